From an optimization exercise on the open Yosys and OpenROAD flow, aimed at small area, a short achievable clock period and few clock cycles; shortcuts taken in it are not production practice.
Only simulation tests tie the RTL to the original design; equivalence was not proved.
The runs stand in the order in which they began. Some may have run side by side, so a run need not build on the results above it, and the first need not be the original design.
Some runs may be left out. An edit can pass the tests and still lose a function that they never use.
No activity file was given, so power comes from the tool's default toggle rates.

**flow/run.sh**
```bash
#!/bin/bash
# synth_recipe.tcl (not shown) runs the flow's synth.tcl, then flattens the netlist and writes it again
# the make line also repeats each setting of config.mk as NAME=value (left out here)
make -C /OpenROAD-flow-scripts/flow DESIGN_CONFIG=/design/flow/config.mk WORK_HOME=/design/flow/orfs CLKGATE_MAP_FILE= SYNTH_SCRIPT=/design/flow/synth_recipe.tcl finish
```
**flow/config.mk**
```make
export PLATFORM = sky130hd
export DESIGN_NAME = alu_top
export DESIGN_NICKNAME = alu_top
export VERILOG_FILES = /design/flow/design.v
export SDC_FILE = /design/flow/constraint.sdc
export NUM_CORES = 4
export LEC_CHECK = 0
export CAP_MARGIN = 20
export CORE_MARGIN = 2
export CORE_UTILIZATION = 40
export PLACE_DENSITY = 0.6
export SLEW_MARGIN = 20
```
**flow/constraint.sdc**
```tcl
create_clock -name core_clock -period 100.0 [get_ports {clk}]
set_input_delay 20.0000 -clock core_clock [delete_from_list [all_inputs] [get_ports {clk}]]
set_output_delay 20.0000 -clock core_clock [all_outputs]
set_load 0.01 [all_outputs]
```
**flow/design.v**
```verilog
module alu (
    input  wire [31:0] A,
    input  wire [31:0] B,
    input  wire [4:0]  OP,
    input  wire        SIGNED_OP,
    output reg  [31:0] Y,
    output reg         Carry,
    output reg         Overflow
);
    wire [32:0] A_ext = {SIGNED_OP & A[31], A};
    wire [32:0] B_ext = {SIGNED_OP & B[31], B};
    wire        sub   = OP[0];
    wire [32:0] T     = A_ext + (sub ? ~B_ext : B_ext) + {32'd0, sub};
    wire [31:0] mul   = A * B;
    always @(*) begin
        Y        = 32'd0;
        Carry    = 1'b0;
        Overflow = 1'b0;
        case (OP)
            5'd0, 5'd1: begin
                Y        = T[31:0];
                Carry    = T[32];
                Overflow = T[32] ^ T[31];
            end
            5'd2:  Y = A & B;
            5'd3:  Y = A | B;
            5'd4:  Y = A ^ B;
            5'd5:  Y = ~A;
            5'd6:  Y = {A[30:0], 1'b0};
            5'd7:  Y = {1'b0, A[31:1]};
            5'd8:  Y = {A[30:0], A[31]};
            5'd9:  Y = {A[0], A[31:1]};
            5'd10: Y = B;
            5'd11: Y = mul;
            default: Y = 32'd0;
        endcase
    end
endmodule
module alu_top (
    input  wire        clk,
    input  wire        rst,
    input  wire        in_valid,
    output wire        in_ready,
    input  wire [31:0] a,
    input  wire [31:0] b,
    input  wire [4:0]  op,
    input  wire        signed_op,
    output reg         out_valid,
    output reg  [31:0] y,
    output reg         zero,
    output reg         carry,
    output reg         overflow,
    output reg         negative,
    output reg         parity
);
    localparam [4:0] OP_DIV = 5'd12;
    reg  [31:0] a_r, b_r;
    reg  [4:0]  op_r;
    reg         s_r;
    reg         v_r;       
    reg         first;     
    reg  [2:0]  cnt;       
    reg         rdy;
    assign in_ready = rdy;
    wire [31:0] alu_y;
    wire        alu_c, alu_v;
    alu u_alu (.A(a_r), .B(b_r), .OP(op_r), .SIGNED_OP(s_r),
               .Y(alu_y), .Carry(alu_c), .Overflow(alu_v));
    reg  [4:0] clz;
    integer i;
    always @(*) begin
        clz = 5'd0;
        for (i = 0; i < 32; i = i + 1)
            if (b_r[i]) clz = 5'd31 - i[4:0];
    end
    wire        bz    = (b_r == 32'd0);
    wire [31:0] d     = first ? (b_r << clz) : b_r;
    wire [2:0]  kin   = first ? {1'b0, ~clz[1:0]} + 3'd1 : 3'd0;
    wire [32:0] w0    = {a_r, 1'b0} >> kin;
    wire [3:0]  dbits = {a_r, 1'b0} << (3'd4 - kin);  
    reg  [32:0] w;
    reg  [33:0] t;
    reg  [31:0] q;
    always @(*) begin
        w = w0;
        q = first ? 32'd0 : y;
        for (i = 0; i < 4; i = i + 1) begin
            t = {1'b0, w} - {2'b00, d};
            q = {q[30:0], ~t[33]};
            w = {(t[33] ? w[31:0] : t[31:0]), (i < 3) ? dbits[3 - i] : 1'b0};
        end
    end
    wire [2:0] cnt_now = first ? clz[4:2] : cnt;
    wire       div_done = (first & bz) | (cnt_now == 3'd0);
    wire is_div = (op_r == OP_DIV);
    wire done   = ~is_div | div_done;
    wire cont   = v_r & ~done;
    wire [31:0] res   = is_div ? (bz & first ? 32'd0 : q) : alu_y;
    wire        res_c = is_div ? 1'b0 : alu_c;
    wire        res_v = is_div ? 1'b0 : alu_v;
    wire take = in_valid & rdy;
    always @(posedge clk) begin
        if (cont) begin
            a_r <= w[32:1];
            b_r <= d;
        end else begin
            a_r      <= a;
            b_r      <= b;
            op_r     <= op;
            s_r      <= signed_op;
        end
        if (cont) begin
            cnt   <= cnt_now - 3'd1;
            first <= 1'b0;
        end else begin
            first <= 1'b1;
        end
        if (v_r) begin
            y        <= res;
            zero     <= (res == 32'd0);
            carry    <= res_c;
            overflow <= res_v;
            negative <= res[31];
            parity   <= ^res;
        end
        if (rst) begin
            v_r       <= 1'b0;
            out_valid <= 1'b0;
            rdy       <= 1'b1;
        end else begin
            out_valid <= v_r & done;
            if (cont) begin
                v_r <= 1'b1;
                rdy <= (cnt_now == 3'd1);
            end else begin
                v_r <= take;
                rdy <= ~(take & (op == OP_DIV) & (b[31:28] == 4'd0));
            end
        end
    end
endmodule
```
==> flow_summary.ini, run 1 <==
[floorplanning]
core-area_um2 = 88100
dieArea_um2 = 90910
core.rowCount = 109
die_w_um = 301.5
die_h_um = 301.5
initial_core_util_pct = 40.19
pin_count = 112

[worst_setup_path]
worst_r2r_startpoint = b_r[4]$_DFF_P_
worstRegToRegCells = 63
start_kind = flop
critPathTopFamily = buffers and inverters
crit_chain = clkdlybuf4s50_1
worstPathArrival_ps = 1550
r2r_end = parity$_DFFE_PP_
cp-startpoint = y[25]$_DFFE_PP_
cp_data_required_time_ps = 80000
slowest_stage = clkdlybuf4s50_1
cp-endpoint = y[25]
critPathBufInv = 1
cp-end-kind = output pin
worstSetupPathType = flop to output pin
slowest_delay_ps = 580
crit_path_max_fanout = 2
r2r_slack_ps = 80040
cp.depth = 1

[sta]
worstMarginPinSlew_ps = 1259
final.setup.worst_slack_ps = 78450
rsz0062_at_grt = no
hold_violations = 0
post-route-period-util_pct = 21.55
tns_ps = 0
setup_viol = 0
slew_violations = 0
slew_headroom_pct = 13.93
fin_crit_ps = 21550
skew_ps = 18.28
fmax_mhz = 46.41

[worst_hold_path]
hold_class = flop to flop

[route]
wl_per_cell_um = 25.82
drt-total-wl_mm = 145.1
ant_nets = 0
drt_pre_antenna_iters = 8
drt_iter0_markers = 3705
vias = 33530
post_drt_via_cell_ratio = 5.969
drcViolationCount = 0

[run_status]
outcome = finished clean

[yosys]
synth_edf_count = 45
avgSynthCellArea_um2 = 7.989
synth_seq_cells = 113
syn_nets = 5285
synth_cell_types = 91
syn-instance-count = 4432
yosys_warnings = 2
synth_area_um2 = 35410
synth_ff_type = dfxtp_1
synth-seq-area-share_pct = 7.662
async_flop_share_pct = 0

[finish]
nets = 5288
layout_common_cells = 651 x inv_1, 618 x nand2_1, 413 x fa_1
fill_cells = 9122
final_common_cell = inv_1
synthToLayoutAreaGrowth_pct = 8.708
final_util_pct = 43.69
drive_above_1_share_pct = 6.677

[placed_design]
gp_congestion = 0.9898
dp_slack_ps = 77950
port-buffer-count = 111
dp_hpwl_mm = 109.2

[clock_tree]
cts_hold_buf = 0
cts_setup_buffers = 0
clock_latency_ps = 520
cts_resized = 0
numCtsBuffers = 17
root_buffer = clkbuf_16
clock_sinks = 113
clkTransAtPathRegs_ps = 70
cts_max_level = 4
cts_tree = done
clockBufferDepth = 2

[global_routing]
antenna_found_initial = 6
overflow = 0
grt_max_degree = 113
grt_usage_pct = 31.98
grt_pass1_vias = 32850
grt_pass1_wl_mm = 212.7

[job]
drv_cap = 0
[layout make-up]
class,count,area (µm²),share of cell area (%)
antenna,5,12.51,0.03251
clock buffer,17,425.4,1.105
clock inverter,15,157.7,0.4096
inverter,665,2496,6.485
multi-input combinational,3420,29300,76.12
sequential,113,2716,7.058
tap,1165,1458,3.787
timing repair buffer,218,1927,5.006
[flip-flops by register name, indices dropped and copies added (netlist names)]
signal,cells
parity,1
carry,1
y,32
zero,1
s_r,1
v_r,1
rdy,1
cnt,3
out_valid,1
first,1
op_r,5
b_r,32
overflow,1
a_r,32
[metrics by stage]
step / std cells / hold WS (ps) / instance area (µm²)
finish: 5618 / 499.3 / 38490
CTS: 5613 / 492.1 / 38480
floorplan: 4432 / 496.9 / 35410
detailed placement: 5581 / 483.2 / 37890
global route: 5613 / 538.4 / 38480
global placement: 5581 / 490.9 / 37890
[Yosys cell counts (35+ instances only)]
library cell | n | area share (%)
o21ai_0 | 160 | 2.3
buf_1 | 62 | 0.66
nor2_1 | 340 | 3.6
fa_1 | 413 | 23
a211oi_1 | 35 | 0.74
xor2_1 | 101 | 2.5
ha_1 | 367 | 13
a21o_1 | 79 | 1.7
nand2_1 | 620 | 6.6
xnor2_1 | 166 | 4.1
nor3_1 | 42 | 0.59
mux2i_1 | 167 | 4.7
nand3_1 | 58 | 0.82
inv_1 | 651 | 6.9
edfxtp_1 | 45 | 3.8
mux2_2 | 100 | 3.2
clkbuf_1 | 139 | 1.5
a21oi_1 | 226 | 3.2
dfxtp_1 | 68 | 3.8
[layer usage]
| layer | up-vias | GRT usage [%] | part of all wire, % |
|---|---|---|---|
| li1 | 14760 | - | - |
| met1 | 16350 | 41.66 | 39 |
| met2 | 1922 | 48.90 | 43 |
| met3 | 501 | 7.233 | 11 |
| met4 | 6 | 17.94 | 6.6 |
| met5 | - | 0 | 0.025 |
[logic make-up (layout without fill, tap and decap cells)]
kind of cell / count (synthesis) / count (layout) / share of synthesized area [%]
other: 0 / 5 / 0
AND/OR/NAND/NOR: 1226 / 1226 / 14.72
AO/OA/AOI/OAI: 862 / 862 / 16.09
adder cells (fa/ha/maj): 780 / 780 / 36.32
buffers and inverters: 899 / 915 / 9.771
XOR/XNOR: 268 / 268 / 6.669
multiplexers: 284 / 284 / 8.761
flip-flops: 113 / 113 / 7.662
[how the worst min path moves through the flow]
stage	startpoint	end	slack [ps]	cells after the start
6_report	rdy$_SDFF_PP1_	v_r$_SDFF_PP0_	500	2
5_1_grt	rdy$_SDFF_PP1_	v_r$_SDFF_PP0_	540	2
4_1_cts	rdy$_SDFF_PP1_	v_r$_SDFF_PP0_	490	2
3_5_place_dp	rdy$_SDFF_PP1_	v_r$_SDFF_PP0_	480	2
3_3_place_gp	rdy$_SDFF_PP1_	v_r$_SDFF_PP0_	490	2
2_1_floorplan	rdy$_SDFF_PP1_	v_r$_SDFF_PP0_	500	2
Testbench counts, summed over its fixed seeds: cycles 17,325.
Power of run 1 is not shown: default switching activity piles up to over one toggle a cycle in this logic, so the estimate is an artifact.
==> run 2: changes to the inputs <==
==> flow/design.v (replaced) <==
module alu #(
    parameter DIV = 1               
) (
    input  wire [33:0] S,
    input  wire [33:0] C,
    input  wire [31:0] Y,
    input  wire        div,
    input  wire        idle,
    input  wire        sin,
    input  wire        mbit,
    output wire [33:0] SO,
    output wire [33:0] CO,
    output wire        qp,
    output wire        qn
);
    wire [3:0] p  = S[33:30] ^ C[33:30];
    wire [3:0] g  = S[33:30] & C[33:30];
    wire       c3 = g[2] | (p[2] & g[1]) | (p[2] & p[1] & g[0]);
    wire       f3 = p[3] ^ c3;
    wire       en = (DIV != 0) & div & ~idle;
    assign qp = en & ~f3;
    assign qn = en & f3 & ~(&p[2:0]);
    wire        add = qn | (~div & mbit);
    wire [33:0] X   = {qp, qp, ({32{qp}} & ~Y) | ({32{add}} & Y)};
    wire [33:0] S2  = {S[32:0], sin};
    wire [33:0] C2  = {C[32:0], 1'b0};
    assign SO = S2 ^ C2 ^ X;
    assign CO = {(S2[32:0] & C2[32:0]) | (X[32:0] & (S2[32:0] | C2[32:0])), qp};
endmodule
module alu_top (
    input  wire        clk,
    input  wire        rst,
    input  wire        in_valid,
    output wire        in_ready,
    input  wire [31:0] a,
    input  wire [31:0] b,
    input  wire [4:0]  op,
    input  wire        signed_op,
    output reg         out_valid,
    output reg  [31:0] y,
    output reg         zero,
    output reg         carry,
    output reg         overflow,
    output reg         negative,
    output reg         parity
);
    localparam [4:0] OP_MUL = 5'd11;
    localparam [4:0] OP_DIV = 5'd12;
    localparam K   = 8;             
    localparam KD  = 4;             
    localparam LKD = 2;             
    localparam [3:0] M_ADD = 4'd0, M_AND = 4'd1, M_OR  = 4'd2, M_XOR = 4'd3,
                     M_NOT = 4'd4, M_SHL = 4'd5, M_SHR = 4'd6, M_ROL = 4'd7,
                     M_ROR = 4'd8, M_PSB = 4'd9, M_ZRO = 4'd10;
    reg  [31:0] a_r, b_r, qn_r;
    reg  [4:0]  op_r;
    reg         s_r;
    reg         va, first, rdy;
    reg  [2:0]  cnt;                
    reg  [33:0] S, C;
    reg         cb, mb, vb;
    reg  [3:0]  md;
    assign in_ready = rdy;
    wire is_mul = (op_r == OP_MUL);
    wire is_div = (op_r == OP_DIV);
    wire dfirst = first & is_div;
    reg  [4:0] lz;
    integer i;
    always @(*) begin
        lz = 5'd0;
        for (i = 0; i < 32; i = i + 1)
            if (b_r[i]) lz = 5'd31 - i[4:0];
    end
    wire        bz = (b_r == 32'd0);
    wire [31:0] Y  = dfirst ? (b_r << lz) : b_r;   
    wire [LKD-1:0] kidle = dfirst ? ~lz[LKD-1:0] : {LKD{1'b0}};
    reg  [KD-1:0]  din;                             
    always @(*) begin
        for (i = 0; i < KD; i = i + 1)
            din[i] = dfirst & (i <= kidle) & a_r[(kidle - i) & (KD - 1)];
    end
    wire [31:0] a_sh = (a_r >> kidle) >> 1;
    wire [33:0] s0 = first ? (is_div ? {2'b00, a_sh} : 34'd0) : S;
    wire [33:0] c0 = first ? 34'd0 : C;
    wire [33:0] sv [0:K];
    wire [33:0] cv [0:K];
    wire [K-1:0] qpv, qnv;
    assign sv[0] = s0;
    assign cv[0] = c0;
    genvar g;
    generate
        for (g = 0; g < K; g = g + 1) begin : step
            alu #(.DIV(g < KD)) u_step (
                .S(sv[g]), .C(cv[g]), .Y(Y), .div(is_div),
                .idle(g < kidle), .sin(g < KD ? din[g % KD] : 1'b0), .mbit(a_r[31 - g]),
                .SO(sv[g + 1]), .CO(cv[g + 1]), .qp(qpv[K - 1 - g]), .qn(qnv[K - 1 - g])
            );
        end
    endgenerate
    wire [31:0] qp_cat = {(dfirst ? {(32-KD){1'b0}} : a_r[31-KD:0]), qpv[K-1:K-KD]};
    wire [31:0] qn_cat = {(first ? {(32-KD){1'b0}} : qn_r[31-KD:0]), qnv[K-1:K-KD]};
    wire [33:0] wsum   = sv[KD] + cv[KD];
    wire        wneg   = wsum[33];
    wire [2:0]  cnt_now = first ? (is_mul ? 3'd3 : lz[4:LKD]) : cnt;
    wire last = (cnt_now == 0);
    wire done = ~(is_mul | is_div) | last | (dfirst & bz);
    wire cont = va & ~done;
    wire       sub   = (op_r == 5'd1);
    wire [32:0] a_ext = {s_r & a_r[31], a_r};
    wire [32:0] b_ext = {s_r & b_r[31], b_r} ^ {33{sub}};
    reg [3:0] md_d;
    always @(*) begin
        case (op_r)
            5'd0, 5'd1, OP_MUL, OP_DIV: md_d = M_ADD;
            5'd2:  md_d = M_AND;
            5'd3:  md_d = M_OR;
            5'd4:  md_d = M_XOR;
            5'd5:  md_d = M_NOT;
            5'd6:  md_d = M_SHL;
            5'd7:  md_d = M_SHR;
            5'd8:  md_d = M_ROL;
            5'd9:  md_d = M_ROR;
            5'd10: md_d = M_PSB;
            default: md_d = M_ZRO;
        endcase
    end
    reg  [33:0] s_d, c_d;
    reg         cb_d;
    always @(*) begin
        if (dfirst & bz) begin
            s_d  = 34'd0;
            c_d  = 34'd0;
            cb_d = 1'b0;
        end else if (is_div & last) begin
            s_d  = {2'b00, qp_cat};
            c_d  = {2'b11, ~qn_cat};
            cb_d = ~wneg;
        end else if (is_div) begin
            s_d  = sv[KD];
            c_d  = cv[KD];
            cb_d = 1'b0;
        end else if (is_mul) begin
            s_d  = sv[K];
            c_d  = cv[K];
            cb_d = 1'b0;
        end else begin
            s_d  = {1'b0, a_ext};
            c_d  = {sub, b_ext};
            cb_d = sub;
        end
    end
    reg  [32:0] t;
    reg         cy;
    always @(*) begin
        cy = cb;
        for (i = 0; i < 33; i = i + 1) begin
            t[i] = S[i] ^ C[i] ^ cy;
            cy   = (S[i] & C[i]) | (S[i] & cy) | (C[i] & cy);
        end
    end
    reg [31:0] r;
    always @(*) begin
        case (md)
            M_ADD:   r = t[31:0];
            M_AND:   r = S[31:0] & C[31:0];
            M_OR:    r = S[31:0] | C[31:0];
            M_XOR:   r = S[31:0] ^ C[31:0];
            M_NOT:   r = ~S[31:0];
            M_SHL:   r = {S[30:0], 1'b0};
            M_SHR:   r = {1'b0, S[31:1]};
            M_ROL:   r = {S[30:0], S[31]};
            M_ROR:   r = {S[0], S[31:1]};
            M_PSB:   r = C[31:0];
            default: r = 32'd0;
        endcase
    end
    wire take = in_valid & rdy;
    always @(posedge clk) begin
        if (cont) begin
            a_r <= is_mul ? {a_r[31-K:0], {K{1'b0}}} : qp_cat;
            b_r <= Y;
        end else begin
            a_r  <= a;
            b_r  <= b;
            op_r <= op;
        end
        s_r   <= signed_op;
        qn_r  <= qn_cat;
        cnt   <= cnt_now - 1'b1;
        first <= ~cont;
        S  <= s_d;
        C  <= c_d;
        cb <= cb_d;
        md <= md_d;
        mb <= (op_r[4:1] == 4'd0);
        y        <= r;
        zero     <= (r == 32'd0);
        carry    <= mb & t[32];
        overflow <= mb & (t[32] ^ t[31]);
        negative <= r[31];
        parity   <= ^r;
        if (rst) begin
            va        <= 1'b0;
            vb        <= 1'b0;
            out_valid <= 1'b0;
            rdy       <= 1'b1;
        end else begin
            vb        <= va & done;
            out_valid <= vb;
            if (cont) begin
                va  <= 1'b1;
                rdy <= (cnt_now == 1);
            end else begin
                va  <= take;
                rdy <= ~(take & ((op == OP_MUL) |
                                 ((op == OP_DIV) & (b[31:32-KD] == 0))));
            end
        end
    end
endmodule
==> flow_summary.ini, run 2 <==
[run_status]
outcome = finished clean

[worst_setup_path]
crit_path_max_fanout = 2
worstPathArrival_ps = 1490
critPathBufInv = 1
r2r_slack_ps = 81020
slowest_delay_ps = 540
slowest_stage = clkdlybuf4s50_1
critPathTopFamily = buffers and inverters
cp_data_required_time_ps = 80000
worstSetupPathType = flop to output pin
cp-end-kind = output pin
crit_chain = clkdlybuf4s50_1
start_kind = flop

[global_routing]
grt_usage_pct = 32.00
grt_pass1_vias = 23260
busiest_layer = met2
grtUsageMet2_pct = 49.46
antenna_found_initial = 2
overflow = 0
grt_use_met3_pct = 7.160
grt_pass1_wl_mm = 153.5
grt_max_degree = 79
grt_use_met1_pct = 43.71

[clock_tree]
clock_latency_ps = 620
cts_resized = 0
cts_setup_buffers = 0
clkTransAtPathRegs_ps = 60
root_buffer = clkbuf_16
cts_max_level = 1
numCtsBuffers = 30
cts_tree = done
cts_hold_buf = 0
clock_sinks = 216
clockBufferDepth = 3

[floorplanning]
die_h_um = 253.9
die_w_um = 253.9
core.rowCount = 91
pin_count = 112
core-area_um2 = 61710
initial_core_util_pct = 40.46
dieArea_um2 = 64440

[route]
ant_nets = 0
post_drt_via_cell_ratio = 6.116
wl_per_cell_um = 26.93
drt-total-wl_mm = 103.3
vias = 23460
drcViolationCount = 0
drt_iter0_markers = 2775
drt_pre_antenna_iters = 6

[sta]
hold_violations = 0
rsz0062_at_grt = no
fin_crit_ps = 21490
worstMarginPinSlew_ps = 1123
slew_violations = 0
fmax_mhz = 46.54
post-route-period-util_pct = 21.49
setup_viol = 0
skew_ps = 21.11
slew_headroom_pct = 24.83
tns_ps = 0

[finish]
final_util_pct = 45.16
layout_common_cells = 330 x nor2_1, 309 x nand2_1, 282 x inv_1
fill_cells = 6157
nets = 3476
synthToLayoutAreaGrowth_pct = 11.59
reg_top3 = C: 34 flops, S: 34 flops
final_common_cell = nor2_1
drive_above_1_share_pct = 6.940

[power]
vdd_drop_max_v = 0.00001161
power_leakage_nw = 12.47
powerDensity_nw_per_um2 = 15.92

[yosys]
synth_area_leaders = fa_1 22%, dfxtp_1 17%, ha_1 7.7%, mux2i_1 6.1%, nor2_1 5.0%
synth-xor-area-share_pct = 2.490
synth_top_family_by_area = adder cells
synth_simple_gate_area_share_pct = 15.65
async_flop_share_pct = 0
yosys_warnings = 1
synth_mux_area_share_pct = 7.446
synth_edf_count = 5
synth_seq_cells = 216
avgSynthCellArea_um2 = 8.329
post-synth-top-count-cell = nor2_1
synthAdderAreaFrac_pct = 29.71
synth-seq-area-share_pct = 17.52
synth_ff_type = dfxtp_1
synth_top_area_share_pct = 22.05
yosys.area.top_type = fa_1
yosys-top-cells-count = 333 x nor2_1, 311 x nand2_1, 284 x inv_1, 275 x fa_1, 211 x dfxtp_1
syn_nets = 3499
syn-instance-count = 2998
synth_cell_types = 91
synth_area_um2 = 24970
synth_compound_area_share_pct = 19.07

[placed_design]
dp_hpwl_mm = 78.04
gp_congestion = 0.9810
port-buffer-count = 111

[job]
drv_cap = 0

[worst_hold_path]
hold_class = flop to flop
run 2: layer usage:
metal / vias up / wire [µm]
met2: 1390 / 45530
met1: 11620 / 42460
li1: 10240 / -
met3: 204 / 10880
met5: - / 10
met4: 2 / 4436
run 2: path summary, 6_finish.rpt:
kind                      from          endpoint  depth (start not counted)
min reg2reg         mb$_DFF_P_     carry$_DFF_P_                          1
max             rdy$_SDFF_PP1_          in_ready                          1
max reg2reg  op_r[1]$_DFFE_PN_  C[28]$_SDFF_PP0_                         60
min                 mb$_DFF_P_     carry$_DFF_P_                          1
run 2: metrics by stage:
stage	total power [mW]	setup slack, ps	cells	hold slack, ps	instance area [µm²]
after floorplan	0.2456	79100	2998	413.8	24970
after global placement	0.3224	78120	3780	420.9	26820
after detailed placement	0.3260	78160	3780	436.1	26830
after CTS	0.4412	78480	3834	450.4	27860
after global routing	0.4683	78470	3834	471.2	27860
final	0.4436	78510	3836	446.9	27870
run 2: cell families (layout without fill, tap and decap cells):
kind of cell / Yosys count / after routing
simple gates: 886 / 886
compound gates: 692 / 692
buf+inv: 527 / 526
fa+ha+maj: 428 / 428
flops: 216 / 216
mux: 178 / 178
xor+xnor: 71 / 71
other cells: 0 / 2
run 2: layout make-up:
cell class	instances	area [µm²]	share of cell area [%]
Sequential cell	216	4375	15.70
Timing Repair Buffer	186	1674	6.008
Multi-Input combinational cell	2255	18650	66.94
Clock buffer	38	852.1	3.058
Clock inverter	16	182.7	0.6555
Inverter	286	1076	3.861
Tap cell	837	1047	3.758
Antenna cell	2	5.005	0.01796
run 2: where the power goes:
part	switching, mW	leakage (nW)	internal, mW	total [mW]
Sequential	0.0104	1.81	0.0943	0.105
Combinational	0.129	10.2	0.0971	0.226
Clock	0.0476	0.493	0.0657	0.113
Total	0.187	12.5	0.257	0.444
Testbench counts for the RTL of run 2, summed over its fixed seeds: cycles 20,987.
==> run 3: changes to the inputs <==
==> flow/design.v (replaced) <==
module alu (
    input  wire [33:0] S,
    input  wire [33:0] C,
    input  wire [31:0] Y,
    input  wire        div,
    input  wire        idle,
    input  wire        sin,
    input  wire        mpos,
    input  wire        mneg,
    output wire [33:0] SO,
    output wire [33:0] CO,
    output wire        qp,
    output wire        qn
);
    wire [3:0] p  = S[33:30] ^ C[33:30];
    wire [3:0] g  = S[33:30] & C[33:30];
    wire       c3 = g[2] | (p[2] & g[1]) | (p[2] & p[1] & g[0]);
    wire       f3 = p[3] ^ c3;
    wire       en = div & ~idle;
    assign qp = en & ~f3;
    assign qn = en & f3 & ~(&p[2:0]);
    wire        sb  = qp | (~div & mneg);       
    wire        ad  = qn | (~div & mpos);       
    wire [33:0] X   = {sb, sb, ({32{sb}} & ~Y) | ({32{ad}} & Y)};
    wire [33:0] S2  = {S[32:0], sin};
    wire [33:0] C2  = {C[32:0], 1'b0};
    assign SO = S2 ^ C2 ^ X;
    assign CO = {(S2[32:0] & C2[32:0]) | (X[32:0] & (S2[32:0] | C2[32:0])), sb};
endmodule
module alu4 (
    input  wire [33:0] S,
    input  wire [33:0] C,
    input  wire [31:0] Y,
    input  wire        h,
    input  wire        l,
    input  wire        p,
    output wire [33:0] SO,
    output wire [33:0] CO
);
    wire        one = l ^ p;
    wire        two = (h & ~l & ~p) | (~h & l & p);
    wire        neg = h & ~(l & p);
    wire [33:0] Ye  = {2'b00, Y};
    wire [33:0] X   = (({34{one}} & Ye) | ({34{two}} & {Ye[32:0], 1'b0})) ^ {34{neg}};
    wire [33:0] S4  = {S[31:0], 2'b00};
    wire [33:0] C4  = {C[31:0], 2'b00};
    assign SO = S4 ^ C4 ^ X;
    assign CO = {(S4[32:0] & C4[32:0]) | (X[32:0] & (S4[32:0] | C4[32:0])), neg};
endmodule
module alu_top (
    input  wire        clk,
    input  wire        rst,
    input  wire        in_valid,
    output wire        in_ready,
    input  wire [31:0] a,
    input  wire [31:0] b,
    input  wire [4:0]  op,
    input  wire        signed_op,
    output reg         out_valid,
    output reg  [31:0] y,
    output reg         zero,
    output reg         carry,
    output reg         overflow,
    output reg         negative,
    output reg         parity
);
    localparam [4:0] OP_MUL = 5'd11;
    localparam [4:0] OP_DIV = 5'd12;
    localparam K   = 8;             
    localparam KD  = 4;             
    localparam LKD = 2;             
    reg  [31:0] a_r, b_r, qn_r;
    reg  [4:0]  op_r;
    reg         s_r;
    reg         va, first, rdy;
    reg  [2:0]  cnt;                
    reg  [33:0] S, C;
    reg         cb, mb, vb;
    assign in_ready = rdy;
    wire is_mul = (op_r == OP_MUL);
    wire is_div = (op_r == OP_DIV);
    wire dfirst = first & is_div;
    reg  [4:0] lz;
    integer i;
    always @(*) begin
        lz = 5'd0;
        for (i = 0; i < 32; i = i + 1)
            if (b_r[i]) lz = 5'd31 - i[4:0];
    end
    wire        bz = (b_r == 32'd0);
    wire [31:0] Y  = b_r << (lz & {5{is_div}});    
    wire [LKD-1:0] kidle = dfirst ? ~lz[LKD-1:0] : {LKD{1'b0}};
    reg  [KD-1:0]  din;                             
    always @(*) begin
        for (i = 0; i < KD; i = i + 1)
            din[i] = dfirst & (i <= kidle) & a_r[(kidle - i) & (KD - 1)];
    end
    wire [31:0] a_sh = (a_r >> kidle) >> 1;
    wire [33:0] s0 = first ? (is_div ? {2'b00, a_sh} : 34'd0) : S;
    wire [33:0] c0 = first ? 34'd0 : C;
    wire [3:0] bh = {a_r[31], a_r[29], a_r[27], a_r[25]};
    wire [3:0] bl = {a_r[30], a_r[28], a_r[26], a_r[24]};
    wire [3:0] bp = {a_r[29], a_r[27], a_r[25], a_r[23]};
    wire [3:0] mpos, mneg;
    generate
        genvar d;
        for (d = 0; d < 2; d = d + 1) begin : split
            wire one = bl[3-d] ^ bp[3-d];
            wire two = (bh[3-d] & ~bl[3-d] & ~bp[3-d]) | (~bh[3-d] & bl[3-d] & bp[3-d]);
            wire neg = bh[3-d] & ~(bl[3-d] & bp[3-d]);
            assign mpos[2*d]     = two & ~neg;    
            assign mneg[2*d]     = two & neg;
            assign mpos[2*d + 1] = one & ~neg;    
            assign mneg[2*d + 1] = one & neg;
        end
    endgenerate
    wire [33:0] sv [0:KD+2];
    wire [33:0] cv [0:KD+2];
    wire [KD-1:0] qpv, qnv;
    assign sv[0] = s0;
    assign cv[0] = c0;
    genvar g;
    generate
        for (g = 0; g < KD; g = g + 1) begin : step
            alu u_step (
                .S(sv[g]), .C(cv[g]), .Y(Y), .div(is_div),
                .idle((g < kidle) | bz), .sin(din[g]), .mpos(mpos[g]), .mneg(mneg[g]),
                .SO(sv[g + 1]), .CO(cv[g + 1]), .qp(qpv[KD - 1 - g]), .qn(qnv[KD - 1 - g])
            );
        end
        for (g = 0; g < 2; g = g + 1) begin : step4
            alu4 u_step4 (
                .S(sv[KD + g]), .C(cv[KD + g]), .Y(Y),
                .h(bh[1-g]), .l(bl[1-g]), .p(bp[1-g]),
                .SO(sv[KD + g + 1]), .CO(cv[KD + g + 1])
            );
        end
    endgenerate
    wire [31:0] qp_cat = {(dfirst ? {(32-KD){1'b0}} : a_r[31-KD:0]), qpv};
    wire [31:0] qn_cat = {(first ? {(32-KD){1'b0}} : qn_r[31-KD:0]), qnv};
    wire [33:0] wsum   = sv[KD] + cv[KD];
    wire        wneg   = wsum[33];
    wire [2:0]  cnt_now = first ? (is_mul ? 3'd3 : lz[4:LKD]) : cnt;
    wire last = (cnt_now == 0);
    wire done = ~(is_mul | is_div) | last;
    wire cont = va & ~done;
    wire       is_as = (op_r[4:1] == 4'd0);
    wire       sub   = (op_r == 5'd1);
    wire       shl   = (op_r == 5'd6) | (op_r == 5'd8);
    wire       shr   = (op_r == 5'd7) | (op_r == 5'd9);
    wire       rot   = op_r[3];
    wire [31:0] x = shl ? {a_r[30:0], rot & a_r[31]} :
                    shr ? {rot & a_r[0], a_r[31:1]} : a_r;
    reg  [3:0] tt;                  
    always @(*) begin
        case (op_r)
            5'd2:    tt = 4'b1000;   
            5'd3:    tt = 4'b1110;   
            5'd4:    tt = 4'b0110;   
            5'd5:    tt = 4'b0011;   
            5'd10:   tt = 4'b1010;   
            5'd0, 5'd1, 5'd6, 5'd7, 5'd8, 5'd9:
                     tt = 4'b1100;   
            default: tt = 4'b0000;
        endcase
    end
    reg  [31:0] lres;
    always @(*) begin
        for (i = 0; i < 32; i = i + 1)
            lres[i] = tt[{x[i], b_r[i]}];
    end
    wire [33:0] c_op = is_as ? {sub, {s_r & b_r[31], b_r} ^ {33{sub}}} : 34'd0;
    reg  [33:0] s_d, c_d;
    reg         cb_d;
    always @(*) begin
        if (is_div & last) begin
            s_d  = {2'b00, qp_cat};
            c_d  = {2'b11, ~qn_cat};
            cb_d = ~wneg;
        end else if (is_div) begin
            s_d  = sv[KD];
            c_d  = cv[KD];
            cb_d = 1'b0;
        end else if (is_mul) begin
            s_d  = sv[KD+2];
            c_d  = cv[KD+2];
            cb_d = 1'b0;
        end else begin
            s_d  = {1'b0, is_as & s_r & a_r[31], lres};
            c_d  = c_op;
            cb_d = sub;
        end
    end
    reg  [32:0] t;
    reg         cy;
    always @(*) begin
        cy = cb;
        for (i = 0; i < 33; i = i + 1) begin
            t[i] = S[i] ^ C[i] ^ cy;
            cy   = (S[i] & C[i]) | (S[i] & cy) | (C[i] & cy);
        end
    end
    wire [31:0] r = t[31:0];
    wire take = in_valid & rdy;
    always @(posedge clk) begin
        if (cont) begin
            a_r <= is_mul ? {a_r[31-K:0], {K{1'b0}}} : qp_cat;
            b_r <= Y;
        end else begin
            a_r  <= a;
            b_r  <= b;
            op_r <= op;
        end
        s_r   <= signed_op;
        qn_r  <= qn_cat;
        cnt   <= cnt_now - 1'b1;
        first <= ~cont;
        S  <= s_d;
        C  <= c_d;
        cb <= cb_d;
        mb <= is_as;
        y        <= r;
        zero     <= (r == 32'd0);
        carry    <= mb & t[32];
        overflow <= mb & (t[32] ^ t[31]);
        negative <= r[31];
        parity   <= ^r;
        if (rst) begin
            va        <= 1'b0;
            vb        <= 1'b0;
            out_valid <= 1'b0;
            rdy       <= 1'b1;
        end else begin
            vb        <= va & done;
            out_valid <= vb;
            if (cont) begin
                va  <= 1'b1;
                rdy <= (cnt_now == 1);
            end else begin
                va  <= take;
                rdy <= ~(take & ((op == OP_MUL) |
                                 ((op == OP_DIV) & (b[31:32-KD] == 0))));
            end
        end
    end
endmodule
==> flow_summary.ini, run 3 <==
[run_status]
outcome = finished clean

[sta]
hold_violations = 0
rsz0062_at_grt = no
skew_ps = 25.98
slew_headroom_pct = 28.18
post-route-period-util_pct = 21.45
setup_viol = 0
fin_hold_ws_ps = 448.7
worstMarginPinSlew_ps = 1076
slew_violations = 0
fin_crit_ps = 21450
fmax_mhz = 46.63
tns_ps = 0

[clock_tree]
numCtsBuffers = 26
clock_sinks = 216
cts_resized = 0
clkTransAtPathRegs_ps = 60
root_buffer = clkbuf_16
clockBufferDepth = 3
cts_max_level = 1
cts_hold_buf = 0
clock_latency_ps = 590
cts_setup_buffers = 0
cts_tree = done

[global_routing]
grt_pass1_vias = 22340
grt_use_met1_pct = 41.50
grt_pass1_wl_mm = 148.6
grtUsageMet2_pct = 52.63
overflow = 0
grt_max_degree = 65
grt_usage_pct = 33.27
antenna_found_initial = 5
busiest_layer = met2
grt_use_met3_pct = 8.312

[placed_design]
place_inst = 3519
dp_hpwl_mm = 76.85
port-buffer-count = 111
gp_congestion = 0.9951

[route]
drcViolationCount = 0
drt_pre_antenna_iters = 7
wl_per_cell_um = 28.59
drt-total-wl_mm = 102.0
vias = 22410
drt_iter0_markers = 2838
ant_nets = 0
post_drt_via_cell_ratio = 6.280

[power]
power_switching_uw = 158.5
p_int_uw = 233.5
p_total_uw = 392.0
clockPowerShare_pct = 25.9
powerDensity_nw_per_um2 = 14.92
swShare_pct = 40.43
pwr-share-seq_pct = 26.3
power_frac_comb_pct = 47.8
vdd_drop_max_v = 0.00001536
power_leakage_nw = 11.08

[finish]
synthToLayoutAreaGrowth_pct = 11.56
nets = 3154
final_common_cell = nand2_1
reg_top3 = C: 34 flops, S: 34 flops
instances_no_fill = 3569
layout_common_cells = 310 x nand2_1, 292 x inv_1, 217 x fa_1
final_util_pct = 45.35
drive_above_1_share_pct = 9.143

[worst_setup_path]
slowest_delay_ps = 540
cp-end-kind = output pin
crit_chain = clkdlybuf4s50_1
crit_path_max_fanout = 2
slowest_stage = clkdlybuf4s50_1
critPathBufInv = 1
r2r_slack_ps = 79590
critPathTopFamily = buffers and inverters
worstRegToRegCells = 60
worst_r2r_startpoint = b_r[21]$_DFF_P_
start_kind = flop
cp_data_required_time_ps = 80000
worstSetupPathType = flop to output pin
r2r_end = cb$_DFF_P_
worstPathArrival_ps = 1450

[floorplanning]
dieArea_um2 = 60820
die_w_um = 246.6
core.rowCount = 88
pin_count = 112
core-area_um2 = 57920
die_h_um = 246.6
initial_core_util_pct = 40.65

[yosys]
synth_top_area_share_pct = 18.45
syn-instance-count = 2802
yosys_warnings = 1
avgSynthCellArea_um2 = 8.403
synth_seq_cells = 216
synth_edf_count = 5
post-synth-top-count-cell = nand2_1
synth_area_leaders = fa_1 18%, dfxtp_1 18%, mux2i_1 7.8%, nand2_1 5.0%, inv_1 4.7%
synth_ff_type = dfxtp_1
yosys.area.top_type = fa_1
synth_cell_types = 100
yosys-top-cells-count = 312 x nand2_1, 293 x inv_1, 217 x fa_1, 211 x dfxtp_1, 192 x a21oi_1
synth-seq-area-share_pct = 18.58
syn_nets = 3174
synth_area_um2 = 23540
async_flop_share_pct = 0

[worst_hold_path]
hold-path-endpoint = overflow$_DFF_P_
min_from = mb$_DFF_P_
hold_class = flop to flop
hold_depth = 1

[job]
drv_cap = 0
==> run 3: cell count changes in the layout (fill, tap and decap cells not counted), moves of 33 or more <==
cell     before  now
nor2_1      330  176
a21oi_1     152  189
fa_1        275  217
xnor2_1      61  117
ha_1        153   82
a22oi_1      16   52
mux4_2        4   37
==> run 3: per-layer routing <==
layer | vias to the layer above | part of all wire (%)
li1 | 9524 | -
met1 | 11070 | 38
met2 | 1479 | 45
met3 | 340 | 11
met4 | 4 | 6.0
met5 | - | 0.028
==> run 3: kinds of logic (layout without fill, tap and decap cells) <==
family | count (synthesis) | in the layout | share of synthesized area (%)
buffers and inverters | 527 | 525 | 8.705
AOI/OAI and AO/OA | 676 | 676 | 18.80
other | 0 | 4 | 0
and+or+nand+nor | 707 | 707 | 13.61
DFF | 216 | 216 | 18.58
muxes | 246 | 246 | 12.57
xor gates and xnor gates | 131 | 131 | 4.932
adders and majority gates | 299 | 299 | 22.81
==> run 3: power groups by stage <==
stage               clock, mW  sequential [mW]  combinational, mW
finish                  0.102            0.103              0.187
global route            0.105            0.104              0.204
global placement            0            0.104              0.180
detailed placement          0            0.105              0.183
floorplan                   0            0.101              0.120
CTS                     0.102            0.103              0.185
==> run 3: cell type report <==
type | count | area, µm²
fill | 5749 | 31650
multi-input combinational | 2059 | 17270
sequential | 216 | 4375
timing repair buffer | 183 | 1652
inverter | 296 | 1112
tap | 765 | 957.2
clock buffer | 33 | 738.2
clock inverter | 13 | 148.9
antenna | 4 | 10.01
==> run 3: worst max path at each step <==
stage / to / cells past startpoint / startpoint
floorplan: rdy$_SDFF_PP1_ / 5 / op[1]
global placement: rdy$_SDFF_PP1_ / 5 / b[30]
detailed placement: rdy$_SDFF_PP1_ / 6 / op[1]
CTS: in_ready / 1 / rdy$_SDFF_PP1_
global route: in_ready / 1 / rdy$_SDFF_PP1_
finish: in_ready / 1 / rdy$_SDFF_PP1_
==> run 3: stage by stage <==
stage                     setup WS (ps)  area, µm²
final                             78550      26270
after global routing              78520      26260
after detailed placement          78200      25370
after CTS                         78530      26260
after global placement            78210      25370
after floorplan                   78940      23540
Testbench counts for the RTL of run 3, summed over its fixed seeds: cycles 20,987.
==> run 4: changes to the inputs <==
--- a/flow/design.v
+++ b/flow/design.v
@@ -69,7 +69,7 @@
     localparam K   = 8;             
     localparam KD  = 4;             
     localparam LKD = 2;             
-    reg  [31:0] a_r, b_r, qn_r;
+    reg  [31:0] a_r, b_r;
     reg  [4:0]  op_r;
     reg         s_r;
     reg         va, first, rdy;
@@ -136,8 +136,9 @@
             );
         end
     endgenerate
-    wire [31:0] qp_cat = {(dfirst ? {(32-KD){1'b0}} : a_r[31-KD:0]), qpv};
-    wire [31:0] qn_cat = {(first ? {(32-KD){1'b0}} : qn_r[31-KD:0]), qnv};
+    wire [KD:0]   qv     = {1'b0, qpv} - {1'b0, qnv};
+    wire [31-KD:0] qhi   = dfirst ? {(32-KD){1'b0}} : a_r[31-KD:0];
+    wire [31:0]   qp_cat = {qhi - {{(31-KD){1'b0}}, qv[KD]}, qv[KD-1:0]};
     wire [33:0] wsum   = sv[KD] + cv[KD];
     wire        wneg   = wsum[33];
     wire [2:0]  cnt_now = first ? (is_mul ? 3'd3 : lz[4:LKD]) : cnt;
@@ -175,8 +176,8 @@
     always @(*) begin
         if (is_div & last) begin
             s_d  = {2'b00, qp_cat};
-            c_d  = {2'b11, ~qn_cat};
-            cb_d = ~wneg;
+            c_d  = {34{wneg}};
+            cb_d = 1'b0;
         end else if (is_div) begin
             s_d  = sv[KD];
             c_d  = cv[KD];
@@ -212,7 +213,6 @@
             op_r <= op;
         end
         s_r   <= signed_op;
-        qn_r  <= qn_cat;
         cnt   <= cnt_now - 1'b1;
         first <= ~cont;
         S  <= s_d;
--- a/flow/config.mk
+++ b/flow/config.mk
@@ -5,8 +5,9 @@
 export SDC_FILE = /design/flow/constraint.sdc
 export NUM_CORES = 4
 export LEC_CHECK = 0
+export ABC_AREA = 1
 export CAP_MARGIN = 20
 export CORE_MARGIN = 2
-export CORE_UTILIZATION = 40
-export PLACE_DENSITY = 0.6
+export CORE_UTILIZATION = 55
+export PLACE_DENSITY = 0.7
 export SLEW_MARGIN = 20
==> flow_summary.ini, run 4 <==
[yosys]
yosys.area.top_type = fa_1
yosys_warnings = 1
synth_seq_cells = 188
yosys-top-cells-count = 946 x nand2_1, 398 x inv_1, 335 x o21ai_0, 217 x fa_1, 214 x nor2_1
synth_ff_type = dfxtp_1
synth_cell_types = 65
post-synth-top-count-cell = nand2_1
async_flop_share_pct = 0
synth_edf_count = 5
syn_nets = 3724
avgSynthCellArea_um2 = 6.714
synth_area_um2 = 22480
syn-instance-count = 3348
synth-seq-area-share_pct = 16.97
synth_top_area_share_pct = 19.33
synth_area_leaders = fa_1 19%, dfxtp_1 16%, nand2_1 16%, o21ai_0 7.5%, inv_1 6.6%

[power]
vdd_drop_max_v = 0.00001460
power_leakage_nw = 11.44
powerDensity_nw_per_um2 = 17.28
p_total_uw = 424.9

[worst_setup_path]
cp-end-kind = output pin
slowest_stage = clkdlybuf4s50_1
critPathTopFamily = buffers and inverters
critPathBufInv = 1
worstPathArrival_ps = 1410
worstRegToRegCells = 103
r2r_end = C[19]$_DFF_P_
crit_path_max_fanout = 2
start_kind = flop
crit_chain = clkdlybuf4s50_1
slowest_delay_ps = 550
r2r_slack_ps = 81120
cp_data_required_time_ps = 80000
worst_r2r_startpoint = b_r[2]$_DFF_P_
worstSetupPathType = flop to output pin

[finish]
final_common_cell = nand2_1
fill_cells = 3804
layout_common_cells = 946 x nand2_1, 397 x inv_1, 335 x o21ai_0
instances_no_fill = 3896
drive_above_1_share_pct = 4.403
nets = 3724
final_util_pct = 60.64
synthToLayoutAreaGrowth_pct = 9.413
reg_top3 = C: 34 flops, S: 34 flops
fin_area_um2 = 24590

[sta]
fin_crit_ps = 21410
slew_headroom_pct = 9.733
post-route-period-util_pct = 21.41
final.setup.worst_slack_ps = 78590
setup_viol = 0
slew_violations = 0
hold_violations = 0
rsz0062_at_grt = no
fmax_mhz = 46.70
worstMarginPinSlew_ps = 1337
fin_hold_ws_ps = 425.0
skew_ps = 17.49
tns_ps = 0

[route]
wl_per_cell_um = 27.14
vias = 25210
drcViolationCount = 0
drt_pre_antenna_iters = 9
drt-total-wl_mm = 105.7
post_drt_via_cell_ratio = 6.472
ant_nets = 0
drt_iter0_markers = 4157

[worst_hold_path]
min_from = vb$_SDFF_PP0_
hold_class = flop to flop
hold-path-endpoint = out_valid$_SDFF_PP0_
hold_depth = 2

[clock_tree]
clockBufferDepth = 2
cts_resized = 0
clkTransAtPathRegs_ps = 80
cts_hold_buf = 0
numCtsBuffers = 17
clock_sinks = 188
clock_latency_ps = 510
root_buffer = clkbuf_16
cts_tree = done
cts_max_level = 4
cts_setup_buffers = 0

[global_routing]
grt_pass1_vias = 23150
overflow = 0
grt_pass1_wl_mm = 151.4
grt_max_degree = 100
grt_usage_pct = 50.03
antenna_found_initial = 5

[placed_design]
port-buffer-count = 111
gp_congestion = 1.101
placed_area_um2 = 23930
place_inst = 3858
dp_hpwl_mm = 81.77
dp_slack_ps = 78510

[floorplanning]
core-area_um2 = 40550
die_h_um = 206.2
pin_count = 112
initial_core_util_pct = 55.43
core.rowCount = 74
die_w_um = 206.2
dieArea_um2 = 42500

[run_status]
outcome = finished clean

[job]
drv_cap = 0
## run 4: changes by cell type after synthesis, moves of 39 or more
cell,before,now
a211oi_1,59,18
a21oi_1,192,108
a22oi_1,52,4
clkbuf_1,189,145
inv_1,293,398
mux2i_1,184,5
nand2_1,312,946
nand3_1,26,185
nor2b_1,51,0
o211ai_1,17,66
o21ai_0,161,335
o21ai_1,4,57
xnor2_1,117,25
xor2_1,13,52
## run 4: kinds of logic (layout without fill, tap and decap cells)
group,count (synthesis),count (layout),share of synthesized area (%)
other,0,3,0
AND/OR/NAND/NOR,1419,1419,25.55
multiplexers,6,6,0.2839
adder cells (fa/ha/maj),303,303,24.11
XOR/XNOR,79,79,3.145
AO/OA/AOI/OAI,738,738,19.28
buffers and inverters,615,628,10.67
flip-flops,188,188,16.97
## run 4: worst reg2reg max path, delay by kind of cell (launching register included)
family	cells	cell delay [ps]
flip-flops	1	550
buffers and inverters	16	2950
AND/OR/NAND/NOR	52	6670
adder cells (fa/ha/maj)	8	3420
AO/OA/AOI/OAI	19	3610
XOR/XNOR	8	1490
## run 4: cell type report
type,count,area (µm²),share of cell area [%]
timing repair buffer,176,1599,6.502
clock inverter,13,171.4,0.6970
clock buffer,19,442.9,1.801
antenna,3,7.507,0.03053
multi-input combinational,2545,16320,66.34
inverter,420,1578,6.415
sequential,188,3814,15.51
tap,532,665.6,2.707
## run 4: worst max-delay path by stage
stage	startpoint	to	slack, ps	depth (start not counted)
after CTS	rdy$_SDFF_PP1_	in_ready	78580	1
after global placement	op[1]	flop	78510	7
after floorplan	op[1]	flop	79170	6
after detailed placement	op[1]	flop	78510	7
final	rdy$_SDFF_PP1_	in_ready	78590	1
after global routing	rdy$_SDFF_PP1_	in_ready	78560	1
## run 4: metal layers
| metal | vias to the layer above | part of all wire (%) | wire length (µm) | track usage (%) |
|---|---|---|---|---|
| li1 | 10900 | - | - | - |
| met4 | 6 | 9.1 | 9601 | 35.84 |
| met5 | - | 0.065 | 69 | 0 |
| met1 | 11720 | 35 | 37400 | 61.82 |
| met3 | 474 | 16 | 16630 | 19.65 |
| met2 | 2111 | 40 | 42040 | 70.73 |
## run 4: report_power, final
| group | total, mW | switching [mW] | internal [mW] |
|---|---|---|---|
| registers | 0.0964 | 0.00913 | 0.0872 |
| clock network | 0.0753 | 0.0368 | 0.0385 |
| logic | 0.253 | 0.152 | 0.101 |
| total | 0.425 | 0.198 | 0.227 |
Testbench counts for the RTL of run 4, summed over its fixed seeds: cycles 20,987.
==> run 5: changes to the inputs <==
==> flow/flow/run.sh (new file) <==
#!/bin/bash
set -e
cp standard.sh standard.sh.txt
cp config.mk config.mk.txt
bash standard.sh > standard.log 2>&1
==> flow/standard.sh (new file) <==
#!/bin/bash
# synth_recipe.tcl (not shown) runs the flow's synth.tcl, then flattens the netlist and writes it again
# the make line also repeats each setting of config.mk as NAME=value (left out here)
make -C /OpenROAD-flow-scripts/flow DESIGN_CONFIG=/design/flow/config.mk WORK_HOME=/design/flow/orfs CLKGATE_MAP_FILE= SYNTH_SCRIPT=/design/flow/synth_recipe.tcl "${@:-finish}"
removed: flow/run.sh
==> flow_summary.ini, run 5 <==
[run_status]
outcome = finished clean

[sta]
slew_violations = 0
skew_ps = 17.49
final.setup.worst_slack_ps = 78590
post-route-period-util_pct = 21.41
fin_hold_ws_ps = 425.0
setup_viol = 0
hold_violations = 0
slew_headroom_pct = 9.733
fin_crit_ps = 21410
worstMarginPinSlew_ps = 1337
tns_ps = 0
rsz0062_at_grt = no
fmax_mhz = 46.70

[finish]
drive_above_1_share_pct = 4.403
reg_top3 = C: 34 flops, S: 34 flops
final_common_cell = nand2_1
synthToLayoutAreaGrowth_pct = 9.413
layout_common_cells = 946 x nand2_1, 397 x inv_1, 335 x o21ai_0
nets = 3724
instances_no_fill = 3896

[power]
p_total_uw = 424.9
swShare_pct = 46.67
power_frac_comb_pct = 59.6
power_leakage_nw = 11.44
p_int_uw = 226.6
pwr-share-seq_pct = 22.7
powerDensity_nw_per_um2 = 17.28
vdd_drop_max_v = 0.00001460
power_switching_uw = 198.3
clockPowerShare_pct = 17.7

[global_routing]
grt_pass1_wl_mm = 151.4
antenna_found_initial = 5
grt_pass1_vias = 23150
grt_usage_pct = 50.03
overflow = 0
grt_max_degree = 100

[yosys]
synth-seq-area-share_pct = 16.97
yosys_warnings = 1
synth_area_leaders = fa_1 19%, dfxtp_1 16%, nand2_1 16%, o21ai_0 7.5%, inv_1 6.6%
syn-instance-count = 3348
synth_ff_type = dfxtp_1
synth_cell_types = 65
yosys.area.top_type = fa_1
avgSynthCellArea_um2 = 6.714
yosys-top-cells-count = 946 x nand2_1, 398 x inv_1, 335 x o21ai_0, 217 x fa_1, 214 x nor2_1
synth_area_um2 = 22480
post-synth-top-count-cell = nand2_1
syn_nets = 3724
synth_top_area_share_pct = 19.33
synth_edf_count = 5
async_flop_share_pct = 0
synth_seq_cells = 188

[worst_setup_path]
slowest_delay_ps = 550
cp_data_required_time_ps = 80000
worstSetupPathType = flop to output pin
slowest_stage = clkdlybuf4s50_1
critPathTopFamily = buffers and inverters
cp-end-kind = output pin
worstPathArrival_ps = 1410
crit_path_max_fanout = 2
start_kind = flop
critPathBufInv = 1
crit_chain = clkdlybuf4s50_1

[route]
drt-total-wl_mm = 105.7
drt_pre_antenna_iters = 9
ant_nets = 0
wl_per_cell_um = 27.14
drt_iter0_markers = 4157
vias = 25210
post_drt_via_cell_ratio = 6.472
drcViolationCount = 0

[floorplanning]
dieArea_um2 = 42500
pin_count = 112
die_w_um = 206.2
core-area_um2 = 40550
core.rowCount = 74
initial_core_util_pct = 55.43
die_h_um = 206.2

[job]
drv_cap = 0

[clock_tree]
cts_max_level = 4
cts_hold_buf = 0
clock_sinks = 188
clockBufferDepth = 2
cts_resized = 0
cts_tree = done
numCtsBuffers = 17
clock_latency_ps = 510
cts_setup_buffers = 0
root_buffer = clkbuf_16
clkTransAtPathRegs_ps = 80

[placed_design]
gp_congestion = 1.101
dp_slack_ps = 78510
port-buffer-count = 111
dp_hpwl_mm = 81.77
place_inst = 3858

[worst_hold_path]
hold_class = flop to flop
==> run 5: cell counts in the layout (fill, tap and decap cells not counted) <==
Identical to the previous run, type by type.
==> run 5: final timing paths <==
check | from | to | slack (ps) | cells after the start
worst max-delay path | rdy$_SDFF_PP1_ | in_ready | 78590 | 1
worst min-delay path | vb$_SDFF_PP0_ | out_valid$_SDFF_PP0_ | 430 | 2
worst max register to register | b_r[2]$_DFF_P_ | C[19]$_DFF_P_ | 81120 | 103
worst min register to register | vb$_SDFF_PP0_ | out_valid$_SDFF_PP0_ | 430 | 2
==> run 5: worst register-to-register path: cells and delay by family (launching register included) <==
family,cells,cell delay (ps)
AOI/OAI and AO/OA,19,3610
xor gates and xnor gates,8,1490
adders and majority gates,8,3420
buffers and inverters,16,2950
DFF,1,550
and+or+nand+nor,52,6670
==> run 5: layer usage <==
layer | part of all wire [%] | up-vias | global-route usage, %
met5 | 0.065 | - | 0
met4 | 9.1 | 6 | 35.84
met3 | 16 | 474 | 19.65
met2 | 40 | 2111 | 70.73
met1 | 35 | 11720 | 61.82
li1 | - | 10900 | -
==> run 5: cells by family after synthesis <==
group           count (synthesis)  synth area share (%)
fa+ha+maj                     303                 24.11
simple gates                 1419                 25.55
buf+inv                       615                 10.67
compound gates                738                 19.28
flops                         188                 16.97
mux                             6                0.2839
xor+xnor                       79                 3.145
==> run 5: final cells by class <==
cell class | instances | area [µm²]
Antenna cell | 3 | 7.507
Multi-Input combinational cell | 2545 | 16320
Tap cell | 532 | 665.6
Fill cell | 3804 | 15960
Clock inverter | 13 | 171.4
Clock buffer | 19 | 442.9
Timing Repair Buffer | 176 | 1599
Sequential cell | 188 | 3814
Inverter | 420 | 1578
==> run 5: power by group through the flow <==
stage	Combinational (mW)	Clock, mW	Sequential (mW)
2_1_floorplan	0.156	0	0.0964
3_3_place_gp	0.234	0	0.0969
3_5_place_dp	0.242	0	0.0973
4_1_cts	0.244	0.0751	0.0956
5_1_grt	0.274	0.0772	0.0969
6_report	0.253	0.0753	0.0964
==> run 5: stage by stage <==
step	util (%)	area [µm²]
CTS	60.52	24540
finish	60.64	24590
global placement	59.01	23930
detailed placement	59.01	23930
floorplan	-	22480
global route	60.63	24590
==> run 6: changes to the inputs <==
--- a/flow/design.v
+++ b/flow/design.v
@@ -40,8 +40,8 @@
     wire        one = l ^ p;
     wire        two = (h & ~l & ~p) | (~h & l & p);
     wire        neg = h & ~(l & p);
-    wire [33:0] Ye  = {2'b00, Y};
-    wire [33:0] X   = (({34{one}} & Ye) | ({34{two}} & {Ye[32:0], 1'b0})) ^ {34{neg}};
+    wire [33:0] Yp  = {2'b00, Y} ^ {34{neg}};
+    wire [33:0] X   = ({34{one}} & Yp) | ({34{two}} & {Yp[32:0], neg});
     wire [33:0] S4  = {S[31:0], 2'b00};
     wire [33:0] C4  = {C[31:0], 2'b00};
     assign SO = S4 ^ C4 ^ X;
@@ -80,23 +80,43 @@
     wire is_mul = (op_r == OP_MUL);
     wire is_div = (op_r == OP_DIV);
     wire dfirst = first & is_div;
-    reg  [4:0] lz;
+    wire        bz  = ~|b_r;
+    wire        dv  = is_div & ~bz;
+    wire        z16 = dv & ~|b_r[31:16];
+    wire [31:0] b1  = z16 ? {b_r[15:0], 16'd0} : b_r;
+    wire        z8  = dv & ~|b1[31:24];
+    wire [31:0] b2  = z8 ? {b1[23:0], 8'd0} : b1;
+    wire        z4  = dv & ~|b2[31:28];
+    wire [31:0] b3  = z4 ? {b2[27:0], 4'd0} : b2;
+    wire        z2  = dv & ~|b3[31:30];
+    wire [31:0] b4  = z2 ? {b3[29:0], 2'd0} : b3;
+    wire        z1  = dv & ~b4[31];
+    wire [31:0] Y   = z1 ? {b4[30:0], 1'b0} : b4;
+    wire [4:0]  lz  = {z16, z8, z4, z2, z1};
     integer i;
-    always @(*) begin
-        lz = 5'd0;
-        for (i = 0; i < 32; i = i + 1)
-            if (b_r[i]) lz = 5'd31 - i[4:0];
-    end
-    wire        bz = (b_r == 32'd0);
-    wire [31:0] Y  = b_r << (lz & {5{is_div}});    
     wire [LKD-1:0] kidle = dfirst ? ~lz[LKD-1:0] : {LKD{1'b0}};
     reg  [KD-1:0]  din;                             
     always @(*) begin
         for (i = 0; i < KD; i = i + 1)
             din[i] = dfirst & (i <= kidle) & a_r[(kidle - i) & (KD - 1)];
     end
-    wire [31:0] a_sh = (a_r >> kidle) >> 1;
-    wire [33:0] s0 = first ? (is_div ? {2'b00, a_sh} : 34'd0) : S;
+    wire       shl = (op_r == 5'd6) | (op_r == 5'd8);
+    wire       shr = (op_r == 5'd7) | (op_r == 5'd9);
+    wire       rot = op_r[3];
+    reg [31:0] x;
+    always @(*) begin
+        if (dfirst)
+            case (kidle)
+                2'd0: x = {1'b0, a_r[31:1]};
+                2'd1: x = {2'b0, a_r[31:2]};
+                2'd2: x = {3'b0, a_r[31:3]};
+                default: x = {4'b0, a_r[31:4]};
+            endcase
+        else if (shl) x = {a_r[30:0], rot & a_r[31]};
+        else if (shr) x = {rot & a_r[0], a_r[31:1]};
+        else x = a_r;
+    end
+    wire [33:0] s0 = first ? (is_div ? {2'b00, x} : 34'd0) : S;
     wire [33:0] c0 = first ? 34'd0 : C;
     wire [3:0] bh = {a_r[31], a_r[29], a_r[27], a_r[25]};
     wire [3:0] bl = {a_r[30], a_r[28], a_r[26], a_r[24]};
@@ -139,19 +159,20 @@
     wire [KD:0]   qv     = {1'b0, qpv} - {1'b0, qnv};
     wire [31-KD:0] qhi   = dfirst ? {(32-KD){1'b0}} : a_r[31-KD:0];
     wire [31:0]   qp_cat = {qhi - {{(31-KD){1'b0}}, qv[KD]}, qv[KD-1:0]};
-    wire [33:0] wsum   = sv[KD] + cv[KD];
-    wire        wneg   = wsum[33];
+    reg  [1:0]  gp;
+    always @(*) begin
+        gp = {sv[KD][0] & cv[KD][0], sv[KD][0] | cv[KD][0]};
+        for (i = 1; i < 33; i = i + 1)
+            gp = {(sv[KD][i] & cv[KD][i]) | ((sv[KD][i] | cv[KD][i]) & gp[1]),
+                  (sv[KD][i] | cv[KD][i]) & gp[0]};
+    end
+    wire        wneg   = sv[KD][33] ^ cv[KD][33] ^ gp[1];
     wire [2:0]  cnt_now = first ? (is_mul ? 3'd3 : lz[4:LKD]) : cnt;
     wire last = (cnt_now == 0);
     wire done = ~(is_mul | is_div) | last;
     wire cont = va & ~done;
     wire       is_as = (op_r[4:1] == 4'd0);
     wire       sub   = (op_r == 5'd1);
-    wire       shl   = (op_r == 5'd6) | (op_r == 5'd8);
-    wire       shr   = (op_r == 5'd7) | (op_r == 5'd9);
-    wire       rot   = op_r[3];
-    wire [31:0] x = shl ? {a_r[30:0], rot & a_r[31]} :
-                    shr ? {rot & a_r[0], a_r[31:1]} : a_r;
     reg  [3:0] tt;                  
     always @(*) begin
         case (op_r)
@@ -176,8 +197,8 @@
     always @(*) begin
         if (is_div & last) begin
             s_d  = {2'b00, qp_cat};
-            c_d  = {34{wneg}};
-            cb_d = 1'b0;
+            c_d  = {34{1'b1}};
+            cb_d = ~wneg;
         end else if (is_div) begin
             s_d  = sv[KD];
             c_d  = cv[KD];
==> flow/flow/run.sh (replaced) <==
#!/bin/bash
# The standard layout (standard.sh), with the port buffers that
# buffer_ports inserts made sky130_fd_sc_hd__buf_1 instead of its default
# pick. Each ORFS step keeps its own log under orfs/logs; the make output
# goes to standard.log.
set -euo pipefail
bash standard.sh BUFFER_PORTS_ARGS="-buffer_cell sky130_fd_sc_hd__buf_1" finish > standard.log 2>&1
==> flow_summary.ini, run 6 <==
[floorplanning]
pin_count = 112
die_w_um = 207.2
core-area_um2 = 40740
core.rowCount = 74
initial_core_util_pct = 55.72
dieArea_um2 = 42910
die_h_um = 207.2

[worst_setup_path]
slowest_stage = clkinv_1
crit_path_max_fanout = 45
cpMostUsedCell = nand2_1
start_kind = flop
cp-startpoint = op_r[0]$_DFFE_PN_
worstRegToRegCells = 141
cp_data_required_time_ps = 100390
slowest_delay_ps = 880
r2r_end = cb$_DFF_P_
worst_r2r_startpoint = op_r[0]$_DFFE_PN_
cp-endpoint = cb$_DFF_P_
worstSetupPathType = flop to flop
worstPathArrival_ps = 22510
r2r_slack_ps = 77880
cp-end-kind = flop

[route]
drt-total-wl_mm = 99.65
drt_pre_antenna_iters = 7
post_drt_via_cell_ratio = 6.238
ant_nets = 0
drcViolationCount = 0
drt_iter0_markers = 3395
wl_per_cell_um = 26.22
vias = 23700

[clock_tree]
clockBufferDepth = 2
clock_sinks = 188
cts_resized = 0
numCtsBuffers = 17
clkTransAtPathRegs_ps = 80
root_buffer = clkbuf_16
cts_setup_buffers = 0
cts_max_level = 4
cts_tree = done
cts_hold_buf = 0
clock_latency_ps = 520

[placed_design]
gp_congestion = 1.057
port-buffer-count = 111
place_inst = 3767
dp_hpwl_mm = 78.10

[sta]
skew_ps = 17.41
fin_crit_ps = 22120
tns_ps = 0
rsz0062_at_grt = no
setup_viol = 0
slew_headroom_pct = 23.92
slew_violations = 0
hold_violations = 0
post-route-period-util_pct = 22.12
worstMarginPinSlew_ps = 1129
fmax_mhz = 45.21

[yosys]
synth_area_leaders = fa_1 19%, dfxtp_1 16%, nand2_1 12%, inv_1 8.0%, o21ai_0 7.8%
syn_nets = 3680
avgSynthCellArea_um2 = 6.922
async_flop_share_pct = 0
synth_seq_cells = 188
synth_top_family_by_area = adder cells
synth_compound_area_share_pct = 21.39
syn-instance-count = 3279
synth_mux_area_share_pct = 0.1323
synth-seq-area-share_pct = 16.80
synth-xor-area-share_pct = 5.788
yosys_warnings = 1
synth_edf_count = 5
synthAdderAreaFrac_pct = 25.13
synth_area_um2 = 22700
synth_simple_gate_area_share_pct = 18.78
synth_top_area_share_pct = 18.79
synth_ff_type = dfxtp_1
yosys-top-cells-count = 708 x nand2_1, 486 x inv_1, 354 x o21ai_0, 213 x fa_1, 210 x nor2_1
post-synth-top-count-cell = nand2_1
synth_cell_types = 55
yosys.area.top_type = fa_1

[finish]
fill_cells = 3902
synthToLayoutAreaGrowth_pct = 5.931
layout_common_cells = 707 x nand2_1, 484 x inv_1, 353 x o21ai_0
drive_above_1_share_pct = 4.377
reg_top3 = C: 34 flops, S: 34 flops
instances_no_fill = 3800
final_util_pct = 59.02
nets = 3655
final_common_cell = nand2_1

[global_routing]
antenna_found_initial = 4
grt_usage_pct = 46.25
grt_pass1_vias = 22310
grt_max_degree = 113
overflow = 0
grt_pass1_wl_mm = 146.0

[job]
drv_cap = 0

[power]
p_total_uw = 423.5
powerDensity_nw_per_um2 = 17.61
vdd_drop_max_v = 0.00001675
power_leakage_nw = 11.16

[worst_hold_path]
hold_class = flop to flop

[run_status]
outcome = finished clean
[run 6: worst min path at each step]
stage | endpoint | start | slack, ps | cells after the start
after floorplan | out_valid$_SDFF_PP0_ | vb$_SDFF_PP0_ | 390 | 2
after global placement | out_valid$_SDFF_PP0_ | vb$_SDFF_PP0_ | 400 | 2
after detailed placement | out_valid$_SDFF_PP0_ | vb$_SDFF_PP0_ | 410 | 2
after CTS | out_valid$_SDFF_PP0_ | vb$_SDFF_PP0_ | 410 | 2
after global routing | out_valid$_SDFF_PP0_ | vb$_SDFF_PP0_ | 440 | 2
final | out_valid$_SDFF_PP0_ | vb$_SDFF_PP0_ | 410 | 2
[run 6: power by group]
part | switching, mW | internal (mW) | leakage, nW | total [mW]
combinational | 0.161 | 0.0946 | 9.28 | 0.255
clock | 0.0400 | 0.0341 | 0.297 | 0.0741
sequential | 0.00790 | 0.0861 | 1.58 | 0.0940
[run 6: cell families after synthesis]
kind of cell | count (synthesis)
multiplexers | 3
AND/OR/NAND/NOR | 1044
adder cells (fa/ha/maj) | 328
buffers and inverters | 718
flip-flops | 188
AO/OA/AOI/OAI | 848
XOR/XNOR | 150
[run 6: final cells by class]
cell class / count / area, µm² / share of cell area (%)
timing repair buffer: 160 / 784.5 / 3.263
clock inverter: 15 / 191.4 / 0.7962
sequential: 188 / 3814 / 15.86
antenna: 1 / 2.502 / 0.01041
inverter: 514 / 1931 / 8.029
clock buffer: 17 / 425.4 / 1.769
multi-input combinational: 2373 / 16230 / 67.50
tap: 532 / 665.6 / 2.768
[run 6: through the flow]
stage	worst slack, ps	cell area (µm²)	hold WS, ps
after floorplan	79170	22700	388.3
after global placement	78310	23420	399.5
after detailed placement	78120	23420	414.8
after CTS	77970	24030	409.9
after global routing	75740	24040	436.5
final	77880	24040	405.8
[run 6: critical path, delay by kind of cell, from the launching register on]
family | cells | cell delay (ps)
adders and majority gates | 10 | 3960
DFF | 1 | 810
xor gates and xnor gates | 5 | 990
buffers and inverters | 20 | 5840
and+or+nand+nor | 99 | 8860
AOI/OAI and AO/OA | 7 | 1360
[run 6: layer usage]
metal / global-route usage (%) / part of all wire [%]
met1: 58.95 / 38
met2: 67.01 / 41
met3: 16.01 / 14
met4: 28.97 / 7.2
met5: 0 / 0.041
Testbench counts for the RTL of run 6, summed over its fixed seeds: cycles 20,987.
==> run 7: changes to the inputs <==
--- a/flow/design.v
+++ b/flow/design.v
@@ -40,8 +40,8 @@
     wire        one = l ^ p;
     wire        two = (h & ~l & ~p) | (~h & l & p);
     wire        neg = h & ~(l & p);
-    wire [33:0] Yp  = {2'b00, Y} ^ {34{neg}};
-    wire [33:0] X   = ({34{one}} & Yp) | ({34{two}} & {Yp[32:0], neg});
+    wire [33:0] Ye  = {2'b00, Y};
+    wire [33:0] X   = (({34{one}} & Ye) | ({34{two}} & {Ye[32:0], 1'b0})) ^ {34{neg}};
     wire [33:0] S4  = {S[31:0], 2'b00};
     wire [33:0] C4  = {C[31:0], 2'b00};
     assign SO = S4 ^ C4 ^ X;
==> flow_summary.ini, run 7 <==
[yosys]
async_flop_share_pct = 0
synth_ff_type = dfxtp_1
synth_top_area_share_pct = 18.93
yosys_warnings = 1
post-synth-top-count-cell = nand2_1
yosys-top-cells-count = 703 x nand2_1, 465 x o21ai_0, 426 x inv_1, 212 x fa_1, 196 x nor2_1
synth_edf_count = 5
synth_seq_cells = 188
syn-instance-count = 3218
synth-seq-area-share_pct = 17.01
synth_cell_types = 60
yosys.area.top_type = fa_1
syn_nets = 3618
synth_area_leaders = fa_1 19%, dfxtp_1 16%, nand2_1 12%, o21ai_0 10%, inv_1 7.1%
synth_area_um2 = 22420
avgSynthCellArea_um2 = 6.967

[worst_hold_path]
min_from = vb$_SDFF_PP0_
hold_class = flop to flop
hold_depth = 2
hold-path-endpoint = out_valid$_SDFF_PP0_

[finish]
nets = 3585
layout_common_cells = 702 x nand2_1, 465 x o21ai_0, 425 x inv_1
fin_area_um2 = 23680
final_common_cell = nand2_1
drive_above_1_share_pct = 4.378
synthToLayoutAreaGrowth_pct = 5.631
final_util_pct = 59.20
reg_top3 = C: 34 flops, S: 34 flops
instances_no_fill = 3725

[worst_setup_path]
r2r_slack_ps = 77110
crit_path_max_fanout = 54
slowest_stage = clkinv_1
start_kind = flop
cpMostUsedCell = nand2_1
cp-end-kind = flop
worstSetupPathType = flop to flop
r2r_end = cb$_DFF_P_
cp_data_required_time_ps = 100380
slowest_delay_ps = 770
worstPathArrival_ps = 23270
worst_r2r_startpoint = op_r[0]$_DFFE_PN_
worstRegToRegCells = 140

[floorplanning]
die_h_um = 205.9
core-area_um2 = 40010
initial_core_util_pct = 56.04
die_w_um = 205.9
pin_count = 112
core.rowCount = 73
dieArea_um2 = 42390

[clock_tree]
cts_tree = done
cts_setup_buffers = 0
numCtsBuffers = 17
cts_max_level = 4
clock_latency_ps = 530
clock_sinks = 188
root_buffer = clkbuf_16
cts_hold_buf = 0
clkTransAtPathRegs_ps = 90
clockBufferDepth = 2
cts_resized = 0

[route]
drt-total-wl_mm = 99.72
route.met3.wl_mm = 13.50
post_drt_via_cell_ratio = 6.419
drcViolationCount = 0
wl_met2_mm = 41.54
wl_per_cell_um = 26.77
wl_met1_mm = 36.12
ant_nets = 0
vias = 23910
highest_layer = met4
drt_pre_antenna_iters = 9
drt_iter0_markers = 3746

[sta]
worstMarginPinSlew_ps = 1116
post-route-period-util_pct = 22.89
slew_violations = 0
setup_viol = 0
tns_ps = 0
skew_ps = 27.52
hold_violations = 0
rsz0062_at_grt = no
slew_headroom_pct = 25.59
fmax_mhz = 43.69
fin_crit_ps = 22890
fin_hold_ws_ps = 411.3

[global_routing]
antenna_found_initial = 0
grt_pass1_wl_mm = 142.9
grt_pass1_vias = 21830
grt_usage_pct = 47.11
grt_max_degree = 102
overflow = 0

[placed_design]
placed_area_um2 = 23050
dp_hpwl_mm = 76.38
gp_congestion = 1.054
port-buffer-count = 111
place_inst = 3691

[run_status]
outcome = finished clean

[power]
power_leakage_nw = 10.73
powerDensity_nw_per_um2 = 17.71
vdd_drop_max_v = 0.00001469

[job]
drv_cap = 0
run 7: area by class of cell:
cell class / instances / area, µm²
Sequential cell: 188 / 3814
Antenna cell: 2 / 5.005
Multi-Input combinational cell: 2370 / 16140
Clock inverter: 15 / 196.4
Clock buffer: 17 / 425.4
Inverter: 454 / 1705
Tap cell: 525 / 656.9
Timing Repair Buffer: 154 / 739.5
Fill cell: 3898 / 16320
run 7: worst max path at each step:
stage                 endpoint  slack (ps)  depth (start not counted)              start
floorplan                 flop       79190                          6              op[0]
global route        cb$_DFF_P_       75240                        140  op_r[0]$_DFFE_PN_
global placement    cb$_DFF_P_       78160                        140  op_r[0]$_DFFE_PN_
finish              cb$_DFF_P_       77110                        140  op_r[0]$_DFFE_PN_
detailed placement  cb$_DFF_P_       77760                        140  op_r[0]$_DFFE_PN_
CTS                 cb$_DFF_P_       77670                        140  op_r[0]$_DFFE_PN_
run 7: cells by family (layout without fill, tap and decap cells):
logic type / after synthesis / after routing / share of synthesized area [%]
xor gates and xnor gates: 125 / 125 / 4.883
adders and majority gates: 327 / 327 / 25.35
muxes: 5 / 5 / 0.2232
and+or+nand+nor: 1044 / 1044 / 19.06
AOI/OAI and AO/OA: 869 / 869 / 22.27
other: 0 / 2 / 0
buffers and inverters: 660 / 640 / 11.20
DFF: 188 / 188 / 17.01
run 7: per-stage QoR:
| stage | power, mW | worst slack (ps) |
|---|---|---|
| after floorplan | 0.2491 | 79190 |
| after global placement | 0.3324 | 78160 |
| after detailed placement | 0.3349 | 77760 |
| after CTS | 0.4118 | 77670 |
| after global routing | 0.4429 | 75240 |
| final | 0.4195 | 77110 |
run 7: metal layers:
layer,global-route usage (%),up-vias
li1,-,10400
met1,60.69,11180
met2,67.97,1949
met3,12.98,381
met4,33.65,0
met5,0,-
run 7: where the power goes:
| part | switching [mW] | internal [mW] |
|---|---|---|
| Sequential | 0.00826 | 0.0857 |
| Combinational | 0.154 | 0.0947 |
| Clock | 0.0419 | 0.0347 |
| Total | 0.204 | 0.215 |
run 7: worst max-delay path: cells and delay by family, from the launching register on:
family / cells / cell delay, ps
xor gates and xnor gates: 5 / 1040
AOI/OAI and AO/OA: 8 / 1510
and+or+nand+nor: 100 / 9910
DFF: 1 / 630
buffers and inverters: 17 / 5680
adders and majority gates: 10 / 3920
Testbench counts for the RTL of run 7, summed over its fixed seeds: cycles 20,987.
==> run 8: changes to the inputs <==
==> flow/design.v: back to that of run 4 <==
==> flow_summary.ini, run 8 <==
[route]
drt-total-wl_mm = 103.1
wl_per_cell_um = 26.55
post_drt_via_cell_ratio = 6.442
drcViolationCount = 0
drt_iter0_markers = 3980
vias = 25030
ant_nets = 0
drt_pre_antenna_iters = 7

[finish]
multi_input_area_um2 = 16310
regArea_um2 = 3814
drive_above_1_share_pct = 4.088
nets = 3715
layout_common_cells = 945 x nand2_1, 397 x inv_1, 335 x o21ai_0
reg_top3 = C: 34 flops, S: 34 flops
fill_cells = 4036
final_common_cell = nand2_1
synthToLayoutAreaGrowth_pct = 5.689

[sta]
skew_ps = 19.54
worstMarginPinSlew_ps = 1216
slew_headroom_pct = 18.06
rsz0062_at_grt = no
hold_violations = 0
post-route-period-util_pct = 21.02
tns_ps = 0
fin_crit_ps = 21020
slew_violations = 0
fin_hold_ws_ps = 415.7
fmax_mhz = 47.57
setup_viol = 0

[power]
clockPowerShare_pct = 17.2
power_frac_comb_pct = 59.3
p_int_uw = 211.7
powerDensity_nw_per_um2 = 17.16
pwr-share-seq_pct = 23.5
vdd_drop_max_v = 0.00001428
swShare_pct = 48.07
power_switching_uw = 195.9
power_leakage_nw = 11.07

[yosys]
syn-instance-count = 3348
synth_edf_count = 5
synth_area_um2 = 22480
yosys-top-cells-count = 946 x nand2_1, 398 x inv_1, 335 x o21ai_0, 217 x fa_1, 214 x nor2_1
synth_seq_cells = 188
post-synth-top-count-cell = nand2_1
synth_top_area_share_pct = 19.33
async_flop_share_pct = 0
yosys_warnings = 1
synth_cell_types = 65
synth-seq-area-share_pct = 16.97
syn_nets = 3724
synth_area_leaders = fa_1 19%, dfxtp_1 16%, nand2_1 16%, o21ai_0 7.5%, inv_1 6.6%
avgSynthCellArea_um2 = 6.714
yosys.area.top_type = fa_1
synth_ff_type = dfxtp_1

[worst_setup_path]
cp.depth = 1
worst_r2r_startpoint = b_r[2]$_DFF_P_
worstPathArrival_ps = 1020
cp-startpoint = rdy$_SDFF_PP1_
r2r_slack_ps = 81490
cp-endpoint = in_ready
start_kind = flop
cp-end-kind = output pin
crit_path_max_fanout = 2
worstRegToRegCells = 105
cp_data_required_time_ps = 80000
slowest_delay_ps = 360
r2r_end = C[5]$_DFF_P_
slowest_stage = dfxtp_1
critPathBufInv = 1
worstSetupPathType = flop to output pin
critPathTopFamily = flip-flops
crit_chain = buf_1

[clock_tree]
root_buffer = clkbuf_16
cts_setup_buffers = 0
clkTransAtPathRegs_ps = 70
clockBufferDepth = 2
cts_max_level = 4
clock_sinks = 188
cts_resized = 0
cts_tree = done
numCtsBuffers = 17
cts_hold_buf = 0
clock_latency_ps = 520

[worst_hold_path]
hold_depth = 2
hold_class = flop to flop

[run_status]
outcome = finished clean

[global_routing]
overflow = 0
grt_usage_pct = 49.05
grt_pass1_wl_mm = 149.3
grt_pass1_vias = 23050
antenna_found_initial = 5
grt_max_degree = 100

[floorplanning]
die_h_um = 206.2
core-area_um2 = 40550
initial_core_util_pct = 55.43
dieArea_um2 = 42500
die_w_um = 206.2
pin_count = 112
core.rowCount = 74

[job]
drv_cap = 0

[placed_design]
dp_hpwl_mm = 80.63
gp_congestion = 1.104
port-buffer-count = 111
==> run 8: cell count changes after synthesis, moves of 27 or more <==
cell      change
nand2_1     +243
ha_1         -29
xor2_1       -42
o21ai_1      +53
clkbuf_1     -27
o22ai_1      -80
o21ai_0     -130
nand3_1     +112
inv_1        -28
==> run 8: logic make-up (layout without fill, tap and decap cells) <==
logic type                 count (synthesis)  count (layout)  share of synthesized area, %
and+or+nand+nor                         1419            1419                         25.55
other                                      0               2                             0
buffers and inverters                    615             618                         10.67
muxes                                      6               6                        0.2839
AOI/OAI and AO/OA                        738             738                         19.28
xor gates and xnor gates                  79              79                         3.145
adders and majority gates                303             303                         24.11
DFF                                      188             188                         16.97
==> run 8: routing by layer <==
layer  part of all wire [%]  global-route usage [%]  vias to the layer above  wire, µm
met2                     40                   69.31                     1980     41290
met1                     36                   61.81                    11750     36990
met5                  0.013                       0                        -        13
li1                       -                       -                    10870         -
met4                    9.0                   36.02                        2      9247
met3                     15                   16.81                      419     15610
==> run 8: how the worst min path moves through the flow <==
stage / startpoint / end / slack, ps
2_1_floorplan: vb$_SDFF_PP0_ / out_valid$_SDFF_PP0_ / 390
3_3_place_gp: vb$_SDFF_PP0_ / out_valid$_SDFF_PP0_ / 400
3_5_place_dp: vb$_SDFF_PP0_ / out_valid$_SDFF_PP0_ / 410
4_1_cts: vb$_SDFF_PP0_ / out_valid$_SDFF_PP0_ / 420
5_1_grt: vb$_SDFF_PP0_ / out_valid$_SDFF_PP0_ / 450
6_report: vb$_SDFF_PP0_ / out_valid$_SDFF_PP0_ / 420
==> run 8: power groups by stage <==
stage | Sequential (mW) | Clock [mW] | Combinational (mW)
finish | 0.0958 | 0.0702 | 0.242
global route | 0.0967 | 0.0727 | 0.266
floorplan | 0.0964 | 0 | 0.156
CTS | 0.0953 | 0.0701 | 0.234
detailed placement | 0.0970 | 0 | 0.232
global placement | 0.0966 | 0 | 0.226
==> run 8: final cells by class <==
cell class	count	area share, %
Tap cell	532	2.802
Sequential cell	188	16.05
Clock inverter	13	0.5161
Inverter	420	6.641
Timing Repair Buffer	167	3.523
Clock buffer	18	1.807
Multi-Input combinational cell	2545	68.64
Antenna cell	2	0.02107
==> run 8: metrics by stage <==
stage	area, µm²	util (%)	instances	worst slack [ps]	power (mW)
final	23760	58.58	3885	78980	0.4076
after global routing	23750	58.57	3883	78940	0.4351
after CTS	23740	58.53	3882	78960	0.3993
after detailed placement	23180	57.17	3851	78870	0.3287
after global placement	23180	57.17	3851	78880	0.3224
after floorplan	22480	-	3348	79170	0.2525
Testbench counts for the RTL of run 8, summed over its fixed seeds: cycles 20,987.
==> run 9: changes to the inputs <==
--- a/flow/config.mk
+++ b/flow/config.mk
@@ -9,5 +9,7 @@
 export CAP_MARGIN = 20
 export CORE_MARGIN = 2
 export CORE_UTILIZATION = 55
+export CTS_CLUSTER_DIAMETER = 80
+export CTS_CLUSTER_SIZE = 40
 export PLACE_DENSITY = 0.7
 export SLEW_MARGIN = 20
==> flow_summary.ini, run 9 <==
[clock_tree]
cts_max_level = 4
cts_tree = done
numCtsBuffers = 17
clock_sinks = 188
cts_setup_buffers = 0
clockBufferDepth = 2
clock_latency_ps = 520
cts_resized = 0
root_buffer = clkbuf_16
clkTransAtPathRegs_ps = 70
cts_hold_buf = 0

[floorplanning]
die_w_um = 206.2
core-area_um2 = 40550
pin_count = 112
initial_core_util_pct = 55.43
die_h_um = 206.2
core.rowCount = 74
dieArea_um2 = 42500

[yosys]
syn-instance-count = 3348
syn_nets = 3724
post-synth-top-count-cell = nand2_1
synth_ff_type = dfxtp_1
synth_area_leaders = fa_1 19%, dfxtp_1 16%, nand2_1 16%, o21ai_0 7.5%, inv_1 6.6%
synth_seq_cells = 188
async_flop_share_pct = 0
yosys-top-cells-count = 946 x nand2_1, 398 x inv_1, 335 x o21ai_0, 217 x fa_1, 214 x nor2_1
yosys_warnings = 1
synth_top_area_share_pct = 19.33
synth_edf_count = 5
avgSynthCellArea_um2 = 6.714
synth_area_um2 = 22480
synth_cell_types = 65
yosys.area.top_type = fa_1
synth-seq-area-share_pct = 16.97

[finish]
final_util_pct = 58.58
fill_cells = 4036
nets = 3715
drive_above_1_share_pct = 4.088
multi_input_area_um2 = 16310
reg_top3 = C: 34 flops, S: 34 flops
instances_no_fill = 3885
layout_common_cells = 945 x nand2_1, 397 x inv_1, 335 x o21ai_0
synthToLayoutAreaGrowth_pct = 5.689
final_common_cell = nand2_1
regArea_um2 = 3814

[sta]
post-route-period-util_pct = 21.02
fin_crit_ps = 21020
final.setup.worst_slack_ps = 78980
setup_viol = 0
tns_ps = 0
slew_violations = 0
rsz0062_at_grt = no
fmax_mhz = 47.57
hold_violations = 0
slew_headroom_pct = 18.06
skew_ps = 19.54
worstMarginPinSlew_ps = 1216

[worst_setup_path]
slowest_delay_ps = 360
slowest_stage = dfxtp_1
cp-startpoint = rdy$_SDFF_PP1_
cp-end-kind = output pin
r2r_slack_ps = 81490
crit_chain = buf_1
crit_path_max_fanout = 2
cp.depth = 1
worst_r2r_startpoint = b_r[2]$_DFF_P_
critPathTopFamily = flip-flops
worstSetupPathType = flop to output pin
worstPathArrival_ps = 1020
start_kind = flop
cp_data_required_time_ps = 80000
critPathBufInv = 1
r2r_end = C[5]$_DFF_P_
cp-endpoint = in_ready
worstRegToRegCells = 105

[placed_design]
dp_slack_ps = 78870
gp_congestion = 1.104
place_inst = 3851
port-buffer-count = 111
dp_hpwl_mm = 80.63

[global_routing]
antenna_found_initial = 5
grt_max_degree = 100
grt_usage_pct = 49.05
grt_pass1_vias = 23050
overflow = 0
grt_pass1_wl_mm = 149.3

[route]
wl_per_cell_um = 26.55
post_drt_via_cell_ratio = 6.442
ant_nets = 0
drt-total-wl_mm = 103.1
vias = 25030
drt_iter0_markers = 3980
drcViolationCount = 0
drt_pre_antenna_iters = 7

[power]
power_leakage_nw = 11.07
vdd_drop_max_v = 0.00001428
powerDensity_nw_per_um2 = 17.16
p_total_uw = 407.6

[worst_hold_path]
hold_class = flop to flop
hold_depth = 2

[run_status]
outcome = finished clean

[job]
drv_cap = 0
-- run 9: cell counts in the layout (fill, tap and decap cells not counted) --
Identical to the previous run, type by type.
-- run 9: routing by layer --
| layer | share of wire [%] | up-vias | track usage, % |
|---|---|---|---|
| li1 | - | 10870 | - |
| met1 | 36 | 11750 | 61.81 |
| met2 | 40 | 1980 | 69.31 |
| met3 | 15 | 419 | 16.81 |
| met4 | 9.0 | 2 | 36.02 |
| met5 | 0.013 | - | 0 |
-- run 9: layout make-up --
cell class	count	area share, %
clock inverters	13	0.5161
inverters	420	6.641
well taps	532	2.802
diodes	2	0.02107
clock buffers	18	1.807
multi-input cells	2545	68.64
repair buffers	167	3.523
flip-flops and latches	188	16.05
-- run 9: worst min path at each step --
| stage | slack (ps) | end | start |
|---|---|---|---|
| finish | 420 | out_valid$_SDFF_PP0_ | vb$_SDFF_PP0_ |
| global route | 450 | out_valid$_SDFF_PP0_ | vb$_SDFF_PP0_ |
| CTS | 420 | out_valid$_SDFF_PP0_ | vb$_SDFF_PP0_ |
| detailed placement | 410 | out_valid$_SDFF_PP0_ | vb$_SDFF_PP0_ |
| global placement | 400 | out_valid$_SDFF_PP0_ | vb$_SDFF_PP0_ |
| floorplan | 390 | out_valid$_SDFF_PP0_ | vb$_SDFF_PP0_ |
-- run 9: where the power goes --
part	internal, mW	switching (mW)	leakage (nW)
registers	0.0872	0.00855	1.58
logic	0.0917	0.150	9.21
clock network	0.0328	0.0374	0.272
-- run 9: metrics by stage --
step / hold WS [ps] / cell area (µm²)
final: 415.7 / 23760
after floorplan: 388.3 / 22480
after detailed placement: 406.6 / 23180
after global routing: 447.1 / 23750
after global placement: 398.2 / 23180
after CTS: 418.2 / 23740
-- run 9: tightest hold or removal path: stages, from the launching register on --
cell	delay, ps
dfxtp_1	300
inv_1	40
nor2_1	30
-- run 9: kinds of logic (layout without fill, tap and decap cells) --
logic type	count (synthesis)	in the layout	share of synthesized area, %
simple gates	1419	1419	25.55
fa+ha+maj	303	303	24.11
mux	6	6	0.2839
flops	188	188	16.97
buf+inv	615	618	10.67
other cells	0	2	0
compound gates	738	738	19.28
xor+xnor	79	79	3.145
==> run 10: changes to the inputs <==
--- a/flow/config.mk
+++ b/flow/config.mk
@@ -8,8 +8,6 @@
 export ABC_AREA = 1
 export CAP_MARGIN = 20
 export CORE_MARGIN = 2
-export CORE_UTILIZATION = 55
-export CTS_CLUSTER_DIAMETER = 80
-export CTS_CLUSTER_SIZE = 40
-export PLACE_DENSITY = 0.7
+export CORE_UTILIZATION = 40
+export PLACE_DENSITY = 0.6
 export SLEW_MARGIN = 20
==> flow_summary.ini, run 10 <==
[power]
power_leakage_nw = 11.11
pwr-share-seq_pct = 23.4
clockPowerShare_pct = 17.5
power_switching_uw = 196.9
power_frac_comb_pct = 59.1
p_total_uw = 409.0
vdd_drop_max_v = 0.00001607
p_int_uw = 212.1
powerDensity_nw_per_um2 = 16.97
swShare_pct = 48.14

[global_routing]
grt_max_degree = 101
grt_pass1_vias = 21650
antenna_found_initial = 3
grt_pass1_wl_mm = 148.6
grt_usage_pct = 35.86
overflow = 0

[route]
ant_nets = 0
post_drt_via_cell_ratio = 5.847
drcViolationCount = 0
drt_pre_antenna_iters = 6
drt-total-wl_mm = 103.7
vias = 24010
wl_per_cell_um = 25.24
drt_iter0_markers = 3532

[worst_setup_path]
slowest_delay_ps = 330
worstSetupPathType = flop to output pin
worstPathArrival_ps = 990
cp-startpoint = rdy$_SDFF_PP1_
worst_r2r_startpoint = b_r[0]$_DFF_P_
crit_path_max_fanout = 2
cp-end-kind = output pin
start_kind = flop
critPathBufInv = 1
cp_data_required_time_ps = 80000
crit_chain = buf_1
critPathTopFamily = flip-flops
slowest_stage = dfxtp_1

[yosys]
synth_top_area_share_pct = 19.33
yosys.area.top_type = fa_1
synth_seq_cells = 188
yosys-top-cells-count = 946 x nand2_1, 398 x inv_1, 335 x o21ai_0, 217 x fa_1, 214 x nor2_1
synth_edf_count = 5
post-synth-top-count-cell = nand2_1
async_flop_share_pct = 0
synth_area_um2 = 22480
avgSynthCellArea_um2 = 6.714
syn-instance-count = 3348
yosys_warnings = 1
synth_ff_type = dfxtp_1
synth-seq-area-share_pct = 16.97
syn_nets = 3724
synth_area_leaders = fa_1 19%, dfxtp_1 16%, nand2_1 16%, o21ai_0 7.5%, inv_1 6.6%
synth_cell_types = 65

[floorplanning]
pin_count = 112
core.rowCount = 86
core-area_um2 = 55310
initial_core_util_pct = 40.64
dieArea_um2 = 58110
die_h_um = 241.1
die_w_um = 241.1

[run_status]
outcome = finished clean

[sta]
hold_violations = 0
slew_headroom_pct = 26.13
post-route-period-util_pct = 20.99
tns_ps = 0
fin_crit_ps = 20990
final.setup.worst_slack_ps = 79010
fmax_mhz = 47.63
slew_violations = 0
setup_viol = 0
fin_hold_ws_ps = 404.0
rsz0062_at_grt = no
skew_ps = 25.51
worstMarginPinSlew_ps = 1108

[clock_tree]
clockBufferDepth = 2
clock_latency_ps = 530
cts_tree = done
cts_max_level = 4
clock_sinks = 188
clkTransAtPathRegs_ps = 80
cts_hold_buf = 0
numCtsBuffers = 17
cts_setup_buffers = 0
cts_resized = 0
root_buffer = clkbuf_16

[finish]
layout_common_cells = 944 x nand2_1, 397 x inv_1, 334 x o21ai_0
synthToLayoutAreaGrowth_pct = 7.231
nets = 3721
fin_area_um2 = 24100
drive_above_1_share_pct = 4.319
final_util_pct = 43.58
reg_top3 = C: 34 flops, S: 34 flops
final_common_cell = nand2_1
instances_no_fill = 4107

[placed_design]
port-buffer-count = 111
gp_congestion = 1.012
dp_hpwl_mm = 82.09
dp_slack_ps = 78530
placed_area_um2 = 23520
place_inst = 4074

[worst_hold_path]
hold_class = flop to flop
min_from = vb$_SDFF_PP0_

[job]
drv_cap = 0
run 10: cell counts after synthesis:
Identical to the previous run, type by type.
run 10: power by group through the flow:
| stage | Combinational [mW] | Clock, mW | Sequential [mW] |
|---|---|---|---|
| finish | 0.242 | 0.0717 | 0.0956 |
| floorplan | 0.156 | 0 | 0.0964 |
| CTS | 0.237 | 0.0724 | 0.0952 |
| detailed placement | 0.235 | 0 | 0.0970 |
| global placement | 0.233 | 0 | 0.0970 |
| global route | 0.268 | 0.0751 | 0.0966 |
run 10: metal layers:
| metal | vias to the layer above | wire length (µm) | GRT usage (%) | part of all wire, % |
|---|---|---|---|---|
| met5 | - | 0 | 0 | 0 |
| met4 | 0 | 6172 | 18.72 | 6.0 |
| met3 | 254 | 13850 | 10.20 | 13 |
| met2 | 1650 | 43180 | 52.30 | 42 |
| met1 | 11210 | 40470 | 48.06 | 39 |
| li1 | 10900 | - | - | - |
run 10: final timing paths:
| path | slack (ps) | endpoint | cells past startpoint |
|---|---|---|---|
| worst max-delay path | 79010 | in_ready | 1 |
| worst min-delay path | 400 | out_valid$_SDFF_PP0_ | 2 |
| worst min register to register | 400 | out_valid$_SDFF_PP0_ | 2 |
| worst max register to register | 81450 | C[4]$_DFF_P_ | 97 |
run 10: kinds of logic after synthesis:
| family | count (synthesis) | synth area share, % |
|---|---|---|
| mux | 6 | 0.2839 |
| simple gates | 1419 | 25.55 |
| buf+inv | 615 | 10.67 |
| fa+ha+maj | 303 | 24.11 |
| flops | 188 | 16.97 |
| xor+xnor | 79 | 3.145 |
| compound gates | 738 | 19.28 |
run 10: worst min-delay path: stages (launching register included):
cell and delay [ps]:
dfxtp_1 300, inv_1 40, nor2_1 30
run 10: cell type report:
type | instances | area, µm²
Clock buffer | 17 | 425.4
Antenna cell | 2 | 5.005
Clock inverter | 14 | 151.4
Fill cell | 5986 | 31200
Multi-Input combinational cell | 2545 | 16310
Timing Repair Buffer | 173 | 882.1
Sequential cell | 188 | 3814
Inverter | 420 | 1578
Tap cell | 748 | 935.9
==> run 11: changes to the inputs <==
--- a/flow/config.mk
+++ b/flow/config.mk
@@ -8,6 +8,7 @@
 export ABC_AREA = 1
 export CAP_MARGIN = 20
 export CORE_MARGIN = 2
-export CORE_UTILIZATION = 40
-export PLACE_DENSITY = 0.6
+export CORE_UTILIZATION = 55
+export GPL_TIMING_DRIVEN = 0
+export PLACE_DENSITY = 0.7
 export SLEW_MARGIN = 20
==> flow_summary.ini, run 11 <==
[finish]
nets = 3859
synthToLayoutAreaGrowth_pct = 7.715
reg_top3 = C: 34 flops, S: 34 flops
fill_cells = 3965
final_common_cell = nand2_1
drive_above_1_share_pct = 3.375
layout_common_cells = 946 x nand2_1, 398 x inv_1, 335 x o21ai_0
final_util_pct = 59.70

[route]
ant_nets = 0
drt-total-wl_mm = 113.5
post_drt_via_cell_ratio = 6.534
route.met3.wl_mm = 19.29
vias = 26340
drt_pre_antenna_iters = 10
highest_layer = met5
wl_met2_mm = 44.20
wl_per_cell_um = 28.14
drt_iter0_markers = 4882
wl_met1_mm = 39.12
drcViolationCount = 0

[yosys]
async_flop_share_pct = 0
synth_area_leaders = fa_1 19%, dfxtp_1 16%, nand2_1 16%, o21ai_0 7.5%, inv_1 6.6%
synth_ff_type = dfxtp_1
synth_seq_cells = 188
syn_nets = 3724
synth_edf_count = 5
synth-seq-area-share_pct = 16.97
yosys_warnings = 1
post-synth-top-count-cell = nand2_1
yosys-top-cells-count = 946 x nand2_1, 398 x inv_1, 335 x o21ai_0, 217 x fa_1, 214 x nor2_1
avgSynthCellArea_um2 = 6.714
yosys.area.top_type = fa_1
synth_cell_types = 65
syn-instance-count = 3348
synth_top_area_share_pct = 19.33
synth_area_um2 = 22480

[worst_setup_path]
cp_data_required_time_ps = 80000
worstPathArrival_ps = 1080
crit_chain = buf_4, buf_1
crit_path_max_fanout = 2
slowest_delay_ps = 340
slowest_stage = dfxtp_1
worstSetupPathType = flop to output pin
cp-end-kind = output pin
start_kind = flop

[global_routing]
antenna_found_initial = 10
grt_max_degree = 20
grt_usage_pct = 53.32
grt_pass1_wl_mm = 160.0
grt_pass1_vias = 23980
overflow = 0

[clock_tree]
numCtsBuffers = 17
root_buffer = clkbuf_16
cts_tree = done
clock_sinks = 188
clkTransAtPathRegs_ps = 80
cts_max_level = 4
cts_resized = 0
clock_latency_ps = 520
clockBufferDepth = 2
cts_setup_buffers = 0
cts_hold_buf = 0

[power]
power_switching_uw = 214.0
p_int_uw = 216.9
pwr-share-seq_pct = 22.6
clockPowerShare_pct = 16.9
power_frac_comb_pct = 60.5
powerDensity_nw_per_um2 = 17.80
swShare_pct = 49.66
vdd_drop_max_v = 0.00001701
power_leakage_nw = 11.18

[floorplanning]
initial_core_util_pct = 55.43
pin_count = 112
die_h_um = 206.2
core-area_um2 = 40550
die_w_um = 206.2
dieArea_um2 = 42500
core.rowCount = 74

[sta]
hold_violations = 0
fmax_mhz = 47.43
post-route-period-util_pct = 21.08
worstMarginPinSlew_ps = 1335
setup_viol = 0
fin_crit_ps = 21080
rsz0062_at_grt = no
skew_ps = 18.50
tns_ps = 0
slew_headroom_pct = 9.869
slew_violations = 0

[placed_design]
dp_hpwl_mm = 92.62
gp_congestion = 1.233
port-buffer-count = 111

[worst_hold_path]
hold_class = flop to flop

[run_status]
outcome = finished clean

[job]
drv_cap = 0
[run 11: per-layer routing]
metal	vias up	track usage [%]
li1	11170	-
met1	12090	65.35
met2	2469	74.15
met3	600	22.80
met4	10	39.01
met5	-	0.2381
[run 11: power by group through the flow]
stage / Combinational (mW) / Clock (mW) / Sequential (mW)
finish: 0.261 / 0.0728 / 0.0973
global route: 0.277 / 0.0745 / 0.0979
CTS: 0.247 / 0.0718 / 0.0959
detailed placement: 0.244 / 0 / 0.0977
global placement: 0.238 / 0 / 0.0975
floorplan: 0.156 / 0 / 0.0964
[run 11: worst max-delay path: cells and delay by family (launching register included)]
family / cells / cell delay [ps]
buf+inv: 2 / 230
flops: 1 / 340
[run 11: final cells by class]
class                   instances  area, µm²  share of cell area, %
inverters                     420       1577                  6.511
diodes                          3      7.507                0.03101
flip-flops and latches        188       3814                  15.75
multi-input cells            2545      16300                  67.31
clock inverters                11      120.1                 0.4961
plain buffers                 195      820.8                  3.390
well taps                     532      665.6                  2.749
clock buffers                  21      460.4                  1.902
repair buffers                116      449.2                  1.855
[run 11: cells by family (layout without fill, tap and decap cells)]
kind of cell / count (synthesis) / in the layout / share of synthesized area [%]
adder cells (fa/ha/maj): 303 / 303 / 24.11
AND/OR/NAND/NOR: 1419 / 1419 / 25.55
multiplexers: 6 / 6 / 0.2839
flip-flops: 188 / 188 / 16.97
AO/OA/AOI/OAI: 738 / 738 / 19.28
buffers and inverters: 615 / 763 / 10.67
XOR/XNOR: 79 / 79 / 3.145
other: 0 / 3 / 0
[run 11: path summary, 6_finish.rpt]
check / startpoint / endpoint / slack [ps] / cells past startpoint
min: vb$_SDFF_PP0_ / out_valid$_SDFF_PP0_ / 420 / 2
max: y[31]$_DFF_P_ / y[31] / 78920 / 2
max reg2reg: b_r[1]$_DFF_P_ / C[26]$_DFF_P_ / 79560 / 93
min reg2reg: vb$_SDFF_PP0_ / out_valid$_SDFF_PP0_ / 420 / 2
[run 11: metrics by stage]
stage	hold WS [ps]	cells	power (mW)	setup WS, ps	instance area, µm²
5_1_grt	438.3	4028	0.4494	78880	24200
3_3_place_gp	397.3	3991	0.3354	78840	23560
4_1_cts	420.8	4024	0.4146	78910	24150
6_report	420.6	4031	0.4309	78920	24210
3_5_place_dp	408.1	3992	0.3415	78820	23570
2_1_floorplan	388.3	3348	0.2525	79170	22480

-- port drivers added, routing unchanged --
No port has a modelled driver above. Below, the same layouts with a new extraction and two added sets of constraints.
Step 1, drivers: a clkbuf_16 drives clk and a buf_2 each remaining input, both assumed.
Step 2 adds t to the input delays and takes it off the output delays; t is the mean of the earliest and latest rising clock arrival at the registers after step 1. Input paths then give back, and output paths get back, about the clock's delay inside the block.
Slacks: ideal ports / drivers / drivers and shift; pairs: ideal ports / drivers.
run | shift t [ns] | setup WS [ns] | hold WS [ns] | worst setup path at the end | clock arrival spread, ns
run 1 | 0.575 | 78.455 / 78.389 / 78.088 | 0.499 / 0.499 / 0.499 | input to register | 0.018 / 0.019
run 2 | 0.673 | 78.515 / 78.453 / 78.151 | 0.447 / 0.447 / 0.447 | input to register | 0.022 / 0.022
run 3 | 0.641 | 78.553 / 78.486 / 78.189 | 0.449 / 0.449 / 0.449 | input to register | 0.028 / 0.028
run 4 | 0.565 | 78.586 / 78.525 / 78.476 | 0.425 / 0.425 / 0.425 | input to register | 0.018 / 0.018
run 5 | 0.565 | 78.586 / 78.525 / 78.476 | 0.425 / 0.425 / 0.425 | input to register | 0.018 / 0.018
run 6 | 0.573 | 77.881 / 77.881 / 77.881 | 0.406 / 0.406 / 0.406 | register to register | 0.018 / 0.017
run 7 | 0.574 | 77.109 / 77.109 / 77.109 | 0.411 / 0.411 / 0.411 | register to register | 0.027 / 0.028
run 8 | 0.569 | 78.977 / 78.915 / 78.834 | 0.416 / 0.416 / 0.416 | input to register | 0.020 / 0.020
run 9 | 0.569 | 78.977 / 78.915 / 78.834 | 0.416 / 0.416 / 0.416 | input to register | 0.020 / 0.020
run 10 | 0.577 | 79.006 / 78.949 / 78.594 | 0.404 / 0.404 / 0.404 | input to register | 0.025 / 0.025
run 11 | 0.571 | 78.918 / 78.854 / 78.810 | 0.421 / 0.421 / 0.421 | input to register | 0.019 / 0.019
After both steps every run listed still meets setup and hold. The setup slack of run 10, which loses most, moves by -0.057 ns with the drivers and by -0.412 ns with both steps.
